Context: an optimization exercise on an open-source flow, tuned for small area. The choices shown serve that exercise and are no tape-out recipe. At most, simulation tests tie the RTL to the original design; equivalence was not proved. Runs are listed by start time; runs that overlapped did not see each other's results, and the first one shown may already differ from the original design. Some runs may be left out. An edit can pass the tests and still lose a function that they never use. No functional check of the RTL was part of run 9. Power figures rest on the tool's default switching activity, not on a simulated workload. The clock port is modelled as an ideal driver; clocking choices that lean on that would not hold on a real chip.

`design/flow/design.v`:
```
`timescale 1ns / 1ps
module RegisterBank(clk,writeEnabled,regAddress1,regAddress2,writeAddress,writeData,pc,dataOut1,dataOut2);
	input logic clk;
	input writeEnabled;  
	input logic [3:0] regAddress1;  
	input logic [3:0] regAddress2;  
	input logic [3:0] writeAddress;  
	input logic [31:0] writeData;  
	input logic [31:0] pc; 
	output logic [31:0] dataOut1;  
	output logic [31:0] dataOut2;  
	logic [31:0] regs [15:0];
	always_ff @(posedge clk) 
		begin
			for (int i = 0; i < 16; i++)
				if(writeEnabled && writeAddress == i) begin
					regs[i] <= writeData;  
				end
		end
	assign dataOut1 = (regAddress1 == 4'b1111) ? pc : regs[regAddress1];  
	assign dataOut2 = (regAddress2 == 4'b1111) ? pc : regs[regAddress2];  
endmodule
```
`design/flow/run.sh`:
```
#!/bin/bash
# synth_recipe.tcl (not shown) runs the flow's synth.tcl, then flattens the netlist and writes it again
# the make line also repeats each setting of config.mk as NAME=value (left out here)
make -C /OpenROAD-flow-scripts/flow DESIGN_CONFIG=/design/flow/config.mk WORK_HOME=/design/flow/orfs CLKGATE_MAP_FILE= SYNTH_SCRIPT=/design/flow/synth_recipe.tcl finish
```
`design/flow/constraint.sdc`:
```
create_clock -name core_clock -period 5.0 [get_ports {clk}]
set_input_delay 1.0000 -clock core_clock [delete_from_list [all_inputs] [get_ports {clk}]]
set_output_delay 1.0000 -clock core_clock [all_outputs]
set_load 0.01 [all_outputs]
```
`design/flow/config.mk`:
```
export PLATFORM = sky130hd
export DESIGN_NAME = RegisterBank
export DESIGN_NICKNAME = RegisterBank
export VERILOG_FILES = /design/flow/design.v
export SDC_FILE = /design/flow/constraint.sdc
export NUM_CORES = 4
export LEC_CHECK = 0
export CAP_MARGIN = 20
export CORE_MARGIN = 2
export CORE_UTILIZATION = 40
export SLEW_MARGIN = 20
```
==> run_results.csv, run 1 <==
group,metric,value,unit
floorplan,initial_core_util,0.4035,
yosys,yosys.area.top_type,"edfxtp_1",
route,vias,19740,
clock_tree,cts-root-buf,"clkbuf_16",
final_layout,stdcell_count,2823,
final_layout,layout_commonest_cell,"edfxtp_1",
yosys,synthArstFlopShare,0,
yosys,synth_top_family_by_area,"compound AO/OA/AOI/OAI gates",
floorplan,fp-row-count,88,
placement,pre_cts_slack,0.2215,ns
final_layout,syn_to_final_growth,19.54,%
critical_path,cp-end-kind,"primary output",
placement,routabilityCongestion,0.9601,
grt,grt_pass1_vias,18800,
yosys,ys_types,69,
critical_path,path_max_fanout,25,
route,wire_per_inst,34.02,um
yosys,yosys_warnings,2,
clock_tree,cts_tree,"done",
pwr,p_leak,8.952,nW
timing,setup_viol,0,
timing,setup_slack,0.1616,ns
final_layout,utilization,0.4823,
timing,fmax,0.2067,GHz
pwr,vdd_drop_max,0.0002306,V
timing,finalCritPeriodShare,0.9677,
yosys,ys_ff_latch,480,
pwr,p_per_area,346.0,mW/mm^2
placement,placed_cells,2733,
floorplan,dieArea,0.05991,sq mm
grt,grt_max_degree,37,
clock_tree,htreeDepth,2,
timing,fin_crit,4.838,ns
floorplan,design.core.area,0.05748,sq mm
floorplan,fp.dieH,244.8,um
critical_path,cp-start-kind,"primary input",
grt,grt_first_pass_wirelength,134.4,mm
yosys,synth.area.top_cells,"edfxtp_1 (62%), a22oi_1 (4.9%), mux2i_1 (3.8%), o22ai_1 (3.1%), a21oi_1 (2.3%)",
clock_tree,cts.repair.resized,0,
clock_tree,hold_buffers,0,
route,wl_met1,35.14,mm
yosys,synth.avg_cell_area,12.72,sq um
route,routed_wl,96.04,mm
grt,grt_usage,0.3119,
yosys,synth_compound_area_frac,0.2104,
yosys,syn-num-nets,1901,
timing,max_slew_margin,0.3838,
route,dr.max_layer_used,"met5",
clock_tree,cts_buffers,50,
yosys,synth_top_flop_cell,"edfxtp_1",
route,ant_nets,0,
route,wl_met3,13.63,mm
critical_path,cp.required,4.00,ns
clock_tree,cts_buffer_depth,3,
final_layout,drive_above_1_share,0.1555,
floorplan,dieWidth,244.8,um
final_layout,top_regs,"regs (480)",
yosys,synth_cells,1823,
route,wl_met2,41.35,mm
route,drt-initial-drc-count,3562,
placement,io_buffers,141,
floorplan,io_pins,142,
yosys,synthXorXnorAreaFrac,0,
yosys,muxShareOfSynthArea,0.04818,
clock_tree,path_clk_slew,0.06,ns
grt,antenna_found_initial,1,
outcome,status,"finished clean",
timing,rsz0062_at_grt,"false",
critical_path,critPathKind,"primary input to primary output",
yosys,syn_area,0.02319,sq mm
clock_tree,post_cts_buffers,0,
yosys,ys_seq_area_frac,0.6216,
final_layout,fin_nets,2098,
yosys,synth_edf_count,480,
route,drt_pass1_iterations,6,
timing,hold_viol_final,0,
route,drc_errors,0,
timing,slew_viol_final,0,
clock_tree,cts.sinks,480,
final_layout,diodes,0,
final_layout,top_register,"regs",
job,drv_cap,0,
placement,dp_hpwl,61.18,mm
grt,overflow,0,
min_path,hp-class,"primary input to flop",
yosys,synth_top_area_share,0.6216,
final_layout,layout_common_cells,"edfxtp_1 (480), buf_4 (157), a22oi_1 (150)",
critical_path,worst_ep_arrival_time,3.84,ns
yosys,yosys.area_share.simple,0.07808,
timing,finalSetupTns,0,ns
timing,worst_pin_slew,0.9220,ns
final_layout,largest_reg_flops,480,
route,vias_per_cell,6.992,
yosys,synth_fa_ha_area_frac,0,
layout make-up:
cell class	instances	area (sq um)
clock buffer	58	1303
sequential	480	14410
timing repair buffer	303	2755
inverter	9	33.78
fill	5106	29760
multi-input combinational	1176	7944
tap	765	957.2
clock inverter	32	312.8
power by group:
| group | total [mW] | switching (mW) | internal, mW |
|---|---|---|---|
| Combinational | 1.26 | 0.789 | 0.476 |
| Clock | 3.77 | 1.60 | 2.17 |
| Sequential | 4.56 | 0.0427 | 4.52 |
final timing paths:
check / startpoint / endpoint / cells after the start
min: writeData[26] / regs[11][26]$_DFFE_PP_ / 1
max: regAddress1[2] / dataOut1[31] / 8
worst max-delay path: stages:
cell	delay (ns)
buf_2	0.65
buf_4	0.26
nand2b_1	0.21
nor2_1	0.10
a221o_1	0.36
a211oi_1	0.52
a21oi_1	0.18
clkdlybuf4s50_1	0.52
cell usage after synthesis, drive strengths merged, types with 5 or more instances:
cell / instances
a221oi: 56
a32oi: 7
o22ai: 115
o22a: 18
nor2b: 23
nor3b: 10
buf: 124
a32o: 10
a21o: 10
edfxtp: 480
inv: 8
a21oi: 106
nor4: 15
a22o: 30
a31oi: 16
a22oi: 150
a211oi: 5
and2: 8
nand2: 122
or3: 8
o211ai: 14
o221ai: 30
mux2: 13
o21ai: 108
mux2i: 88
nor2: 77
nand3: 26
nand2b: 16
clkbuf: 34
nor3: 37
and3: 5
layer usage:
metal | vias up | GRT usage
met5 | - | 0
met4 | 2 | 0.1713
met3 | 411 | 0.07752
met2 | 1922 | 0.4640
met1 | 9575 | 0.4185
li1 | 7828 | -
stage by stage:
stage	total power, mW	cell area (sq um)	hold WS [ns]
floorplan	5.208	23190	1.099
finish	9.590	27720	1.289
CTS	9.558	27720	1.284
global route	9.780	27720	1.320
global placement	5.849	26100	1.892
detailed placement	5.857	26100	1.917
logic make-up after synthesis:
group / after synthesis
muxes: 105
buffers and inverters: 167
DFF: 480
and+or+nand+nor: 362
AOI/OAI and AO/OA: 709
==> run 2: changes to the inputs <==
==> design/flow/design.v (replaced) <==
`timescale 1ns / 1ps
module rb_oai22(input logic a1, a2, b1, b2, output logic y);
	assign y = ~((a1 | a2) & (b1 | b2));
endmodule
module rb_nor8(input logic [7:0] a, output logic y);
	assign y = ~|a;
endmodule
module rb_rdbit(input logic [15:0] n, input logic [15:0] d, output logic y);
	logic [7:0] p;
	genvar k;
	generate
		for (k = 0; k < 8; k++) begin : g_p
			rb_oai22 u (.a1(n[2*k]), .a2(d[2*k]), .b1(n[2*k+1]), .b2(d[2*k+1]), .y(p[k]));
		end
	endgenerate
	rb_nor8 u_y (.a(p), .y(y));
endmodule
module RegisterBank(clk,writeEnabled,regAddress1,regAddress2,writeAddress,writeData,pc,dataOut1,dataOut2);
	input logic clk;
	input writeEnabled;
	input logic [3:0] regAddress1;
	input logic [3:0] regAddress2;
	input logic [3:0] writeAddress;
	input logic [31:0] writeData;
	input logic [31:0] pc;
	output logic [31:0] dataOut1;
	output logic [31:0] dataOut2;
	logic [31:0] regs [14:0];
	always_ff @(posedge clk)
		for (int i = 0; i < 15; i++)
			if (writeEnabled && writeAddress == i)
				regs[i] <= writeData;
	logic [15:0] n1, n2;
	always_comb
		for (int i = 0; i < 16; i++) begin
			n1[i] = regAddress1 != i;
			n2[i] = regAddress2 != i;
		end
	genvar b;
	generate
		for (b = 0; b < 32; b++) begin : g_bit
			logic [15:0] d;
			for (genvar i = 0; i < 15; i++) begin : g_d
				assign d[i] = regs[i][b];
			end
			assign d[15] = pc[b];
			rb_rdbit u_r1 (.n(n1), .d(d), .y(dataOut1[b]));
			rb_rdbit u_r2 (.n(n2), .d(d), .y(dataOut2[b]));
		end
	endgenerate
endmodule
--- a/design/flow/config.mk
+++ b/design/flow/config.mk
@@ -11 +11,2 @@
 export SLEW_MARGIN = 20
+export SYNTH_HIERARCHICAL = 1
==> run 2 against run 1 <==
Net effect: largest cell class unchanged; still clean on timing, DRC and antenna; total power down 8.4%; routed wire length shrank 32%; worst setup slack worse by 0.023 ns; sequential cell count unchanged; synthesized cell count down 31%.
==> run_results.csv, run 2 <==
group,metric,value,unit
clock_tree,htreeDepth,2,
final_layout,layout_common_cells,"o22ai_1 (512), edfxtp_1 (480), clkdlybuf4s50_1 (141)",
clock_tree,cts-root-buf,"clkbuf_16",
pwr,p_per_area,370.1,mW/mm^2
timing,hold_slack,1.309,ns
timing,worst_pin_slew,0.9583,ns
yosys,ys_types,13,
clock_tree,cts.repair.resized,0,
pwr,vdd_drop_max,0.0002410,V
clock_tree,cts_tree,"done",
floorplan,dieArea,0.04961,sq mm
placement,dpl_cell_area,0.02223,sq mm
grt,grt_pass1_vias,14700,
route,drt_pass1_iterations,6,
grt,grt_max_degree,33,
critical_path,cp-end-kind,"primary output",
yosys,synth_top_area_share,0.7532,
yosys,ys_ff_latch,480,
pwr,power,8.789,mW
critical_path,cp-start-kind,"primary input",
clock_tree,cts_buffers,49,
floorplan,io_pins,142,
timing,finalSetupTns,0,ns
final_layout,syn_to_final_growth,24.10,%
yosys,synth.most_common_cell,"o22ai_1",
yosys,synth_top_family_by_area,"compound AO/OA/AOI/OAI gates",
grt,grt_first_pass_wirelength,94.48,mm
yosys,syn-num-nets,1328,
pwr,p_leak,7.656,nW
yosys,synth_common_cells,"o22ai_1 (512), edfxtp_1 (480), or4_1 (128)",
grt,grt_usage,0.2606,
critical_path,cp.required,4.00,ns
placement,pre_cts_slack,0.3008,ns
clock_tree,post_cts_buffers,0,
yosys,yosys_warnings,8,
timing,hold_viol_final,0,
floorplan,fp-row-count,80,
grt,antenna_found_initial,1,
critical_path,critPathKind,"primary input to primary output",
yosys,yosys.area.top_type,"edfxtp_1",
yosys,muxShareOfSynthArea,0,
timing,rsz0062_at_grt,"false",
final_layout,layout_commonest_cell,"o22ai_1",
job,drv_cap,0,
clock_tree,cts.sinks,480,
yosys,synth_fa_ha_area_frac,0,
clock_tree,cts_buffer_depth,3,
timing,finalCritPeriodShare,0.9723,
route,drc_errors,0,
route,ant_nets,0,
critical_path,worst_ep_arrival_time,3.86,ns
final_layout,layout.area.seq,0.01441,sq mm
floorplan,initial_core_util,0.4033,
floorplan,dieWidth,222.7,um
grt,overflow,0,
final_layout,top_regs,"regs (480)",
placement,io_buffers,141,
placement,dp_hpwl,36.30,mm
yosys,synthXorXnorAreaFrac,0,
final_layout,final_area,0.02375,sq mm
outcome,status,"finished clean",
min_path,hp-class,"primary input to flop",
final_layout,largest_reg_flops,480,
placement,routabilityCongestion,0.8056,
route,vias_per_cell,6.730,
yosys,synthArstFlopShare,0,
clock_tree,path_clk_slew,0.06,ns
critical_path,path_max_fanout,32,
yosys,synth_cells,1250,
timing,setup_viol,0,
route,vias,14540,
timing,slew_viol_final,0,
timing,setup_slack,0.1384,ns
yosys,synth_compound_area_frac,0.1674,
yosys,synth_edf_count,480,
final_layout,top_register,"regs",
yosys,synth.area.top_cells,"edfxtp_1 (75%), o22ai_1 (17%), or4_1 (5.0%), nor2_1 (1.5%), nand2_1 (0.37%)",
floorplan,fp.dieH,222.7,um
yosys,yosys.area_share.simple,0.07944,
yosys,ys_seq_area_frac,0.7532,
timing,max_slew_margin,0.3596,
final_layout,fin_nets,1583,
floorplan,design.core.area,0.04745,sq mm
yosys,synth_top_flop_cell,"edfxtp_1",
yosys,synth.avg_cell_area,15.31,sq um
route,drt-initial-drc-count,2166,
timing,fmax,0.2057,GHz
final_layout,nFillCells,3990,
route,routed_wl,65.56,mm
timing,fin_crit,4.862,ns
clock_tree,hold_buffers,0,
yosys,syn_area,0.01914,sq mm
final_layout,drive_above_1_share,0.09197,
final_layout,multi_input_area,0.004837,sq mm
route,wire_per_inst,30.35,um
## run 2: where the power goes
group,switching (mW),internal [mW],leakage [nW],total [mW]
registers,0.0360,4.52,4.34,4.55
logic,0.420,0.318,2.59,0.737
clock network,1.48,2.02,0.733,3.50
## run 2: final cells by class
cell class,instances,area share
flip-flops and latches,480,0.6069
well taps,615,0.03240
clock inverters,20,0.007112
clock buffers,70,0.05674
repair buffers,204,0.09304
diodes,1,0.0001054
multi-input cells,770,0.2037
## run 2: routing by layer
layer | global-route usage | vias up | part of all wire
met5 | 0.01271 | - | 0.0013
met4 | 0.07794 | 2 | 0.023
met3 | 0.07141 | 139 | 0.13
met2 | 0.3891 | 997 | 0.44
met1 | 0.3720 | 7259 | 0.41
li1 | - | 6140 | -
## run 2: cells by family (layout without fill, tap and decap cells)
family                 count (synthesis)  after routing
AO/OA/AOI/OAI                        512            512
AND/OR/NAND/NOR                      258            258
flip-flops                           480            480
other                                  0              1
buffers and inverters                  0            294
## run 2: path summary, 6_finish.rpt
path,cells after the start,endpoint,slack [ns],startpoint
hold / removal,1,regs[2][23]$_DFFE_PP_,1.31,writeData[23]
setup / recovery,8,dataOut2[18],0.14,regAddress2[1]
## run 2: per-module statistics from Yosys, one instance, submodules excluded, a selection
| module | flip-flops and latches | cells inside |
|---|---|---|
| RegisterBank | 480 | 546 |
| rb_nor8 | 0 | 3 |
| rb_oai22 | 0 | 1 |
## run 2: worst max-delay path: stages
cell and delay (ns):
clkdlybuf4s50_1 0.55, nor2b_1 0.27, nand2_1 0.14, buf_12 0.26, o22ai_1 0.11, or4_1 0.59
nor2_1 0.32, clkdlybuf4s50_1 0.61
## run 2: through the flow
stage / cells / utilization
global placement: 2069 / 0.4685
detailed placement: 2069 / 0.4685
CTS: 2159 / 0.5005
floorplan: 1250 / -
finish: 2160 / 0.5006
global route: 2159 / 0.5005
==> run 3: changes to the inputs <==
==> design/flow/flow/run.sh (new file) <==
#!/bin/bash
set -euo pipefail
bash standard.sh \
  "BUFFER_PORTS_ARGS=-buffer_cell sky130_fd_sc_hd__buf_1" \
  "CTS_ARGS=-sink_clustering_enable -repair_clock_nets -dont_use_dummy_load -buf_list {sky130_fd_sc_hd__clkbuf_4 sky130_fd_sc_hd__clkbuf_8}" \
  finish > flow_make.log 2>&1
==> design/flow/standard.sh (new file) <==
#!/bin/bash
# synth_recipe.tcl (not shown) runs the flow's synth.tcl, then flattens the netlist and writes it again
# the make line also repeats each setting of config.mk as NAME=value (left out here)
make -C /OpenROAD-flow-scripts/flow DESIGN_CONFIG=/design/flow/config.mk WORK_HOME=/design/flow/orfs CLKGATE_MAP_FILE= SYNTH_SCRIPT=/design/flow/synth_recipe.tcl "${@:-finish}"
--- a/design/flow/config.mk
+++ b/design/flow/config.mk
@@ -7,6 +7,7 @@
 export LEC_CHECK = 0
-export CAP_MARGIN = 20
+export CAP_MARGIN = 0
 export CORE_MARGIN = 2
 export CORE_UTILIZATION = 40
-export SLEW_MARGIN = 20
+export CTS_BUF_LIST = sky130_fd_sc_hd__clkbuf_4 sky130_fd_sc_hd__clkbuf_8
+export SLEW_MARGIN = 0
 export SYNTH_HIERARCHICAL = 1
removed: design/flow/run.sh
==> run 3 against run 2 <==
Net effect: still clean; critical path depth is the same; worst setup slack gained 0.48 ns; maximum frequency is 11% higher; sequential power is essentially flat; final cell count down 0.74%; final area decreased by 5.7%; worst hold slack lost 0.44 ns; die area unchanged; non-clock buffer count down 5; synthesized area unchanged; total power fell by 10%.
==> run_results.csv, run 3 <==
group,metric,value,unit
yosys,synth_compound_area_frac,0.1674,
yosys,synthArstFlopShare,0,
floorplan,dieWidth,222.7,um
yosys,synth_top_area_share,0.7532,
clock_tree,path_clk_slew,0.07,ns
final_layout,fin_nets,1607,
floorplan,dieArea,0.04961,sq mm
min_path,hp-start,"writeData[5]",
grt,grt_max_degree,33,
final_layout,drive_above_1_share,0.1048,
route,drc_errors,0,
floorplan,design.core.area,0.04745,sq mm
timing,worst_pin_slew,1.115,ns
yosys,synth.most_common_cell,"o22ai_1",
final_layout,largest_reg_flops,480,
critical_path,cp-start-kind,"primary input",
clock_tree,hold_buffers,0,
final_layout,layout.area.seq,0.01441,sq mm
grt,grt_first_pass_wirelength,95.38,mm
yosys,synth_fa_ha_area_frac,0,
timing,slew_viol_final,0,
yosys,ys_seq_area_frac,0.7532,
route,routed_wl,67.64,mm
yosys,synth_top_flop_cell,"edfxtp_1",
grt,grt_usage,0.2663,
clock_tree,cts_buffer_depth,3,
placement,dp_hpwl,37.18,mm
yosys,synth_edf_count,480,
timing,hold_viol_final,0,
grt,overflow,0,
floorplan,io_pins,142,
pwr,vdd_drop_max,0.0001528,V
yosys,muxShareOfSynthArea,0,
critical_path,worst_ep_arrival_time,3.38,ns
route,vias_per_cell,7.008,
floorplan,initial_core_util,0.4033,
placement,io_buffers,141,
timing,rsz0062_at_grt,"false",
clock_tree,cts_buffers,78,
yosys,yosys_warnings,8,
job,drv_cap,0,
route,drt-initial-drc-count,2281,
yosys,yosys.area_share.simple,0.07944,
route,drt_pass1_iterations,5,
yosys,syn_area,0.01914,sq mm
timing,max_slew_margin,0.2548,
final_layout,top_register,"regs",
critical_path,path_max_fanout,13,
timing,fin_crit,4.378,ns
critical_path,cp-end-kind,"primary output",
timing,finalSetupTns,0,ns
floorplan,fp-row-count,80,
critical_path,cp.required,4.00,ns
yosys,synth.avg_cell_area,15.31,sq um
min_path,hold_end,"regs[13][5]$_DFFE_PP_",
route,wire_per_inst,31.55,um
yosys,ys_types,13,
clock_tree,cts-root-buf,"clkbuf_8",
timing,fmax,0.2284,GHz
route,vias,15030,
floorplan,fp.dieH,222.7,um
clock_tree,cts_tree,"done",
min_path,min_path_cells,1,
final_layout,nFillCells,4128,
placement,routabilityCongestion,0.8251,
grt,antenna_found_initial,3,
clock_tree,cts.repair.resized,0,
final_layout,multi_input_area,0.004867,sq mm
min_path,hp-class,"primary input to flop",
final_layout,top_regs,"regs (480)",
outcome,status,"finished clean",
yosys,synth_common_cells,"o22ai_1 (512), edfxtp_1 (480), or4_1 (128)",
grt,grt_pass1_vias,14530,
pwr,p_per_area,352.3,mW/mm^2
clock_tree,post_cts_buffers,0,
pwr,power,7.894,mW
yosys,ys_ff_latch,480,
pwr,p_leak,7.069,nW
yosys,synthXorXnorAreaFrac,0,
timing,setup_viol,0,
final_layout,layout_common_cells,"o22ai_1 (512), edfxtp_1 (480), buf_1 (141)",
yosys,synth_cells,1250,
yosys,synth.area.top_cells,"edfxtp_1 (75%), o22ai_1 (17%), or4_1 (5.0%), nor2_1 (1.5%), nand2_1 (0.37%)",
final_layout,layout_commonest_cell,"o22ai_1",
final_layout,syn_to_final_growth,17.08,%
route,ant_nets,0,
yosys,synth_top_family_by_area,"compound AO/OA/AOI/OAI gates",
yosys,syn-num-nets,1328,
critical_path,critPathKind,"primary input to primary output",
clock_tree,htreeDepth,3,
yosys,yosys.area.top_type,"edfxtp_1",
timing,finalCritPeriodShare,0.8756,
clock_tree,cts.sinks,480,
[run 3: cell counts after synthesis]
Identical to the previous run, type by type.
[run 3: Yosys stat by module (local to each module, per instance), a selection]
module / copies in the design / cell area [sq um]
rb_nor8: 64 / 18.77
rb_oai22: 512 / 6.256
RegisterBank: 1 / 14730
[run 3: layout make-up]
type	count	share of cell area
timing repair buffer	199	0.05701
clock buffer	78	0.04791
multi-input combinational	770	0.2172
antenna	2	0.0002234
tap	615	0.03434
sequential	480	0.6433
[run 3: worst max path at each step]
stage               startpoint  slack (ns)  cells after the start                    to
2_1_floorplan  writeAddress[3]        1.12                      2  regs[4][0]$_DFFE_PP_
3_3_place_gp    regAddress1[3]        0.77                      8          dataOut1[28]
3_5_place_dp    regAddress1[3]        0.72                      8          dataOut1[28]
4_1_cts         regAddress1[3]        0.70                      8          dataOut1[28]
5_1_grt         regAddress1[3]        0.56                      8          dataOut1[28]
6_report        regAddress1[3]        0.62                      8           dataOut1[6]
[run 3: metrics by stage]
stage	hold slack (ns)	utilization	worst slack, ns	cell area, sq um	cells
final	0.8655	0.4723	0.6220	22410	2144
after global routing	0.8730	0.4722	0.5636	22400	2142
after CTS	0.8185	0.4722	0.6978	22400	2142
after detailed placement	1.476	0.4495	0.7176	21330	2064
after global placement	1.481	0.4495	0.7744	21330	2064
after floorplan	1.099	-	1.123	19140	1250
[run 3: worst max-delay path: stages]
cell and delay (ns):
buf_1 0.27, nor2b_1 0.17, nand2_1 0.71, buf_4 0.28, o22ai_1 0.08, or4_1 0.44
nor2_1 0.23, buf_1 0.19
[run 3: power breakdown]
group	switching [mW]	leakage, nW	internal, mW
Combinational	0.430	2.17	0.186
Sequential	0.0358	4.34	4.52
Clock	1.35	0.561	1.37
Total	1.82	7.07	6.08
[run 3: logic make-up (layout without fill, tap and decap cells)]
logic type	count (synthesis)	after routing
AND/OR/NAND/NOR	258	258
flip-flops	480	480
AO/OA/AOI/OAI	512	512
other	0	2
buffers and inverters	0	277
[run 3: layer usage]
| metal | vias up | part of all wire | global-route usage |
|---|---|---|---|
| li1 | 6139 | - | - |
| met1 | 7404 | 0.39 | 0.3788 |
| met2 | 1287 | 0.43 | 0.3837 |
| met3 | 194 | 0.14 | 0.07630 |
| met4 | 2 | 0.033 | 0.1102 |
| met5 | - | 0.00016 | 0 |
==> run 4: changes to the inputs <==
==> design/flow/run.sh (new file) <==
#!/bin/bash
# synth_recipe.tcl (not shown) runs the flow's synth.tcl, then flattens the netlist and writes it again
# the make line also repeats each setting of config.mk as NAME=value (left out here)
make -C /OpenROAD-flow-scripts/flow DESIGN_CONFIG=/design/flow/config.mk WORK_HOME=/design/flow/orfs CLKGATE_MAP_FILE= SYNTH_SCRIPT=/design/flow/synth_recipe.tcl finish
removed: design/flow/flow/run.sh
removed: design/flow/standard.sh
==> run 4 against run 3 <==
Net effect: still clean on timing, DRC and antenna; routed wire length shrank 2.5%; worst hold slack gained 0.40 ns; maximum frequency shrank 10%; final cell count grew 2.9%; final area grew 5.8%; sequential share of layout area shrank 3.5 points; combinational power grew about 20%; synthesized area is the same; via count shrank 2.1%; critical path type unchanged; critical endpoint is now dataOut1[18]; largest power group unchanged; highest routed layer unchanged.
==> run_results.csv, run 4 <==
group,metric,value,unit
outcome,status,"finished clean",
final_layout,syn_to_final_growth,23.86,%
clock_tree,post_cts_buffers,0,
critical_path,cp-start-kind,"primary input",
clock_tree,cts-root-buf,"clkbuf_8",
grt,grt_max_degree,33,
floorplan,fp.dieH,222.7,um
timing,worst_pin_slew,0.9657,ns
yosys,synth_top_flop_cell,"edfxtp_1",
clock_tree,cts_buffers,78,
final_layout,top_register,"regs",
floorplan,dieArea,0.04961,sq mm
clock_tree,cts.repair.resized,0,
yosys,yosys_warnings,8,
route,routed_wl,65.95,mm
yosys,ys_ff_latch,480,
timing,fmax,0.2055,GHz
yosys,synth_edf_count,480,
route,drc_errors,0,
final_layout,drive_above_1_share,0.1263,
route,drt-initial-drc-count,2051,
placement,routabilityCongestion,0.8056,
clock_tree,htreeDepth,3,
route,vias_per_cell,6.666,
placement,dp_hpwl,36.30,mm
timing,rsz0062_at_grt,"false",
job,drv_cap,0,
yosys,ys_types,13,
final_layout,final_area,0.02370,sq mm
timing,setup_viol,0,
placement,dpl_cell_area,0.02223,sq mm
final_layout,layout_common_cells,"o22ai_1 (512), edfxtp_1 (480), clkdlybuf4s50_1 (141)",
final_layout,nFillCells,4006,
yosys,synth_top_area_share,0.7532,
timing,hold_viol_final,0,
critical_path,path_max_fanout,32,
yosys,synth.avg_cell_area,15.31,sq um
pwr,p_leak,7.696,nW
final_layout,layout_commonest_cell,"o22ai_1",
timing,max_slew_margin,0.3547,
placement,placed_cells,2069,
clock_tree,cts.sinks,480,
timing,finalCritPeriodShare,0.9731,
yosys,synth_cells,1250,
yosys,ys_seq_area_frac,0.7532,
final_layout,largest_reg_flops,480,
floorplan,io_pins,142,
critical_path,worst_ep_arrival_time,3.87,ns
min_path,hp-class,"primary input to flop",
route,ant_nets,0,
grt,grt_pass1_vias,14870,
timing,fin_crit,4.866,ns
pwr,vdd_drop_max,0.0001546,V
yosys,syn-num-nets,1328,
placement,io_buffers,141,
timing,slew_viol_final,0,
critical_path,critPathKind,"primary input to primary output",
floorplan,initial_core_util,0.4033,
timing,finalSetupTns,0,ns
yosys,synth.most_common_cell,"o22ai_1",
yosys,synth.area.top_cells,"edfxtp_1 (75%), o22ai_1 (17%), or4_1 (5.0%), nor2_1 (1.5%), nand2_1 (0.37%)",
floorplan,dieWidth,222.7,um
clock_tree,path_clk_slew,0.06,ns
final_layout,top_regs,"regs (480)",
route,vias,14710,
yosys,syn_area,0.01914,sq mm
yosys,yosys.area.top_type,"edfxtp_1",
final_layout,stdcell_count,2207,
pwr,p_per_area,360.7,mW/mm^2
grt,overflow,0,
yosys,synthArstFlopShare,0,
critical_path,cp.required,4.00,ns
yosys,synth_common_cells,"o22ai_1 (512), edfxtp_1 (480), or4_1 (128)",
clock_tree,cts_buffer_depth,3,
floorplan,fp-row-count,80,
clock_tree,hold_buffers,0,
critical_path,cp-end-kind,"primary output",
timing,hold_slack,1.267,ns
grt,antenna_found_initial,1,
grt,grt_first_pass_wirelength,95.30,mm
clock_tree,cts_tree,"done",
route,wire_per_inst,29.88,um
floorplan,design.core.area,0.04745,sq mm
final_layout,fin_nets,1612,
route,drt_pass1_iterations,8,
grt,grt_usage,0.2625,
-- run 4: cell count changes in the layout (fill, tap and decap cells not counted), sizes merged --
cell           change
clkinvlp           +4
clkinv            +26
diode              -1
clkbuf            +28
bufinv             +1
clkdlybuf4s50    +141
buf              -136
-- run 4: logic make-up (layout without fill, tap and decap cells) --
group,count (synthesis),after routing,share of synthesized area
AO/OA/AOI/OAI,512,512,0.1674
buffers and inverters,0,341,0
flip-flops,480,480,0.7532
other,0,1,0
AND/OR/NAND/NOR,258,258,0.07944
-- run 4: worst paths after layout --
check	from	endpoint	slack, ns	cells after the start
setup / recovery	regAddress1[3]	dataOut1[18]	0.13	8
hold / removal	writeData[23]	regs[2][23]$_DFFE_PP_	1.27	1
-- run 4: Yosys stat by module, one instance, submodules excluded, excerpt --
module,flip-flops and latches,cells inside,copies in the design
RegisterBank,480,546,1
rb_nor8,0,3,64
rb_oai22,0,1,512
-- run 4: metal layers --
metal / vias up / track usage / share of wire / wire, um
met4: 2 / 0.08508 / 0.022 / 1475
met5: - / 0.01271 / 0.0013 / 84
met2: 1070 / 0.3898 / 0.44 / 28780
met3: 137 / 0.07035 / 0.13 / 8901
li1: 6201 / - / - / -
met1: 7301 / 0.3749 / 0.40 / 26700
-- run 4: cell type report --
| type | count | area (sq um) | area share |
|---|---|---|---|
| Antenna cell | 1 | 2.502 | 0.0001056 |
| Clock inverter | 31 | 168.9 | 0.007126 |
| Clock buffer | 106 | 1303 | 0.05495 |
| Sequential cell | 480 | 14410 | 0.6081 |
| Tap cell | 615 | 769.5 | 0.03246 |
| Timing Repair Buffer | 204 | 2210 | 0.09322 |
| Multi-Input combinational cell | 770 | 4837 | 0.2041 |
-- run 4: power breakdown --
part           switching (mW)  internal (mW)
sequential             0.0359           4.52
combinational           0.420          0.318
clock                    1.52           1.74
total                    1.98           6.57
-- run 4: per-stage QoR --
step	total power [mW]	setup slack [ns]	util
CTS	8.576	0.2605	0.4996
global route	8.811	0.1114	0.4996
finish	8.550	0.1343	0.4996
floorplan	4.897	1.123	-
global placement	5.351	0.2904	0.4685
detailed placement	5.361	0.3008	0.4685
-- run 4: critical path, stage by stage --
cell             delay (ns)
clkdlybuf4s50_1        0.61
nor2_1                 0.15
nand2_1                0.14
buf_12                 0.27
o22ai_1                0.13
or4_1                  0.60
nor2_1                 0.34
clkdlybuf4s50_1        0.62
==> run 5: changes to the inputs <==
==> design/flow/flow/run.sh (new file) <==
#!/bin/bash
set -euo pipefail
bash standard.sh synth > flow_synth.log 2>&1
bash standard.sh \
  "BUFFER_PORTS_ARGS=-buffer_cell sky130_fd_sc_hd__buf_1" \
  "CTS_ARGS=-sink_clustering_enable -repair_clock_nets -dont_use_dummy_load -sink_clustering_size 30 -sink_clustering_max_diameter 100 -buf_list sky130_fd_sc_hd__clkbuf_16" \
  finish > flow_make.log 2>&1
==> design/flow/standard.sh (new file) <==
#!/bin/bash
# synth_recipe.tcl (not shown) runs the flow's synth.tcl, then flattens the netlist and writes it again
# the make line also repeats each setting of config.mk as NAME=value (left out here)
make -C /OpenROAD-flow-scripts/flow DESIGN_CONFIG=/design/flow/config.mk WORK_HOME=/design/flow/orfs CLKGATE_MAP_FILE= SYNTH_SCRIPT=/design/flow/synth_recipe.tcl "${@:-finish}"
--- a/design/flow/config.mk
+++ b/design/flow/config.mk
@@ -10,3 +10,3 @@
 export CORE_UTILIZATION = 40
-export CTS_BUF_LIST = sky130_fd_sc_hd__clkbuf_4 sky130_fd_sc_hd__clkbuf_8
+export GPL_TIMING_DRIVEN = 0
 export SLEW_MARGIN = 0
removed: design/flow/run.sh
==> run 5 against run 4 <==
Net effect: final area fell by 5.9%; clock-buffer cell count fell by 87; synthesized cell count unchanged; combinational power decreased by 15%; first-iteration DRC count down 2.4%; non-clock buffer count did not move; die area did not move; total power fell by 18%; final cell count down 5.3%; worst hold slack got worse by 0.35 ns; critical path type unchanged; critical endpoint is now dataOut1[23]; highest routed layer is now met4.
==> run_results.csv, run 5 <==
group,metric,value,unit
final_layout,final_area,0.02231,sq mm
final_layout,layout_common_cells,"o22ai_1 (512), edfxtp_1 (480), buf_1 (141)",
final_layout,layout.area.seq,0.01441,sq mm
yosys,yosys_warnings,8,
pwr,p_clk_frac,0.261,
floorplan,io_pins,142,
floorplan,initial_core_util,0.4033,
final_layout,fin_nets,1553,
grt,grt_max_degree,31,
critical_path,critPathKind,"primary input to primary output",
critical_path,path_cells,"buf_1, nor2_1, nand2_2, buf_12, o22ai_1, or4_1, nor2_1, buf_1",
grt,overflow,0,
pwr,share_seq_of_total_power,0.649,
grt,grt_usage,0.2576,
timing,fin_crit,4.396,ns
floorplan,fp-row-count,80,
placement,dp_hpwl,42.72,mm
critical_path,max_stage_delay,0.56,ns
clock_tree,cts.repair.resized,0,
critical_path,path_max_fanout,20,
min_path,hp-start,"writeData[20]",
pwr,comb_power_share,0.090,
grt,globalRouteMet1Util,0.3791,
critical_path,cp-end-kind,"primary output",
final_layout,multi_input_area,0.004932,sq mm
final_layout,top_register,"regs",
outcome,status,"finished clean",
grt,antenna_found_initial,1,
clock_tree,post_cts_buffers,0,
timing,finalSetupTns,0,ns
route,wire_per_inst,31.55,um
pwr,p_leak,6.925,nW
placement,dpl_cell_area,0.02183,sq mm
min_path,hp-class,"primary input to flop",
timing,hold_viol_final,0,
grt,use_met3,0.05343,
yosys,synth.area.top_cells,"edfxtp_1 (75%), o22ai_1 (17%), or4_1 (5.0%), nor2_1 (1.5%), nand2_1 (0.37%)",
pwr,p_per_area,313.5,mW/mm^2
route,routed_wl,65.91,mm
final_layout,syn_to_final_growth,16.59,%
timing,rsz0062_at_grt,"false",
route,drt_pass1_iterations,7,
clock_tree,hold_buffers,0,
pwr,switching_share,0.2283,
timing,finalCritPeriodShare,0.8792,
route,drt-initial-drc-count,2001,
final_layout,largest_reg_flops,480,
min_path,hold_end,"regs[9][20]$_DFFE_PP_",
yosys,yosys.area.top_type,"edfxtp_1",
timing,slew_viol_final,0,
final_layout,utilization,0.4703,
yosys,synthArstFlopShare,0,
critical_path,cp.required,4.00,ns
yosys,syn_area,0.01914,sq mm
yosys,ys_seq_area_frac,0.7532,
pwr,power.switching,1.597,mW
clock_tree,cts_tree,"done",
route,ant_nets,0,
floorplan,design.core.area,0.04745,sq mm
yosys,synth.avg_cell_area,15.31,sq um
pwr,cellInternalPower,5.398,mW
critical_path,cp_slowest_cell,"or4_1",
clock_tree,htreeDepth,1,
yosys,synth_edf_count,480,
placement,io_buffers,141,
yosys,synth_cells,1250,
final_layout,nFillCells,4122,
route,vias_per_cell,6.982,
route,drc_errors,0,
clock_tree,cts.sinks,480,
final_layout,layout_commonest_cell,"o22ai_1",
final_layout,top_regs,"regs (480)",
timing,max_slew_margin,0.4725,
pwr,vdd_drop_max,0.0001786,V
yosys,synth_top_flop_cell,"edfxtp_1",
clock_tree,path_clk_slew,0.12,ns
critical_path,worst_ep_arrival_time,3.40,ns
grt,grt_first_pass_wirelength,93.29,mm
grt,use_met2,0.3849,
critical_path,cp-start-kind,"primary input",
job,drv_cap,0,
placement,routabilityCongestion,0.7700,
floorplan,fp.dieH,222.7,um
floorplan,dieWidth,222.7,um
grt,busiest_layer,"met2",
pwr,power,6.995,mW
min_path,min_path_cells,1,
timing,worst_pin_slew,0.7869,ns
yosys,synth_common_cells,"o22ai_1 (512), edfxtp_1 (480), or4_1 (128)",
clock_tree,cts-root-buf,"clkbuf_16",
grt,grt_pass1_vias,14040,
route,vias,14590,
clock_tree,cts_buffers,19,
yosys,ys_ff_latch,480,
yosys,synth.most_common_cell,"o22ai_1",
yosys,syn-num-nets,1328,
final_layout,drive_above_1_share,0.08690,
yosys,synth_top_area_share,0.7532,
timing,fmax,0.2275,GHz
yosys,ys_types,13,
floorplan,dieArea,0.04961,sq mm
timing,setup_viol,0,
clock_tree,cts_buffer_depth,3,
[run 5: cell counts after synthesis]
No cell type changed its count.
[run 5: through the flow]
stage / setup WS [ns] / hold WS (ns) / cells
global route: 0.5477 / 0.9418 / 2088
CTS: 0.6688 / 0.9008 / 2088
floorplan: 1.123 / 1.099 / 1250
global placement: -2.116 / 1.482 / 2006
detailed placement: 0.6798 / 1.484 / 2069
finish: 0.6041 / 0.9133 / 2089
[run 5: layout make-up]
| type | instances | share of cell area |
|---|---|---|
| antenna | 1 | 0.0001122 |
| clock buffer | 19 | 0.02131 |
| multi-input combinational | 770 | 0.2211 |
| sequential | 480 | 0.6460 |
| tap | 615 | 0.03449 |
| timing repair buffer | 204 | 0.07705 |
[run 5: power by group through the flow]
stage	logic, mW	clock network, mW	registers (mW)
floorplan	0.269	0	4.63
global placement	0.552	0	4.64
detailed placement	0.619	0	4.63
CTS	0.621	1.85	4.54
global route	0.665	1.97	4.55
finish	0.629	1.82	4.54
[run 5: critical path, delay by kind of cell]
| family | cells | cell delay, ns |
|---|---|---|
| AOI/OAI and AO/OA | 1 | 0.10 |
| buffers and inverters | 3 | 0.78 |
| and+or+nand+nor | 4 | 1.49 |
[run 5: kinds of logic after synthesis]
kind of cell / count (synthesis) / synth area share
DFF: 480 / 0.7532
and+or+nand+nor: 258 / 0.07944
AOI/OAI and AO/OA: 512 / 0.1674
[run 5: worst max-delay path by stage]
stage	startpoint	to	slack, ns	cells past startpoint
after CTS	regAddress1[0]	dataOut1[23]	0.67	8
final	regAddress1[3]	dataOut1[23]	0.60	8
after detailed placement	regAddress1[3]	dataOut1[23]	0.68	8
after global placement	writeAddress[3]	regs[4][26]$_DFFE_PP_	-2.12	3
after global routing	regAddress1[0]	dataOut1[23]	0.55	8
after floorplan	writeAddress[3]	regs[4][0]$_DFFE_PP_	1.12	2
[run 5: modules after synthesis, one instance, submodules excluded, a selection]
module / flops+latches / cell area, sq um / cells inside
RegisterBank: 480 / 14730 / 546
rb_nor8: 0 / 18.77 / 3
rb_oai22: 0 / 6.256 / 1
[run 5: per-layer routing]
layer | vias up | wire [um]
li1 | 6037 | -
met4 | 0 | 1671
met5 | - | 0
met3 | 135 | 9170
met1 | 7302 | 25930
met2 | 1111 | 29140
==> run 6: changes to the inputs <==
--- a/design/flow/flow/run.sh
+++ b/design/flow/flow/run.sh
@@ -6,2 +6,3 @@
   "CTS_ARGS=-sink_clustering_enable -repair_clock_nets -dont_use_dummy_load -sink_clustering_size 30 -sink_clustering_max_diameter 100 -buf_list sky130_fd_sc_hd__clkbuf_16" \
+  "RECOVER_POWER=100" \
   finish > flow_make.log 2>&1
--- a/design/flow/config.mk
+++ b/design/flow/config.mk
@@ -10,3 +10,2 @@
 export CORE_UTILIZATION = 40
-export GPL_TIMING_DRIVEN = 0
 export SLEW_MARGIN = 0
==> run 6 against run 5 <==
Net effect: the layout now fails its checks (max-capacitance violations, max-slew violations); core utilization fell by 1.5 points; total power barely moved; non-clock buffer count decreased by 5; sequential cell count stayed put; critical endpoint is now dataOut1[16]; largest power group unchanged.
==> run_results.csv, run 6 <==
group,metric,value,unit
floorplan,fp-row-count,80,
yosys,synthArstFlopShare,0,
floorplan,design.core.area,0.04745,sq mm
final_layout,final_area,0.02161,sq mm
critical_path,worst_ep_arrival_time,3.58,ns
yosys,synth.area.top_cells,"edfxtp_1 (75%), o22ai_1 (17%), or4_1 (5.0%), nor2_1 (1.5%), nand2_1 (0.37%)",
yosys,syn-num-nets,1328,
grt,grt_pass1_vias,14050,
clock_tree,cts_tree,"done",
critical_path,worstSetupPathDepth,8,
critical_path,cp-start-kind,"primary input",
pwr,vdd_drop_max,0.0002045,V
placement,io_buffers,141,
floorplan,initial_core_util,0.4033,
job,drv_cap,17,
clock_tree,cts.sinks,480,
critical_path,cp.required,4.00,ns
timing,finalSetupTns,0,ns
route,ant_nets,0,
timing,fmax,0.2186,GHz
final_layout,largest_reg_flops,480,
clock_tree,post_cts_buffers,0,
pwr,switching_share,0.2299,
grt,grt_max_degree,33,
floorplan,fp.dieH,222.7,um
critical_path,max_stage_delay,0.70,ns
final_layout,top_register,"regs",
pwr,share_seq_of_total_power,0.650,
timing,fin_crit,4.575,ns
critical_path,setup.worst_path.start,"regAddress1[3]",
critical_path,critPathBufInv,3,
placement,dpl_cell_area,0.02133,sq mm
yosys,synth.most_common_cell,"o22ai_1",
clock_tree,path_clk_slew,0.11,ns
grt,antenna_found_initial,3,
placement,pre_cts_slack,0.7176,ns
timing,setup_viol,0,
timing,max_slew_margin,-1.081,
floorplan,io_pins,142,
yosys,syn_area,0.01914,sq mm
critical_path,path_cells,"clkbuf_1, nor2b_1, nand2_1, clkbuf_1, o22ai_1, or4_1, nor2_1, buf_1",
pwr,comb_power_share,0.087,
timing,setup_slack,0.4246,ns
floorplan,dieArea,0.04961,sq mm
placement,placed_cells,2064,
yosys,synth_edf_count,480,
grt,overflow,0,
yosys,synth.avg_cell_area,15.31,sq um
placement,dp_hpwl,37.18,mm
route,vias,14820,
clock_tree,cts_buffer_depth,3,
min_path,hp-class,"primary input to flop",
yosys,yosys_warnings,8,
yosys,synth_top_area_share,0.7532,
critical_path,cpLargestDelayFamily,"simple AND/OR/NAND/NOR gates",
critical_path,critPathKind,"primary input to primary output",
final_layout,nFillCells,4212,
yosys,yosys.area.top_type,"edfxtp_1",
yosys,synth_cells,1250,
final_layout,drive_above_1_share,0.04292,
timing,finalCritPeriodShare,0.9151,
clock_tree,cts.repair.resized,0,
critical_path,path_max_fanout,13,
outcome,status,"complete, but fails checks",
placement,routabilityCongestion,0.8251,
route,vias_per_cell,7.112,
pwr,cellInternalPower,5.384,mW
clock_tree,hold_buffers,0,
pwr,power.switching,1.607,mW
clock_tree,cts_buffers,19,
pwr,power,6.990,mW
route,drt_pass1_iterations,6,
final_layout,multi_input_area,0.004758,sq mm
grt,grt_first_pass_wirelength,94.06,mm
route,wire_per_inst,32.13,um
yosys,ys_ff_latch,480,
critical_path,cpMostUsedCell,"clkbuf_1",
final_layout,fin_nets,1548,
outcome,failed_checks,"max-capacitance violations, max-slew violations",
yosys,ys_types,13,
timing,rsz0062_at_grt,"false",
yosys,synth_top_flop_cell,"edfxtp_1",
floorplan,dieWidth,222.7,um
grt,grt_usage,0.2602,
pwr,p_per_area,323.4,mW/mm^2
yosys,synth_common_cells,"o22ai_1 (512), edfxtp_1 (480), or4_1 (128)",
final_layout,layout_common_cells,"o22ai_1 (512), edfxtp_1 (480), or4_1 (128)",
final_layout,stdcell_count,2084,
critical_path,endpoint,"dataOut1[16]",
route,drt-initial-drc-count,2503,
final_layout,layout_commonest_cell,"o22ai_1",
critical_path,cp_slowest_cell,"nand2_1",
clock_tree,htreeDepth,1,
pwr,p_clk_frac,0.263,
final_layout,syn_to_final_growth,12.93,%
final_layout,top_regs,"regs (480)",
timing,hold_viol_final,0,
clock_tree,cts-root-buf,"clkbuf_16",
yosys,ys_seq_area_frac,0.7532,
pwr,p_leak,6.645,nW
route,drc_errors,0,
timing,slew_viol_final,382,
min_path,hp-start,"writeData[7]",
route,routed_wl,66.95,mm
final_layout,layout.area.seq,0.01441,sq mm
timing,worst_pin_slew,3.110,ns
critical_path,cp-end-kind,"primary output",
==> run 6: cell counts after synthesis <==
Identical to the previous run, type by type.
==> run 6: area by class of cell <==
| type | instances | area share |
|---|---|---|
| Multi-Input combinational cell | 770 | 0.2202 |
| Timing Repair Buffer | 199 | 0.05517 |
| Tap cell | 615 | 0.03560 |
| Antenna cell | 1 | 0.0001158 |
| Clock buffer | 19 | 0.02200 |
| Sequential cell | 480 | 0.6669 |
==> run 6: worst min-delay path by stage <==
stage                                         to  slack (ns)  depth (start not counted)
after global placement    regs[10][17]$_DFFE_PP_        1.48                          1
after global routing        regs[7][1]$_DFFE_PP_        0.94                          1
after detailed placement   regs[11][7]$_DFFE_PP_        1.48                          1
after floorplan             regs[0][0]$_DFFE_PP_        1.10                          0
after CTS                  regs[11][7]$_DFFE_PP_        0.90                          1
final                      regs[11][7]$_DFFE_PP_        0.91                          1
==> run 6: power groups by stage <==
stage               registers, mW  logic, mW  clock network [mW]
finish                       4.55      0.605                1.84
detailed placement           4.63      0.603                   0
global placement             4.63      0.596                   0
floorplan                    4.63      0.269                   0
CTS                          4.54      0.605                1.86
global route                 4.56      0.639                1.97
==> run 6: logic make-up after synthesis <==
logic type	share of synthesized area
AOI/OAI and AO/OA	0.1674
and+or+nand+nor	0.07944
DFF	0.7532
==> run 6: modules after synthesis, one instance, submodules excluded, a selection <==
module	flops+latches	cell area, sq um	copies in the design
rb_oai22	0	6.256	512
rb_nor8	0	18.77	64
RegisterBank	480	14730	1
==> run 6: through the flow <==
| step | utilization | hold WS [ns] |
|---|---|---|
| 3_5_place_dp | 0.4495 | 1.476 |
| 2_1_floorplan | - | 1.099 |
| 5_1_grt | 0.4555 | 0.9439 |
| 4_1_cts | 0.4595 | 0.8967 |
| 6_report | 0.4555 | 0.9144 |
| 3_3_place_gp | 0.4495 | 1.481 |
==> run 6: layer usage <==
metal,global-route usage,up-vias,wire length [um]
li1,-,6027,-
met1,0.3818,7467,27280
met2,0.3855,1148,28940
met3,0.05964,175,8741
met4,0.08032,4,1961
met5,0,-,23
==> run 7: changes to the inputs <==
==> design/flow/flow/run.sh (replaced) <==
#!/bin/bash
set -euo pipefail
bash standard.sh synth > flow_synth.log 2>&1
DU="sky130_fd_sc_hd__probe_p_8 sky130_fd_sc_hd__probec_p_8 sky130_fd_sc_hd__lpflow_bleeder_1 sky130_fd_sc_hd__lpflow_clkbufkapwr_1 sky130_fd_sc_hd__lpflow_clkbufkapwr_16 sky130_fd_sc_hd__lpflow_clkbufkapwr_2 sky130_fd_sc_hd__lpflow_clkbufkapwr_4 sky130_fd_sc_hd__lpflow_clkbufkapwr_8 sky130_fd_sc_hd__lpflow_clkinvkapwr_1 sky130_fd_sc_hd__lpflow_clkinvkapwr_16 sky130_fd_sc_hd__lpflow_clkinvkapwr_2 sky130_fd_sc_hd__lpflow_clkinvkapwr_4 sky130_fd_sc_hd__lpflow_clkinvkapwr_8 sky130_fd_sc_hd__lpflow_decapkapwr_12 sky130_fd_sc_hd__lpflow_decapkapwr_3 sky130_fd_sc_hd__lpflow_decapkapwr_4 sky130_fd_sc_hd__lpflow_decapkapwr_6 sky130_fd_sc_hd__lpflow_decapkapwr_8 sky130_fd_sc_hd__lpflow_inputiso0n_1 sky130_fd_sc_hd__lpflow_inputiso0p_1 sky130_fd_sc_hd__lpflow_inputiso1n_1 sky130_fd_sc_hd__lpflow_inputiso1p_1 sky130_fd_sc_hd__lpflow_inputisolatch_1 sky130_fd_sc_hd__lpflow_isobufsrc_1 sky130_fd_sc_hd__lpflow_isobufsrc_16 sky130_fd_sc_hd__lpflow_isobufsrc_2 sky130_fd_sc_hd__lpflow_isobufsrc_4 sky130_fd_sc_hd__lpflow_isobufsrc_8 sky130_fd_sc_hd__lpflow_isobufsrckapwr_16 sky130_fd_sc_hd__lpflow_lsbuf_lh_hl_isowell_tap_1 sky130_fd_sc_hd__lpflow_lsbuf_lh_hl_isowell_tap_2 sky130_fd_sc_hd__lpflow_lsbuf_lh_hl_isowell_tap_4 sky130_fd_sc_hd__lpflow_lsbuf_lh_isowell_4 sky130_fd_sc_hd__lpflow_lsbuf_lh_isowell_tap_1 sky130_fd_sc_hd__lpflow_lsbuf_lh_isowell_tap_2 sky130_fd_sc_hd__lpflow_lsbuf_lh_isowell_tap_4 sky130_fd_sc_hd__buf_6 sky130_fd_sc_hd__buf_8 sky130_fd_sc_hd__buf_12 sky130_fd_sc_hd__buf_16 sky130_fd_sc_hd__bufinv_8 sky130_fd_sc_hd__bufinv_16"
bash standard.sh \
  "BUFFER_PORTS_ARGS=-buffer_cell sky130_fd_sc_hd__buf_1" \
  "CTS_ARGS=-sink_clustering_enable -repair_clock_nets -dont_use_dummy_load -sink_clustering_size 30 -sink_clustering_max_diameter 100 -buf_list sky130_fd_sc_hd__clkbuf_16" \
  "DONT_USE_CELLS=$DU" \
  finish > flow_make.log 2>&1
==> run 7 against run 6 <==
Net effect: now clean on timing, DRC and antenna; synthesized cell count unchanged; via count down 0.36%; sequential share of layout area down 1.5 points; die area unchanged; combinational power up 3%; clock-buffer cell count unchanged; synthesized area unchanged; worst hold slack better by 0.014 ns; final area up 2.3%; final cell count up 0.34%; critical path depth unchanged; worst setup slack better by 0.24 ns.
==> run_results.csv, run 7 <==
group,metric,value,unit
outcome,status,"finished clean",
yosys,ys_types,13,
route,wire_per_inst,32.17,um
critical_path,cp_slowest_cell,"or4_1",
pwr,comb_power_share,0.089,
grt,grt_max_degree,33,
critical_path,cp-start-kind,"primary input",
yosys,synth.area.top_cells,"edfxtp_1 (75%), o22ai_1 (17%), or4_1 (5.0%), nor2_1 (1.5%), nand2_1 (0.37%)",
grt,overflow,0,
min_path,hp-class,"primary input to flop",
pwr,switching_share,0.2301,
route,drt-initial-drc-count,2392,
route,drc_errors,0,
critical_path,cpLargestDelayFamily,"simple AND/OR/NAND/NOR gates",
grt,grt_first_pass_wirelength,95.30,mm
critical_path,critPathBufInv,3,
min_path,min_path_cells,1,
grt,antenna_found_initial,3,
critical_path,worstSetupPathDepth,8,
route,vias,14770,
timing,setup_viol,0,
final_layout,nFillCells,4167,
clock_tree,cts_buffer_depth,3,
yosys,syn_area,0.01914,sq mm
timing,slew_viol_final,0,
yosys,synthArstFlopShare,0,
placement,pre_cts_slack,0.7171,ns
final_layout,utilization,0.4662,
placement,routabilityCongestion,0.8192,
timing,setup_slack,0.6657,ns
yosys,synth_common_cells,"o22ai_1 (512), edfxtp_1 (480), or4_1 (128)",
clock_tree,cts.repair.resized,0,
grt,grt_pass1_vias,14290,
pwr,p_per_area,316.9,mW/mm^2
floorplan,io_pins,142,
yosys,synth_top_flop_cell,"edfxtp_1",
final_layout,syn_to_final_growth,15.57,%
floorplan,fp-row-count,80,
timing,rsz0062_at_grt,"false",
yosys,synth.avg_cell_area,15.31,sq um
pwr,p_leak,6.916,nW
yosys,yosys_warnings,8,
pwr,share_seq_of_total_power,0.648,
critical_path,cp-end-kind,"primary output",
critical_path,path_cells,"buf_1, nor2_1, nand3_2, bufbuf_8, o22ai_1, or4_1, nor2_1, buf_1",
floorplan,initial_core_util,0.4033,
yosys,syn-num-nets,1328,
timing,fmax,0.2307,GHz
final_layout,top_register,"regs",
yosys,synth_cells,1250,
clock_tree,hold_buffers,0,
floorplan,dieArea,0.04961,sq mm
clock_tree,cts_buffers,19,
final_layout,drive_above_1_share,0.06242,
pwr,vdd_drop_max,0.0001884,V
placement,dp_hpwl,38.42,mm
yosys,synth_top_area_share,0.7532,
clock_tree,cts.sinks,480,
placement,io_buffers,141,
timing,worst_pin_slew,1.139,ns
pwr,power,7.009,mW
yosys,synth.most_common_cell,"o22ai_1",
pwr,power.switching,1.613,mW
critical_path,max_stage_delay,0.57,ns
route,vias_per_cell,7.063,
timing,fin_crit,4.334,ns
floorplan,fp.dieH,222.7,um
yosys,synth_edf_count,480,
timing,max_slew_margin,0.2405,
yosys,yosys.area.top_type,"edfxtp_1",
clock_tree,htreeDepth,1,
clock_tree,post_cts_buffers,0,
final_layout,layout_commonest_cell,"o22ai_1",
critical_path,cp.required,4.00,ns
clock_tree,cts-root-buf,"clkbuf_16",
timing,hold_viol_final,0,
critical_path,path_max_fanout,18,
yosys,ys_seq_area_frac,0.7532,
critical_path,critPathKind,"primary input to primary output",
final_layout,largest_reg_flops,480,
floorplan,design.core.area,0.04745,sq mm
final_layout,layout_common_cells,"o22ai_1 (512), edfxtp_1 (480), buf_1 (141)",
final_layout,fin_nets,1554,
yosys,ys_ff_latch,480,
route,drt_pass1_iterations,5,
pwr,cellInternalPower,5.396,mW
floorplan,dieWidth,222.7,um
job,drv_cap,0,
pwr,p_clk_frac,0.263,
grt,grt_usage,0.2637,
critical_path,worst_ep_arrival_time,3.33,ns
timing,finalCritPeriodShare,0.8669,
clock_tree,path_clk_slew,0.11,ns
timing,finalSetupTns,0,ns
route,ant_nets,0,
route,routed_wl,67.26,mm
clock_tree,cts_tree,"done",
final_layout,top_regs,"regs (480)",
==> run 7: cell counts after synthesis <==
Identical to the previous run, type by type.
==> run 7: kinds of logic (layout without fill, tap and decap cells) <==
kind of cell,after synthesis,count (layout),synth area share
AND/OR/NAND/NOR,258,258,0.07944
buffers and inverters,0,224,0
AO/OA/AOI/OAI,512,512,0.1674
other,0,2,0
flip-flops,480,480,0.7532
==> run 7: per-layer routing <==
metal / global-route usage / routed length (um) / up-vias
met3: 0.06030 / 8949 / 215
li1: - / - / 6044
met2: 0.3907 / 28780 / 1179
met1: 0.3865 / 27040 / 7326
met5: 0 / 27 / -
met4: 0.08249 / 2471 / 4
==> run 7: power by group through the flow <==
stage	Sequential, mW	Combinational (mW)	Clock (mW)
final	4.54	0.623	1.84
after global routing	4.55	0.658	1.98
after CTS	4.54	0.613	1.85
after detailed placement	4.64	0.610	0
after global placement	4.63	0.602	0
after floorplan	4.63	0.269	0
==> run 7: stage by stage <==
step	std cells	hold slack (ns)	cell area, sq um
finish	2091	0.9287	22120
global route	2090	0.9569	22120
CTS	2089	0.9198	22110
detailed placement	2070	1.492	21640
global placement	2070	1.480	21640
floorplan	1250	1.099	19140
==> run 7: final timing paths <==
check / startpoint / endpoint / slack (ns)
worst max-delay path: regAddress2[1] / dataOut2[2] / 0.67
worst min-delay path: writeData[11] / regs[11][11]$_DFFE_PP_ / 0.93
==> run 7: final cells by class <==
cell class | instances | area [sq um] | area share
repair buffers | 205 | 1587 | 0.07173
clock buffers | 19 | 475.5 | 0.02150
diodes | 2 | 5.005 | 0.0002263
flip-flops and latches | 480 | 14410 | 0.6517
multi-input cells | 770 | 4867 | 0.2201
well taps | 615 | 769.5 | 0.03479
==> run 7: modules after synthesis, one instance, submodules excluded, excerpt <==
module	copies in the design	area [sq um]
rb_nor8	64	18.77
RegisterBank	1	14730
rb_oai22	512	6.256
==> run 8: changes to the inputs <==
==> design/flow/flow/run.sh (replaced) <==
#!/bin/bash
# The standard layout (standard.sh), run unchanged for synthesis; for the
# later steps: plain buf_1 cells as port buffers, a clock tree without dummy
# loads, and a smaller set of buffer cells for the resizer.
set -euo pipefail
bash standard.sh synth > flow_synth.log 2>&1
DU="sky130_fd_sc_hd__probe_p_8 sky130_fd_sc_hd__probec_p_8 sky130_fd_sc_hd__lpflow_bleeder_1 sky130_fd_sc_hd__lpflow_clkbufkapwr_1 sky130_fd_sc_hd__lpflow_clkbufkapwr_16 sky130_fd_sc_hd__lpflow_clkbufkapwr_2 sky130_fd_sc_hd__lpflow_clkbufkapwr_4 sky130_fd_sc_hd__lpflow_clkbufkapwr_8 sky130_fd_sc_hd__lpflow_clkinvkapwr_1 sky130_fd_sc_hd__lpflow_clkinvkapwr_16 sky130_fd_sc_hd__lpflow_clkinvkapwr_2 sky130_fd_sc_hd__lpflow_clkinvkapwr_4 sky130_fd_sc_hd__lpflow_clkinvkapwr_8 sky130_fd_sc_hd__lpflow_decapkapwr_12 sky130_fd_sc_hd__lpflow_decapkapwr_3 sky130_fd_sc_hd__lpflow_decapkapwr_4 sky130_fd_sc_hd__lpflow_decapkapwr_6 sky130_fd_sc_hd__lpflow_decapkapwr_8 sky130_fd_sc_hd__lpflow_inputiso0n_1 sky130_fd_sc_hd__lpflow_inputiso0p_1 sky130_fd_sc_hd__lpflow_inputiso1n_1 sky130_fd_sc_hd__lpflow_inputiso1p_1 sky130_fd_sc_hd__lpflow_inputisolatch_1 sky130_fd_sc_hd__lpflow_isobufsrc_1 sky130_fd_sc_hd__lpflow_isobufsrc_16 sky130_fd_sc_hd__lpflow_isobufsrc_2 sky130_fd_sc_hd__lpflow_isobufsrc_4 sky130_fd_sc_hd__lpflow_isobufsrc_8 sky130_fd_sc_hd__lpflow_isobufsrckapwr_16 sky130_fd_sc_hd__lpflow_lsbuf_lh_hl_isowell_tap_1 sky130_fd_sc_hd__lpflow_lsbuf_lh_hl_isowell_tap_2 sky130_fd_sc_hd__lpflow_lsbuf_lh_hl_isowell_tap_4 sky130_fd_sc_hd__lpflow_lsbuf_lh_isowell_4 sky130_fd_sc_hd__lpflow_lsbuf_lh_isowell_tap_1 sky130_fd_sc_hd__lpflow_lsbuf_lh_isowell_tap_2 sky130_fd_sc_hd__lpflow_lsbuf_lh_isowell_tap_4 sky130_fd_sc_hd__buf_6 sky130_fd_sc_hd__buf_8 sky130_fd_sc_hd__buf_12 sky130_fd_sc_hd__buf_16 sky130_fd_sc_hd__bufbuf_16 sky130_fd_sc_hd__bufbuf_8 sky130_fd_sc_hd__bufinv_16 sky130_fd_sc_hd__bufinv_8 sky130_fd_sc_hd__clkdlybuf4s15_1 sky130_fd_sc_hd__clkdlybuf4s15_2 sky130_fd_sc_hd__clkdlybuf4s18_1 sky130_fd_sc_hd__clkdlybuf4s18_2 sky130_fd_sc_hd__clkdlybuf4s25_1 sky130_fd_sc_hd__clkdlybuf4s25_2 sky130_fd_sc_hd__clkdlybuf4s50_1 sky130_fd_sc_hd__clkdlybuf4s50_2 sky130_fd_sc_hd__dlygate4sd1_1 sky130_fd_sc_hd__dlygate4sd2_1 sky130_fd_sc_hd__dlygate4sd3_1 sky130_fd_sc_hd__dlymetal6s2s_1 sky130_fd_sc_hd__dlymetal6s4s_1 sky130_fd_sc_hd__dlymetal6s6s_1 sky130_fd_sc_hd__clkbuf_8 sky130_fd_sc_hd__clkbuf_4 sky130_fd_sc_hd__clkbuf_2 sky130_fd_sc_hd__clkbuf_1"
bash standard.sh \
  "BUFFER_PORTS_ARGS=-buffer_cell sky130_fd_sc_hd__buf_1" \
  "CTS_ARGS=-sink_clustering_enable -repair_clock_nets -dont_use_dummy_load -sink_clustering_size 30 -sink_clustering_max_diameter 100 -buf_list sky130_fd_sc_hd__clkbuf_16" \
  "DONT_USE_CELLS=$DU" \
  finish > flow_make.log 2>&1
--- a/design/flow/config.mk
+++ b/design/flow/config.mk
@@ -9,3 +9,3 @@
 export CORE_MARGIN = 2
-export CORE_UTILIZATION = 40
+export CORE_UTILIZATION = 60
 export SLEW_MARGIN = 0
==> run 8 against run 7 <==
Net effect: still clean; clock-buffer cell count stayed put; sequential cell count stayed put; final cell count is 9.7% lower.
==> run_results.csv, run 8 <==
group,metric,value,unit
timing,hold_slack,0.9152,ns
timing,slew_viol_final,0,
clock_tree,cts.repair.resized,0,
route,dr.max_layer_used,"met4",
route,vias,14710,
grt,grt_first_pass_wirelength,89.36,mm
pwr,power,6.941,mW
yosys,synth_edf_count,480,
timing,hold_viol_final,0,
grt,grt_pass1_vias,13830,
timing,max_slew_margin,0.2269,
grt,grt_max_degree,33,
route,drt_pass1_iterations,6,
timing,fmax,0.2178,GHz
final_layout,layout_commonest_cell,"o22ai_1",
route,routed_wl,63.10,mm
route,ant_nets,0,
critical_path,worst_ep_arrival_time,3.59,ns
clock_tree,cts_buffers,19,
pwr,p_leak,6.599,nW
floorplan,fp-row-count,65,
timing,finalCritPeriodShare,0.9184,
grt,overflow,0,
grt,antenna_found_initial,0,
route,wire_per_inst,33.42,um
yosys,synth_cells,1250,
placement,io_buffers,141,
timing,rsz0062_at_grt,"false",
yosys,yosys_warnings,8,
yosys,synthArstFlopShare,0,
clock_tree,cts_buffer_depth,3,
critical_path,cp-end-kind,"primary output",
yosys,yosys.area.top_type,"edfxtp_1",
timing,setup_viol,0,
floorplan,dieArea,0.03334,sq mm
critical_path,cp-start-kind,"primary input",
yosys,ys_seq_area_frac,0.7532,
final_layout,layout_common_cells,"o22ai_1 (512), edfxtp_1 (480), buf_1 (150)",
pwr,vdd_drop_max,0.0002937,V
outcome,status,"finished clean",
grt,grt_usage,0.3735,
placement,pre_cts_slack,0.5863,ns
timing,finalSetupTns,0,ns
critical_path,critPathKind,"primary input to primary output",
route,wl_met3,9.932,mm
yosys,synth.avg_cell_area,15.31,sq um
final_layout,top_register,"regs",
final_layout,largest_reg_flops,480,
clock_tree,cts-root-buf,"clkbuf_16",
placement,dp_hpwl,38.14,mm
timing,fin_crit,4.592,ns
floorplan,io_pins,142,
floorplan,design.core.area,0.03147,sq mm
final_layout,top_regs,"regs (480)",
final_layout,final_area,0.02127,sq mm
yosys,synth_common_cells,"o22ai_1 (512), edfxtp_1 (480), or4_1 (128)",
route,wl_met1,23.94,mm
yosys,ys_types,13,
yosys,synth.most_common_cell,"o22ai_1",
route,vias_per_cell,7.790,
yosys,syn_area,0.01914,sq mm
clock_tree,path_clk_slew,0.11,ns
clock_tree,cts_tree,"done",
timing,setup_slack,0.4081,ns
clock_tree,cts.sinks,480,
floorplan,fp.dieH,182.6,um
route,wl_met2,27.68,mm
final_layout,nFillCells,2257,
floorplan,initial_core_util,0.6080,
pwr,p_per_area,326.3,mW/mm^2
yosys,synth_top_area_share,0.7532,
final_layout,fin_nets,1565,
final_layout,syn_to_final_growth,11.15,%
placement,dpl_cell_area,0.02079,sq mm
clock_tree,hold_buffers,0,
timing,worst_pin_slew,1.160,ns
critical_path,cp.required,4.00,ns
yosys,synth.area.top_cells,"edfxtp_1 (75%), o22ai_1 (17%), or4_1 (5.0%), nor2_1 (1.5%), nand2_1 (0.37%)",
clock_tree,post_cts_buffers,0,
route,drt-initial-drc-count,2551,
final_layout,drive_above_1_share,0.07609,
yosys,synth_top_flop_cell,"edfxtp_1",
critical_path,path_max_fanout,13,
yosys,syn-num-nets,1328,
min_path,hp-class,"primary input to flop",
clock_tree,htreeDepth,1,
placement,routabilityCongestion,0.8815,
yosys,ys_ff_latch,480,
floorplan,dieWidth,182.6,um
route,drc_errors,0,
job,drv_cap,0,
run 8: cell counts after synthesis:
No cell type changed its count.
run 8: path summary, 6_finish.rpt:
check / to / from / slack (ns) / cells after the start
worst max-delay path: dataOut2[16] / regAddress2[1] / 0.41 / 8
worst min-delay path: regs[6][17]$_DFFE_PP_ / writeData[17] / 0.92 / 1
run 8: cell families after synthesis:
family	count (synthesis)	synth area share
AO/OA/AOI/OAI	512	0.1674
AND/OR/NAND/NOR	258	0.07944
flip-flops	480	0.7532
run 8: power by group:
| part | total (mW) | internal, mW | leakage, nW | switching, mW |
|---|---|---|---|---|
| Sequential | 4.54 | 4.51 | 4.34 | 0.0365 |
| Clock | 1.82 | 0.691 | 0.234 | 1.13 |
| Combinational | 0.577 | 0.172 | 2.03 | 0.405 |
run 8: per-module statistics from Yosys (local to each module, per instance), excerpt:
module	times used	flip-flops and latches	area [sq um]	cells
rb_nor8	64	0	18.77	3
rb_oai22	512	0	6.256	1
RegisterBank	1	480	14730	546
run 8: critical path, cell delays in order:
cell and delay (ns):
buf_1 0.28, nor2_1 0.17, nand3_2 0.31, buf_1 0.79, o22ai_1 0.14, or4_1 0.54, nor2_1 0.15, buf_1 0.17
run 8: cell type report:
cell class / count / area (sq um) / area share
sequential: 480 / 14410 / 0.6776
timing repair buffer: 216 / 988.4 / 0.04647
antenna: 1 / 2.502 / 0.0001176
clock buffer: 19 / 475.5 / 0.02235
tap: 402 / 503.0 / 0.02365
multi-input combinational: 770 / 4887 / 0.2298
run 8: routing by layer:
layer  track usage  vias up
met5             0        -
met3        0.1056      159
met2        0.5522     1356
met4       0.09968        0
met1        0.5529     7133
li1              -     6059
run 8: metrics by stage:
stage,instances,util
2_1_floorplan,1250,-
3_3_place_gp,1868,0.6606
3_5_place_dp,1868,0.6606
4_1_cts,1887,0.6757
5_1_grt,1887,0.6757
6_report,1888,0.6758
==> run 9: changes to the inputs <==
--- a/design/flow/design.v
+++ b/design/flow/design.v
@@ -17,2 +17,23 @@
 endmodule
+module rb_nand2(input logic a, b, output logic y);
+	assign y = ~(a & b);
+endmodule
+module rb_rdec(input logic [3:0] a, output logic [15:0] n);
+	logic [3:0] lo, hi;
+	genvar i;
+	generate
+		for (i = 0; i < 4; i++) begin : g_pre
+			assign lo[i] = a[1:0] == i;
+			assign hi[i] = a[3:2] == i;
+		end
+		for (i = 0; i < 16; i++) begin : g_n
+			rb_nand2 u (.a(lo[i % 4]), .b(hi[i / 4]), .y(n[i]));
+		end
+	endgenerate
+endmodule
+module rb_wdec(input logic we, input logic [3:0] a, output logic [14:0] e);
+	always_comb
+		for (int i = 0; i < 15; i++)
+			e[i] = we && a == i;
+endmodule
 module RegisterBank(clk,writeEnabled,regAddress1,regAddress2,writeAddress,writeData,pc,dataOut1,dataOut2);
@@ -28,12 +49,11 @@
 	logic [31:0] regs [14:0];
+	logic [14:0] wen;
+	rb_wdec u_wdec (.we(writeEnabled), .a(writeAddress), .e(wen));
 	always_ff @(posedge clk)
 		for (int i = 0; i < 15; i++)
-			if (writeEnabled && writeAddress == i)
+			if (wen[i])
 				regs[i] <= writeData;
 	logic [15:0] n1, n2;
-	always_comb
-		for (int i = 0; i < 16; i++) begin
-			n1[i] = regAddress1 != i;
-			n2[i] = regAddress2 != i;
-		end
+	rb_rdec u_rdec1 (.a(regAddress1), .n(n1));
+	rb_rdec u_rdec2 (.a(regAddress2), .n(n2));
 	genvar b;
--- a/design/flow/config.mk
+++ b/design/flow/config.mk
@@ -9,3 +9,3 @@
 export CORE_MARGIN = 2
-export CORE_UTILIZATION = 60
+export CORE_UTILIZATION = 40
 export SLEW_MARGIN = 0
==> run 9 against run 8 <==
Net effect: sequential power is essentially flat; die area increased by 49%; sequential cell count unchanged; final cell count increased by 12%; first-iteration DRC count is 23% lower; largest power group unchanged; critical path depth stayed put; critical endpoint is now dataOut2[6]; global-route usage shrank 12 points; clock power grew 3%; synthesized cell count up 0.32%; non-clock buffer count rose by 11; combinational power rose by 2%; synthesized area grew 0.14%.
==> run_results.csv, run 9 <==
group,metric,value,unit
route,vias_per_cell,6.875,
route,drc_errors,0,
floorplan,design.core.area,0.04755,sq mm
grt,grt_usage,0.2564,
final_layout,layout.area.seq,0.01441,sq mm
final_layout,top_regs,"regs (480)",
grt,antenna_found_initial,3,
timing,setup_viol,0,
critical_path,cp-end-kind,"primary output",
clock_tree,cts-root-buf,"clkbuf_16",
clock_tree,cts_buffers,20,
clock_tree,cts_buffer_depth,3,
final_layout,top_register,"regs",
placement,routabilityCongestion,0.8330,
floorplan,io_pins,142,
grt,grt_max_degree,33,
timing,finalCritPeriodShare,0.8780,
yosys,synth_top_area_share,0.7521,
route,routed_wl,65.62,mm
route,wire_per_inst,31.01,um
final_layout,diodes,0,
yosys,ys_seq_area_frac,0.7521,
min_path,hp-class,"primary input to flop",
clock_tree,post_cts_buffers,0,
critical_path,critPathKind,"primary input to primary output",
route,vias,14550,
grt,grt_first_pass_wirelength,92.67,mm
final_layout,largest_reg_flops,480,
grt,busiest_layer,"met2",
yosys,synthXorXnorAreaFrac,0,
floorplan,fp-row-count,80,
grt,grt_pass1_vias,13850,
yosys,synth.area.top_cells,"edfxtp_1 (75%), o22ai_1 (17%), or4_1 (5.0%), nor2_1 (1.5%), nand2_1 (0.65%)",
timing,slew_viol_final,0,
yosys,syn_area,0.01916,sq mm
final_layout,fin_nets,1581,
yosys,yosys.area.top_type,"edfxtp_1",
clock_tree,path_clk_slew,0.11,ns
yosys,muxShareOfSynthArea,0,
clock_tree,htreeDepth,1,
critical_path,cp-start-kind,"primary input",
yosys,yosys_warnings,9,
timing,fin_crit,4.390,ns
placement,dp_hpwl,40.46,mm
yosys,ys_ff_latch,480,
critical_path,max_stage_delay,0.55,ns
yosys,synthArstFlopShare,0,
pwr,comb_power_share,0.084,
pwr,switching_share,0.2296,
timing,setup_slack,0.6098,ns
timing,rsz0062_at_grt,"false",
clock_tree,cts_tree,"done",
yosys,synth_fa_ha_area_frac,0,
route,drt_pass1_iterations,5,
yosys,syn-num-nets,1332,
timing,max_slew_margin,0.2356,
floorplan,dieArea,0.04968,sq mm
job,drv_cap,0,
timing,fmax,0.2278,GHz
critical_path,cpMostUsedCell,"buf_1",
critical_path,cp_slowest_cell,"or4_1",
yosys,synth_top_family_by_area,"compound AO/OA/AOI/OAI gates",
grt,globalRouteMet1Util,0.3712,
critical_path,path_cells,"buf_1, and2_2, nand2_1, buf_2, o22ai_1, or4_1, nor2_1, buf_1",
critical_path,worst_ep_arrival_time,3.39,ns
yosys,synth_compound_area_frac,0.1671,
yosys,synth.avg_cell_area,15.28,sq um
timing,hold_viol_final,0,
yosys,synth_edf_count,480,
floorplan,fp.dieH,222.9,um
critical_path,cpLargestDelayFamily,"simple AND/OR/NAND/NOR gates",
yosys,synth_common_cells,"o22ai_1 (512), edfxtp_1 (480), or4_1 (128)",
final_layout,drive_above_1_share,0.07728,
route,drt-initial-drc-count,1965,
floorplan,initial_core_util,0.4031,
clock_tree,cts.repair.resized,0,
yosys,synth_cells,1254,
outcome,status,"finished clean",
grt,overflow,0,
placement,io_buffers,141,
pwr,p_clk_frac,0.268,
pwr,power.switching,1.611,mW
pwr,p_leak,6.639,nW
yosys,synth_top_flop_cell,"edfxtp_1",
pwr,cellInternalPower,5.406,mW
clock_tree,hold_buffers,0,
critical_path,cp.required,4.00,ns
final_layout,nFillCells,4150,
floorplan,dieWidth,222.9,um
pwr,p_per_area,325.6,mW/mm^2
grt,use_met2,0.3886,
clock_tree,cts.sinks,480,
critical_path,path_max_fanout,14,
final_layout,multi_input_area,0.004855,sq mm
timing,worst_pin_slew,1.147,ns
yosys,yosys.area_share.simple,0.08076,
pwr,vdd_drop_max,0.0002650,V
pwr,share_seq_of_total_power,0.648,
placement,pre_cts_slack,0.7357,ns
yosys,synth.most_common_cell,"o22ai_1",
grt,use_met3,0.06177,
critical_path,critPathBufInv,3,
yosys,ys_types,13,
final_layout,layout_common_cells,"o22ai_1 (512), edfxtp_1 (480), buf_1 (158)",
final_layout,syn_to_final_growth,12.47,%
final_layout,layout_commonest_cell,"o22ai_1",
route,ant_nets,0,
timing,finalSetupTns,0,ns
-- run 9: cell count changes after synthesis --
cell     previous run  this run
nand2_1            19        33
nand4_1             2         0
or3b_1              0         1
or3b_4              1         0
and2_2              0         4
and2b_2             0         8
nand3_1            13         1
nor2b_1             8         0
-- run 9: logic make-up after synthesis --
| kind of cell | after synthesis |
|---|---|
| compound gates | 512 |
| simple gates | 262 |
| flops | 480 |
-- run 9: path summary, 6_finish.rpt --
path	from	depth (start not counted)	slack, ns	to
worst max-delay path	regAddress2[0]	8	0.61	dataOut2[6]
worst min-delay path	writeData[17]	1	0.89	regs[11][17]$_DFFE_PP_
-- run 9: power by group through the flow --
stage / combinational, mW / sequential (mW) / clock, mW
finish: 0.591 / 4.54 / 1.88
CTS: 0.581 / 4.54 / 1.90
global placement: 0.572 / 4.63 / 0
detailed placement: 0.579 / 4.64 / 0
global route: 0.627 / 4.55 / 2.03
floorplan: 0.272 / 4.63 / 0
-- run 9: layout make-up --
cell class,instances,share of cell area
Sequential cell,480,0.6687
Multi-Input combinational cell,774,0.2252
Timing Repair Buffer,227,0.04714
Tap cell,615,0.03570
Clock buffer,20,0.02322
-- run 9: per-stage QoR --
step                      hold slack (ns)  instances  total power [mW]  area [sq um]  utilization
final                              0.8892       2116             7.017         21550       0.4533
after global routing               0.9091       2116             7.210         21550       0.4533
after CTS                          0.8797       2116             7.020         21550       0.4533
after detailed placement            1.487       2096             5.215         21050       0.4428
after global placement              1.482       2096             5.205         21050       0.4428
after floorplan                     1.099       1254             4.900         19160            -
-- run 9: per-module statistics from Yosys, one instance, submodules excluded, excerpt --
module / cell area (sq um) / cells / copies in the design
rb_wdec: 111.4 / 22 / 1
rb_nor8: 18.77 / 3 / 64
rb_oai22: 6.256 / 1 / 512
rb_nand2: 3.754 / 1 / 32
RegisterBank: 14410 / 480 / 1
rb_rdec: 57.56 / 8 / 2
-- run 9: per-layer routing --
layer,up-vias,routed length (um)
met2,1067,28890
met3,157,8268
met1,7251,26540
li1,6066,-
met4,6,1884
met5,-,33
==> run 10: changes to the inputs <==
--- a/design/flow/design.v
+++ b/design/flow/design.v
@@ -17,23 +17,2 @@
 endmodule
-module rb_nand2(input logic a, b, output logic y);
-	assign y = ~(a & b);
-endmodule
-module rb_rdec(input logic [3:0] a, output logic [15:0] n);
-	logic [3:0] lo, hi;
-	genvar i;
-	generate
-		for (i = 0; i < 4; i++) begin : g_pre
-			assign lo[i] = a[1:0] == i;
-			assign hi[i] = a[3:2] == i;
-		end
-		for (i = 0; i < 16; i++) begin : g_n
-			rb_nand2 u (.a(lo[i % 4]), .b(hi[i / 4]), .y(n[i]));
-		end
-	endgenerate
-endmodule
-module rb_wdec(input logic we, input logic [3:0] a, output logic [14:0] e);
-	always_comb
-		for (int i = 0; i < 15; i++)
-			e[i] = we && a == i;
-endmodule
 module RegisterBank(clk,writeEnabled,regAddress1,regAddress2,writeAddress,writeData,pc,dataOut1,dataOut2);
@@ -49,11 +28,12 @@
 	logic [31:0] regs [14:0];
-	logic [14:0] wen;
-	rb_wdec u_wdec (.we(writeEnabled), .a(writeAddress), .e(wen));
 	always_ff @(posedge clk)
 		for (int i = 0; i < 15; i++)
-			if (wen[i])
+			if (writeEnabled && writeAddress == i)
 				regs[i] <= writeData;
 	logic [15:0] n1, n2;
-	rb_rdec u_rdec1 (.a(regAddress1), .n(n1));
-	rb_rdec u_rdec2 (.a(regAddress2), .n(n2));
+	always_comb
+		for (int i = 0; i < 16; i++) begin
+			n1[i] = regAddress1 != i;
+			n2[i] = regAddress2 != i;
+		end
 	genvar b;
==> run 10 against run 9 <==
Net effect: still clean; final cell count down 1.2%; via count up 0.82%; sequential power about the same; final area down 0.39%; combinational power up 0.8%; critical path depth unchanged; maximum frequency down 4.1%; critical endpoint is now dataOut2[30]; highest routed layer unchanged.
==> run_results.csv, run 10 <==
group,metric,value,unit
route,drt_pass1_iterations,5,
final_layout,top_register,"regs",
floorplan,fp.dieH,222.7,um
outcome,status,"finished clean",
floorplan,initial_core_util,0.4033,
floorplan,dieArea,0.04961,sq mm
floorplan,fp-row-count,80,
route,dr.max_layer_used,"met5",
yosys,ys_ff_latch,480,
grt,antenna_found_initial,3,
final_layout,layout_common_cells,"o22ai_1 (512), edfxtp_1 (480), buf_1 (154)",
clock_tree,cts_tree,"done",
final_layout,top_regs,"regs (480)",
yosys,ys_seq_area_frac,0.7532,
yosys,yosys_warnings,8,
final_layout,drive_above_1_share,0.06441,
final_layout,stdcell_count,2090,
timing,setup_viol,0,
yosys,synth_top_area_share,0.7532,
clock_tree,post_cts_buffers,0,
yosys,synth.most_common_cell,"o22ai_1",
critical_path,cp.required,4.00,ns
yosys,synthArstFlopShare,0,
floorplan,io_pins,142,
route,vias_per_cell,7.017,
route,wl_met3,9.297,mm
yosys,synth_top_flop_cell,"edfxtp_1",
final_layout,diodes,0,
yosys,syn-num-nets,1328,
route,ant_nets,0,
grt,grt_max_degree,33,
placement,placed_cells,2071,
critical_path,cp-start-kind,"primary input",
clock_tree,cts-root-buf,"clkbuf_16",
yosys,synth_common_cells,"o22ai_1 (512), edfxtp_1 (480), or4_1 (128)",
pwr,p_leak,6.562,nW
placement,pre_cts_slack,0.6284,ns
route,wl_met2,28.36,mm
route,routed_wl,66.63,mm
clock_tree,cts.repair.resized,0,
placement,dp_hpwl,37.49,mm
critical_path,worst_ep_arrival_time,3.58,ns
clock_tree,path_clk_slew,0.11,ns
route,drc_errors,0,
route,wl_met1,26.71,mm
final_layout,fin_nets,1555,
placement,routabilityCongestion,0.8185,
yosys,synth.avg_cell_area,15.31,sq um
final_layout,layout.area.seq,0.01441,sq mm
placement,io_buffers,141,
timing,finalCritPeriodShare,0.9154,
timing,finalSetupTns,0,ns
clock_tree,cts_buffer_depth,3,
min_path,hp-class,"primary input to flop",
pwr,power,6.966,mW
floorplan,dieWidth,222.7,um
grt,grt_first_pass_wirelength,93.73,mm
timing,hold_viol_final,0,
grt,grt_usage,0.2603,
yosys,ys_types,13,
timing,setup_slack,0.4231,ns
pwr,p_per_area,324.4,mW/mm^2
clock_tree,htreeDepth,1,
timing,fin_crit,4.577,ns
route,wire_per_inst,31.88,um
yosys,yosys.area.top_type,"edfxtp_1",
critical_path,path_max_fanout,32,
route,drt-initial-drc-count,2398,
final_layout,multi_input_area,0.004867,sq mm
timing,hold_slack,0.9161,ns
clock_tree,cts_buffers,19,
critical_path,cp-end-kind,"primary output",
grt,grt_pass1_vias,13950,
job,drv_cap,0,
yosys,synth_edf_count,480,
clock_tree,hold_buffers,0,
final_layout,largest_reg_flops,480,
final_layout,layout_commonest_cell,"o22ai_1",
pwr,vdd_drop_max,0.0002109,V
final_layout,syn_to_final_growth,12.19,%
critical_path,critPathKind,"primary input to primary output",
floorplan,design.core.area,0.04745,sq mm
route,vias,14670,
yosys,synth_cells,1250,
timing,max_slew_margin,0.2500,
timing,rsz0062_at_grt,"false",
yosys,syn_area,0.01914,sq mm
final_layout,nFillCells,4266,
timing,fmax,0.2185,GHz
grt,overflow,0,
timing,slew_viol_final,0,
clock_tree,cts.sinks,480,
timing,worst_pin_slew,1.125,ns
yosys,synth.area.top_cells,"edfxtp_1 (75%), o22ai_1 (17%), or4_1 (5.0%), nor2_1 (1.5%), nand2_1 (0.37%)",
==> run 10: changes by cell type after synthesis, sizes merged <==
cell   previous run  this run
nand2            33        19
nand3             1        13
and2b             8         0
nor2b             0         8
and2              4         0
nand4             0         2
==> run 10: modules after synthesis (local to each module, per instance), excerpt <==
module,area [sq um],cells inside,flops+latches
rb_nor8,18.77,3,0
RegisterBank,14730,546,480
rb_oai22,6.256,1,0
==> run 10: layer usage <==
layer	track usage	vias up
li1	-	6034
met4	0.08075	6
met3	0.06348	169
met2	0.3797	1150
met1	0.3845	7307
met5	0	-
==> run 10: worst paths after layout <==
kind	from	endpoint	slack, ns	cells past startpoint
max	regAddress2[3]	dataOut2[30]	0.42	8
min	writeData[7]	regs[5][7]$_DFFE_PP_	0.92	1
==> run 10: critical path, cell delays in order <==
cell	delay [ns]
buf_1	0.27
nor2b_1	0.16
nand3_2	0.11
buf_2	0.86
o22ai_1	0.14
or4_1	0.51
nor2_1	0.30
buf_1	0.20
==> run 10: power by group <==
part           internal [mW]  switching (mW)
Sequential              4.51          0.0355
Clock                  0.692            1.13
Combinational          0.171           0.426
Total                   5.37            1.60
==> run 10: cell type report <==
cell class	count	share of cell area
multi-input cells	770	0.2267
flip-flops and latches	480	0.6714
well taps	615	0.03584
clock buffers	19	0.02215
repair buffers	206	0.04394
==> run 10: stage by stage <==
step | util | cell area [sq um]
finish | 0.4525 | 21470
CTS | 0.4525 | 21470
floorplan | - | 19140
global placement | 0.4425 | 20990
global route | 0.4525 | 21470
detailed placement | 0.4425 | 20990
==> run 10: logic make-up (layout without fill, tap and decap cells) <==
kind of cell    after synthesis  count (layout)  share of synthesized area
compound gates              512             512                     0.1674
buf+inv                       0             225                          0
flops                       480             480                     0.7532
simple gates                258             258                    0.07944
==> run 11: changes to the inputs <==
==> design/flow/flow/run.sh (replaced) <==
#!/bin/bash
# The standard layout (standard.sh), run unchanged for synthesis; for the
# later steps: plain buf_1 cells as port buffers, a clock tree without dummy
# loads, and a smaller set of buffer cells for the resizer.
set -euo pipefail
bash standard.sh synth > flow_synth.log 2>&1
DU="sky130_fd_sc_hd__probe_p_8 sky130_fd_sc_hd__probec_p_8 sky130_fd_sc_hd__lpflow_bleeder_1 sky130_fd_sc_hd__lpflow_clkbufkapwr_1 sky130_fd_sc_hd__lpflow_clkbufkapwr_16 sky130_fd_sc_hd__lpflow_clkbufkapwr_2 sky130_fd_sc_hd__lpflow_clkbufkapwr_4 sky130_fd_sc_hd__lpflow_clkbufkapwr_8 sky130_fd_sc_hd__lpflow_clkinvkapwr_1 sky130_fd_sc_hd__lpflow_clkinvkapwr_16 sky130_fd_sc_hd__lpflow_clkinvkapwr_2 sky130_fd_sc_hd__lpflow_clkinvkapwr_4 sky130_fd_sc_hd__lpflow_clkinvkapwr_8 sky130_fd_sc_hd__lpflow_decapkapwr_12 sky130_fd_sc_hd__lpflow_decapkapwr_3 sky130_fd_sc_hd__lpflow_decapkapwr_4 sky130_fd_sc_hd__lpflow_decapkapwr_6 sky130_fd_sc_hd__lpflow_decapkapwr_8 sky130_fd_sc_hd__lpflow_inputiso0n_1 sky130_fd_sc_hd__lpflow_inputiso0p_1 sky130_fd_sc_hd__lpflow_inputiso1n_1 sky130_fd_sc_hd__lpflow_inputiso1p_1 sky130_fd_sc_hd__lpflow_inputisolatch_1 sky130_fd_sc_hd__lpflow_isobufsrc_1 sky130_fd_sc_hd__lpflow_isobufsrc_16 sky130_fd_sc_hd__lpflow_isobufsrc_2 sky130_fd_sc_hd__lpflow_isobufsrc_4 sky130_fd_sc_hd__lpflow_isobufsrc_8 sky130_fd_sc_hd__lpflow_isobufsrckapwr_16 sky130_fd_sc_hd__lpflow_lsbuf_lh_hl_isowell_tap_1 sky130_fd_sc_hd__lpflow_lsbuf_lh_hl_isowell_tap_2 sky130_fd_sc_hd__lpflow_lsbuf_lh_hl_isowell_tap_4 sky130_fd_sc_hd__lpflow_lsbuf_lh_isowell_4 sky130_fd_sc_hd__lpflow_lsbuf_lh_isowell_tap_1 sky130_fd_sc_hd__lpflow_lsbuf_lh_isowell_tap_2 sky130_fd_sc_hd__lpflow_lsbuf_lh_isowell_tap_4 sky130_fd_sc_hd__buf_6 sky130_fd_sc_hd__buf_8 sky130_fd_sc_hd__buf_12 sky130_fd_sc_hd__buf_16 sky130_fd_sc_hd__bufbuf_16 sky130_fd_sc_hd__bufbuf_8 sky130_fd_sc_hd__bufinv_16 sky130_fd_sc_hd__bufinv_8 sky130_fd_sc_hd__clkdlybuf4s15_1 sky130_fd_sc_hd__clkdlybuf4s15_2 sky130_fd_sc_hd__clkdlybuf4s18_1 sky130_fd_sc_hd__clkdlybuf4s18_2 sky130_fd_sc_hd__clkdlybuf4s25_1 sky130_fd_sc_hd__clkdlybuf4s25_2 sky130_fd_sc_hd__clkdlybuf4s50_1 sky130_fd_sc_hd__clkdlybuf4s50_2 sky130_fd_sc_hd__dlygate4sd1_1 sky130_fd_sc_hd__dlygate4sd2_1 sky130_fd_sc_hd__dlygate4sd3_1 sky130_fd_sc_hd__dlymetal6s2s_1 sky130_fd_sc_hd__dlymetal6s4s_1 sky130_fd_sc_hd__dlymetal6s6s_1 sky130_fd_sc_hd__clkbuf_8 sky130_fd_sc_hd__clkbuf_4 sky130_fd_sc_hd__clkbuf_2 sky130_fd_sc_hd__clkbuf_1 sky130_fd_sc_hd__buf_2 sky130_fd_sc_hd__buf_4"
bash standard.sh \
  "BUFFER_PORTS_ARGS=-buffer_cell sky130_fd_sc_hd__buf_1" \
  "CTS_ARGS=-sink_clustering_enable -repair_clock_nets -dont_use_dummy_load -sink_clustering_size 30 -sink_clustering_max_diameter 100 -buf_list sky130_fd_sc_hd__clkbuf_16" \
  "DONT_USE_CELLS=$DU" \
  finish > flow_make.log 2>&1
==> run 11 against run 10 <==
Net effect: routed wire length fell by 6.1%; core utilization is 0.62 points higher; first-iteration DRC count down 4.1%; critical endpoint is now dataOut1[21].
==> run_results.csv, run 11 <==
group,metric,value,unit
clock_tree,path_clk_slew,0.11,ns
floorplan,fp-row-count,80,
timing,slew_viol_final,0,
route,wire_per_inst,28.27,um
yosys,synth_common_cells,"o22ai_1 (512), edfxtp_1 (480), or4_1 (128)",
floorplan,dieArea,0.04961,sq mm
yosys,synth.area.top_cells,"edfxtp_1 (75%), o22ai_1 (17%), or4_1 (5.0%), nor2_1 (1.5%), nand2_1 (0.37%)",
clock_tree,cts_tree,"done",
floorplan,io_pins,142,
grt,grt_first_pass_wirelength,92.41,mm
timing,hold_slack,0.9303,ns
critical_path,critPathKind,"primary input to primary output",
yosys,synthArstFlopShare,0,
min_path,hp-class,"primary input to flop",
floorplan,fp.dieH,222.7,um
clock_tree,post_cts_buffers,0,
clock_tree,htreeDepth,1,
placement,routabilityCongestion,0.8937,
yosys,syn-num-nets,1328,
timing,finalSetupTns,0,ns
timing,setup_viol,0,
clock_tree,cts.repair.resized,0,
final_layout,fin_nets,1679,
final_layout,layout_common_cells,"o22ai_1 (512), edfxtp_1 (480), buf_1 (330)",
grt,grt_usage,0.2472,
clock_tree,cts_buffers,19,
clock_tree,cts-root-buf,"clkbuf_16",
timing,finalCritPeriodShare,0.9338,
critical_path,cp.required,4.00,ns
yosys,yosys_warnings,8,
outcome,status,"finished clean",
yosys,synth.most_common_cell,"o22ai_1",
route,vias_per_cell,6.687,
yosys,synth_top_area_share,0.7532,
critical_path,path_max_fanout,11,
floorplan,dieWidth,222.7,um
pwr,vdd_drop_max,0.0002452,V
grt,overflow,0,
timing,hold_viol_final,0,
final_layout,top_regs,"regs (480)",
route,drt-initial-drc-count,2300,
placement,io_buffers,141,
yosys,ys_ff_latch,480,
route,drc_errors,0,
final_layout,top_register,"regs",
final_layout,largest_reg_flops,480,
yosys,ys_types,13,
yosys,synth.avg_cell_area,15.31,sq um
grt,antenna_found_initial,1,
job,drv_cap,0,
pwr,p_per_area,321.0,mW/mm^2
placement,dp_hpwl,45.67,mm
route,routed_wl,62.59,mm
route,drt_pass1_iterations,6,
yosys,syn_area,0.01914,sq mm
route,vias,14800,
timing,rsz0062_at_grt,"false",
timing,fin_crit,4.669,ns
timing,max_slew_margin,0.1979,
critical_path,worst_ep_arrival_time,3.67,ns
clock_tree,hold_buffers,0,
timing,fmax,0.2142,GHz
critical_path,cp-end-kind,"primary output",
floorplan,design.core.area,0.04745,sq mm
final_layout,syn_to_final_growth,13.73,%
yosys,synth_edf_count,480,
grt,grt_pass1_vias,14370,
yosys,synth_top_flop_cell,"edfxtp_1",
clock_tree,cts.sinks,480,
yosys,yosys.area.top_type,"edfxtp_1",
route,ant_nets,0,
final_layout,layout_commonest_cell,"o22ai_1",
grt,grt_max_degree,31,
critical_path,cp-start-kind,"primary input",
final_layout,drive_above_1_share,0.02689,
final_layout,diodes,0,
clock_tree,cts_buffer_depth,3,
yosys,synth_cells,1250,
yosys,ys_seq_area_frac,0.7532,
floorplan,initial_core_util,0.4033,
timing,worst_pin_slew,1.203,ns
pwr,p_leak,6.543,nW
-- run 11: cell counts after synthesis --
Identical to the previous run, type by type.
-- run 11: Yosys stat by module (local to each module, per instance), a selection --
module	times used	cell area (sq um)	flip-flops and latches
rb_oai22	512	6.256	0
RegisterBank	1	14730	480
rb_nor8	64	18.77	0
-- run 11: worst max-delay path: stages --
cell     delay [ns]
buf_1          0.28
nor2b_1        0.17
nand2_1        0.58
buf_1          0.57
o22ai_1        0.14
or4_1          0.56
nor2_1         0.19
buf_1          0.17
-- run 11: path summary, 6_finish.rpt --
kind / startpoint / to / depth (start not counted)
max: regAddress1[3] / dataOut1[21] / 8
min: writeData[1] / regs[7][1]$_DFFE_PP_ / 1
-- run 11: logic make-up (layout without fill, tap and decap cells) --
logic type	count (synthesis)	after routing	share of synthesized area
flip-flops	480	480	0.7532
AO/OA/AOI/OAI	512	512	0.1674
buffers and inverters	0	349	0
AND/OR/NAND/NOR	258	258	0.07944
-- run 11: through the flow --
stage | cells | power [mW] | setup slack [ns] | util | cell area, sq um
finish | 2214 | 6.987 | 0.3312 | 0.4587 | 21760
global placement | 2195 | 5.216 | 0.5047 | 0.4487 | 21290
floorplan | 1250 | 4.897 | 1.123 | - | 19140
CTS | 2214 | 7.010 | 0.4572 | 0.4587 | 21760
global route | 2214 | 7.177 | 0.2752 | 0.4587 | 21760
detailed placement | 2195 | 5.226 | 0.4627 | 0.4487 | 21290
-- run 11: layout make-up --
| cell class | count | area, sq um |
|---|---|---|
| clock buffer | 19 | 475.5 |
| fill | 4270 | 25680 |
| multi-input combinational | 770 | 4867 |
| sequential | 480 | 14410 |
| tap | 615 | 769.5 |
| timing repair buffer | 330 | 1239 |
-- run 11: power breakdown --
group	internal, mW	switching, mW
clock	0.692	1.15
sequential	4.51	0.0375
combinational	0.174	0.420
-- run 11: layer usage --
| metal | up-vias | track usage | routed length [um] |
|---|---|---|---|
| li1 | 6297 | - | - |
| met1 | 7375 | 0.3670 | 25980 |
| met2 | 1012 | 0.3829 | 28340 |
| met3 | 116 | 0.03676 | 6627 |
| met4 | 4 | 0.06278 | 1621 |
| met5 | - | 0 | 22 |
==> run 12: changes to the inputs <==
==> design/flow/flow/run.sh (replaced) <==
#!/bin/bash
# The standard layout (standard.sh), run unchanged for synthesis; for the
# later steps: plain buf_1 cells as port buffers, a clock tree without dummy
# loads, and a smaller set of buffer cells for the resizer.
set -euo pipefail
bash standard.sh synth > flow_synth.log 2>&1
DU="sky130_fd_sc_hd__probe_p_8 sky130_fd_sc_hd__probec_p_8 sky130_fd_sc_hd__lpflow_bleeder_1 sky130_fd_sc_hd__lpflow_clkbufkapwr_1 sky130_fd_sc_hd__lpflow_clkbufkapwr_16 sky130_fd_sc_hd__lpflow_clkbufkapwr_2 sky130_fd_sc_hd__lpflow_clkbufkapwr_4 sky130_fd_sc_hd__lpflow_clkbufkapwr_8 sky130_fd_sc_hd__lpflow_clkinvkapwr_1 sky130_fd_sc_hd__lpflow_clkinvkapwr_16 sky130_fd_sc_hd__lpflow_clkinvkapwr_2 sky130_fd_sc_hd__lpflow_clkinvkapwr_4 sky130_fd_sc_hd__lpflow_clkinvkapwr_8 sky130_fd_sc_hd__lpflow_decapkapwr_12 sky130_fd_sc_hd__lpflow_decapkapwr_3 sky130_fd_sc_hd__lpflow_decapkapwr_4 sky130_fd_sc_hd__lpflow_decapkapwr_6 sky130_fd_sc_hd__lpflow_decapkapwr_8 sky130_fd_sc_hd__lpflow_inputiso0n_1 sky130_fd_sc_hd__lpflow_inputiso0p_1 sky130_fd_sc_hd__lpflow_inputiso1n_1 sky130_fd_sc_hd__lpflow_inputiso1p_1 sky130_fd_sc_hd__lpflow_inputisolatch_1 sky130_fd_sc_hd__lpflow_isobufsrc_1 sky130_fd_sc_hd__lpflow_isobufsrc_16 sky130_fd_sc_hd__lpflow_isobufsrc_2 sky130_fd_sc_hd__lpflow_isobufsrc_4 sky130_fd_sc_hd__lpflow_isobufsrc_8 sky130_fd_sc_hd__lpflow_isobufsrckapwr_16 sky130_fd_sc_hd__lpflow_lsbuf_lh_hl_isowell_tap_1 sky130_fd_sc_hd__lpflow_lsbuf_lh_hl_isowell_tap_2 sky130_fd_sc_hd__lpflow_lsbuf_lh_hl_isowell_tap_4 sky130_fd_sc_hd__lpflow_lsbuf_lh_isowell_4 sky130_fd_sc_hd__lpflow_lsbuf_lh_isowell_tap_1 sky130_fd_sc_hd__lpflow_lsbuf_lh_isowell_tap_2 sky130_fd_sc_hd__lpflow_lsbuf_lh_isowell_tap_4 sky130_fd_sc_hd__buf_6 sky130_fd_sc_hd__buf_8 sky130_fd_sc_hd__buf_12 sky130_fd_sc_hd__buf_16 sky130_fd_sc_hd__bufbuf_16 sky130_fd_sc_hd__bufbuf_8 sky130_fd_sc_hd__bufinv_16 sky130_fd_sc_hd__bufinv_8 sky130_fd_sc_hd__clkdlybuf4s15_1 sky130_fd_sc_hd__clkdlybuf4s15_2 sky130_fd_sc_hd__clkdlybuf4s18_1 sky130_fd_sc_hd__clkdlybuf4s18_2 sky130_fd_sc_hd__clkdlybuf4s25_1 sky130_fd_sc_hd__clkdlybuf4s25_2 sky130_fd_sc_hd__clkdlybuf4s50_1 sky130_fd_sc_hd__clkdlybuf4s50_2 sky130_fd_sc_hd__dlygate4sd1_1 sky130_fd_sc_hd__dlygate4sd2_1 sky130_fd_sc_hd__dlygate4sd3_1 sky130_fd_sc_hd__dlymetal6s2s_1 sky130_fd_sc_hd__dlymetal6s4s_1 sky130_fd_sc_hd__dlymetal6s6s_1 sky130_fd_sc_hd__clkbuf_8 sky130_fd_sc_hd__clkbuf_2 sky130_fd_sc_hd__clkbuf_1"
bash standard.sh \
  "BUFFER_PORTS_ARGS=-buffer_cell sky130_fd_sc_hd__buf_1" \
  "CTS_ARGS=-sink_clustering_enable -repair_clock_nets -dont_use_dummy_load -sink_clustering_size 32 -sink_clustering_max_diameter 100 -buf_list {sky130_fd_sc_hd__clkbuf_4 sky130_fd_sc_hd__clkbuf_16}" \
  "DONT_USE_CELLS=$DU" \
  finish > flow_make.log 2>&1
==> run 12 against run 11 <==
Net effect: combinational power is essentially flat; highest routed layer unchanged; critical path type unchanged; clock power is essentially flat; global-route usage grew 1.5 points; sequential share of layout area grew 0.70 points; sequential cell count is the same; synthesized cell count is the same; critical endpoint unchanged; still clean.
==> run_results.csv, run 12 <==
group,metric,value,unit
floorplan,fp-row-count,80,
grt,grt_usage,0.2624,
clock_tree,cts_buffer_depth,3,
floorplan,design.core.area,0.04745,sq mm
placement,dp_hpwl,41.73,mm
placement,pre_cts_slack,0.6387,ns
clock_tree,post_cts_buffers,0,
yosys,synth_edf_count,480,
final_layout,diodes,0,
timing,worst_pin_slew,1.207,ns
clock_tree,path_clk_slew,0.12,ns
yosys,syn-num-nets,1328,
timing,slew_viol_final,0,
clock_tree,cts.repair.resized,0,
critical_path,path_max_fanout,13,
final_layout,fin_nets,1573,
final_layout,multi_input_area,0.004867,sq mm
floorplan,initial_core_util,0.4033,
outcome,status,"finished clean",
pwr,p_per_area,324.9,mW/mm^2
clock_tree,cts_tree,"done",
timing,hold_viol_final,0,
min_path,hp-class,"primary input to flop",
placement,routabilityCongestion,0.8549,
route,vias,14700,
critical_path,critPathKind,"primary input to primary output",
yosys,yosys_warnings,8,
grt,antenna_found_initial,5,
yosys,synthArstFlopShare,0,
yosys,synth_top_area_share,0.7532,
pwr,p_leak,6.600,nW
yosys,synth_cells,1250,
pwr,comb_power_share,0.085,
route,drt_pass1_iterations,5,
route,vias_per_cell,6.972,
final_layout,top_register,"regs",
grt,grt_first_pass_wirelength,94.63,mm
route,ant_nets,0,
placement,io_buffers,141,
yosys,ys_types,13,
critical_path,cp.required,4.00,ns
clock_tree,htreeDepth,1,
timing,setup_viol,0,
critical_path,cp-start-kind,"primary input",
floorplan,io_pins,142,
final_layout,largest_reg_flops,480,
critical_path,cp-end-kind,"primary output",
pwr,vdd_drop_max,0.0001892,V
clock_tree,hold_buffers,0,
final_layout,top_regs,"regs (480)",
yosys,synth.area.top_cells,"edfxtp_1 (75%), o22ai_1 (17%), or4_1 (5.0%), nor2_1 (1.5%), nand2_1 (0.37%)",
clock_tree,cts-root-buf,"clkbuf_16",
grt,grt_max_degree,33,
timing,finalSetupTns,0,ns
pwr,power.switching,1.624,mW
pwr,share_seq_of_total_power,0.649,
pwr,p_clk_frac,0.265,
route,drc_errors,0,
critical_path,worst_ep_arrival_time,3.46,ns
clock_tree,cts_buffers,19,
yosys,synth_top_flop_cell,"edfxtp_1",
final_layout,layout_commonest_cell,"o22ai_1",
final_layout,layout_common_cells,"o22ai_1 (512), edfxtp_1 (480), buf_1 (154)",
route,wire_per_inst,31.71,um
final_layout,syn_to_final_growth,12.54,%
yosys,synth.avg_cell_area,15.31,sq um
final_layout,layout.area.seq,0.01441,sq mm
yosys,synth_common_cells,"o22ai_1 (512), edfxtp_1 (480), or4_1 (128)",
route,drt-initial-drc-count,2206,
pwr,cellInternalPower,5.373,mW
pwr,switching_share,0.2321,
grt,grt_pass1_vias,14010,
yosys,synth.most_common_cell,"o22ai_1",
timing,setup_slack,0.5385,ns
floorplan,dieArea,0.04961,sq mm
timing,fmax,0.2241,GHz
job,drv_cap,0,
yosys,ys_seq_area_frac,0.7532,
route,routed_wl,66.86,mm
grt,overflow,0,
min_path,min_path_cells,1,
timing,max_slew_margin,0.1952,
clock_tree,cts.sinks,480,
floorplan,dieWidth,222.7,um
timing,fin_crit,4.462,ns
floorplan,fp.dieH,222.7,um
timing,rsz0062_at_grt,"false",
yosys,ys_ff_latch,480,
timing,finalCritPeriodShare,0.8923,
yosys,yosys.area.top_type,"edfxtp_1",
final_layout,nFillCells,4265,
final_layout,drive_above_1_share,0.07569,
yosys,syn_area,0.01914,sq mm
==> run 12: cell count changes in the layout (fill, tap and decap cells not counted) <==
cell / change
buf_4: +33
buf_2: +37
buf_1: -176
==> run 12: through the flow <==
step | power (mW) | util | hold WS (ns) | instance area (sq um) | cells
3_5_place_dp | 5.222 | 0.4439 | 1.492 | 21060 | 2089
2_1_floorplan | 4.897 | - | 1.099 | 19140 | 1250
5_1_grt | 7.161 | 0.4539 | 0.9337 | 21540 | 2108
3_3_place_gp | 5.212 | 0.4439 | 1.477 | 21060 | 2089
4_1_cts | 6.990 | 0.4539 | 0.9033 | 21540 | 2108
6_report | 6.997 | 0.4539 | 0.9176 | 21540 | 2108
==> run 12: per-layer routing <==
metal,GRT usage,vias up,part of all wire
li1,-,6059,-
met1,0.3938,7354,0.41
met2,0.3891,1129,0.43
met3,0.05144,144,0.13
met4,0.07339,10,0.029
met5,0,-,0.00096
==> run 12: critical path: stages <==
cell and delay [ns]:
buf_1 0.26, nor2b_1 0.16, nand2_1 0.60, buf_4 0.37
o22ai_1 0.11, or4_1 0.56, nor2_1 0.21, buf_1 0.17
==> run 12: final timing paths <==
kind	start	to	slack (ns)
worst min-delay path	writeData[20]	regs[5][20]$_DFFE_PP_	0.92
worst max-delay path	regAddress1[3]	dataOut1[21]	0.54
==> run 12: Yosys stat by module (local to each module, per instance), a selection <==
module / flip-flops and latches / cell area, sq um
RegisterBank: 480 / 14730
rb_nor8: 0 / 18.77
rb_oai22: 0 / 6.256
==> run 12: logic make-up (layout without fill, tap and decap cells) <==
logic type,count (synthesis),after routing,synth area share
simple gates,258,258,0.07944
flops,480,480,0.7532
compound gates,512,512,0.1674
buf+inv,0,243,0
==> run 12: area by class of cell <==
type / count / share of cell area
tap: 615 / 0.03573
clock buffer: 19 / 0.02208
multi-input combinational: 770 / 0.2260
timing repair buffer: 224 / 0.04694
sequential: 480 / 0.6693
==> run 12: power by group through the flow <==
| stage | sequential, mW | combinational, mW | clock, mW |
|---|---|---|---|
| floorplan | 4.63 | 0.269 | 0 |
| global placement | 4.63 | 0.580 | 0 |
| detailed placement | 4.64 | 0.586 | 0 |
| CTS | 4.54 | 0.588 | 1.86 |
| global route | 4.55 | 0.632 | 1.98 |
| finish | 4.54 | 0.597 | 1.86 |
==> run 13: changes to the inputs <==
==> design/flow/flow/run.sh: back to that of run 8 <==
--- a/design/flow/config.mk
+++ b/design/flow/config.mk
@@ -9,3 +9,4 @@
 export CORE_MARGIN = 2
-export CORE_UTILIZATION = 40
+export CORE_UTILIZATION = 55
+export PLACE_DENSITY = 0.85
 export SLEW_MARGIN = 0
==> run 13 against run 12 <==
Net effect: global-route usage increased by 6.6 points; core utilization up 16 points; routed wire length is 9.1% lower; critical path type unchanged; critical endpoint is now dataOut2[6]; largest cell class unchanged.
==> run_results.csv, run 13 <==
group,metric,value,unit
timing,worst_pin_slew,1.138,ns
final_layout,layout_common_cells,"o22ai_1 (512), edfxtp_1 (480), buf_1 (145)",
yosys,ys_seq_area_frac,0.7532,
yosys,syn-num-nets,1328,
clock_tree,path_clk_slew,0.11,ns
floorplan,initial_core_util,0.5567,
grt,grt_first_pass_wirelength,88.55,mm
pwr,p_leak,6.579,nW
final_layout,top_regs,"regs (480)",
yosys,synth_top_area_share,0.7532,
final_layout,drive_above_1_share,0.06950,
final_layout,diodes,0,
pwr,vdd_drop_max,0.0002330,V
pwr,p_clk_frac,0.261,
critical_path,path_max_fanout,10,
route,drc_errors,0,
final_layout,largest_reg_flops,480,
timing,finalSetupTns,0,ns
clock_tree,htreeDepth,1,
timing,fin_crit,4.332,ns
critical_path,worst_ep_arrival_time,3.33,ns
final_layout,syn_to_final_growth,11.02,%
pwr,p_per_area,326.5,mW/mm^2
grt,grt_pass1_vias,14910,
outcome,status,"finished clean",
floorplan,fp-row-count,68,
pwr,switching_share,0.2259,
pwr,comb_power_share,0.083,
floorplan,dieArea,0.03630,sq mm
pwr,power,6.937,mW
critical_path,max_stage_delay,0.56,ns
timing,setup_slack,0.6683,ns
timing,rsz0062_at_grt,"false",
route,drt-initial-drc-count,2802,
yosys,synth_cells,1250,
clock_tree,post_cts_buffers,0,
clock_tree,cts.sinks,480,
route,drt_pass1_iterations,9,
grt,grt_usage,0.3284,
final_layout,multi_input_area,0.004827,sq mm
route,vias,15110,
critical_path,cp.required,4.00,ns
placement,io_buffers,141,
timing,hold_viol_final,0,
critical_path,cp_slowest_cell,"or4_1",
timing,max_slew_margin,0.2391,
route,vias_per_cell,7.802,
final_layout,nFillCells,2482,
placement,routabilityCongestion,0.9409,
yosys,yosys_warnings,8,
clock_tree,cts_buffer_depth,3,
timing,hold_slack,0.9009,ns
clock_tree,hold_buffers,0,
route,routed_wl,60.75,mm
clock_tree,cts-root-buf,"clkbuf_16",
final_layout,layout.area.seq,0.01441,sq mm
yosys,synthArstFlopShare,0,
grt,grt_max_degree,33,
final_layout,layout_commonest_cell,"o22ai_1",
placement,dp_hpwl,37.23,mm
critical_path,critPathBufInv,3,
yosys,ys_types,13,
critical_path,cp-end-kind,"primary output",
floorplan,io_pins,142,
yosys,synth.area.top_cells,"edfxtp_1 (75%), o22ai_1 (17%), or4_1 (5.0%), nor2_1 (1.5%), nand2_1 (0.37%)",
min_path,hp-class,"primary input to flop",
yosys,syn_area,0.01914,sq mm
placement,pre_cts_slack,0.8139,ns
pwr,cellInternalPower,5.370,mW
yosys,synth_common_cells,"o22ai_1 (512), edfxtp_1 (480), or4_1 (128)",
route,ant_nets,0,
yosys,synth.most_common_cell,"o22ai_1",
clock_tree,cts.repair.resized,0,
pwr,power.switching,1.567,mW
critical_path,critPathKind,"primary input to primary output",
yosys,ys_ff_latch,480,
timing,finalCritPeriodShare,0.8663,
clock_tree,cts_tree,"done",
yosys,yosys.area.top_type,"edfxtp_1",
critical_path,path_cells,"buf_1, nor2_1, nand2_1, buf_2, o22ai_1, or4_1, nor2_1, buf_1",
final_layout,fin_nets,1562,
floorplan,design.core.area,0.03437,sq mm
critical_path,cpLargestDelayFamily,"simple AND/OR/NAND/NOR gates",
grt,overflow,0,
timing,slew_viol_final,0,
pwr,share_seq_of_total_power,0.656,
clock_tree,cts_buffers,19,
floorplan,dieWidth,190.5,um
final_layout,top_register,"regs",
route,wire_per_inst,31.36,um
final_layout,utilization,0.6181,
yosys,synth_edf_count,480,
timing,fmax,0.2309,GHz
grt,antenna_found_initial,0,
job,drv_cap,0,
critical_path,cp-start-kind,"primary input",
yosys,synth.avg_cell_area,15.31,sq um
timing,setup_viol,0,
floorplan,fp.dieH,190.5,um
yosys,synth_top_flop_cell,"edfxtp_1",
==> run 13: final timing paths <==
path,startpoint,endpoint,slack [ns],cells after the start
setup / recovery,regAddress2[0],dataOut2[6],0.67,8
hold / removal,writeData[26],regs[8][26]$_DFFE_PP_,0.90,1
==> run 13: per-module statistics from Yosys, one instance, submodules excluded, a selection <==
module	copies in the design	flops+latches
rb_nor8	64	0
rb_oai22	512	0
RegisterBank	1	480
==> run 13: layer usage <==
metal / up-vias / wire length [um] / share of wire / global-route usage
met5: - / 0 / 0 / 0
met4: 0 / 3157 / 0.052 / 0.1330
met3: 359 / 9270 / 0.15 / 0.08060
met2: 1657 / 28230 / 0.46 / 0.5324
met1: 7050 / 20090 / 0.33 / 0.4291
li1: 6046 / - / - / -
==> run 13: kinds of logic after synthesis <==
logic type	count (synthesis)	synth area share
compound gates	512	0.1674
flops	480	0.7532
simple gates	258	0.07944
==> run 13: area by class of cell <==
class | instances | area share
Multi-Input combinational cell | 770 | 0.2272
Clock buffer | 19 | 0.02238
Sequential cell | 480 | 0.6784
Timing Repair Buffer | 213 | 0.04517
Tap cell | 455 | 0.02680
==> run 13: through the flow <==
| stage | instance area, sq um | instances |
|---|---|---|
| 2_1_floorplan | 19140 | 1250 |
| 4_1_cts | 21250 | 1937 |
| 3_5_place_dp | 20770 | 1918 |
| 6_report | 21250 | 1937 |
| 3_3_place_gp | 20770 | 1918 |
| 5_1_grt | 21250 | 1937 |
==> run 13: power by group through the flow <==
stage / clock network (mW) / registers, mW / logic (mW)
finish: 1.81 / 4.55 / 0.576
detailed placement: 0 / 4.64 / 0.555
floorplan: 0 / 4.63 / 0.269
global route: 1.92 / 4.56 / 0.605
CTS: 1.79 / 4.55 / 0.558
global placement: 0 / 4.63 / 0.537

static timing again, ports no longer ideal:
Ports are ideal in the flow. The routed layouts listed here were re-timed in OpenROAD.
Step 1 sets driving cells, clkbuf_16 on the clock port and buf_2 on the other inputs (assumed; they add their load-dependent delay and slew).
Step 2 also shifts input and output timing later by t, the mid clock arrival at the registers, as if the neighbouring blocks saw the same clock.
a / b / c = ideal ports / drivers / drivers and shift; a / b = the first two.
| run | t (ns) | slack for setup (ns) | worst hold slack (ns) |
|---|---|---|---|
| run 1 | 0.661 | 0.162 / 0.135 / 0.135 | 1.289 / 1.249 / 1.910 |
| run 2 | 0.631 | 0.138 / 0.115 / 0.115 | 1.309 / 1.298 / 1.929 |
| run 3 | 0.654 | 0.622 / 0.585 / 0.585 | 0.865 / 0.837 / 1.491 |
| run 4 | 0.675 | 0.134 / 0.101 / 0.101 | 1.267 / 1.244 / 1.919 |
| run 5 | 0.599 | 0.604 / 0.573 / 0.573 | 0.913 / 0.882 / 1.480 |
| run 6 | 0.601 | 0.425 / 0.390 / -0.013 | 0.914 / 0.885 / 1.486 |
| run 7 | 0.593 | 0.666 / 0.641 / 0.641 | 0.929 / 0.905 / 1.498 |
| run 8 | 0.592 | 0.408 / 0.383 / 0.383 | 0.915 / 0.880 / 1.472 |
| run 9 | 0.589 | 0.610 / 0.537 / 0.537 | 0.889 / 0.856 / 1.444 |
| run 10 | 0.591 | 0.423 / 0.396 / 0.396 | 0.916 / 0.884 / 1.475 |
| run 11 | 0.602 | 0.331 / 0.307 / 0.307 | 0.930 / 0.903 / 1.505 |
| run 12 | 0.591 | 0.538 / 0.454 / 0.454 | 0.918 / 0.884 / 1.476 |
| run 13 | 0.593 | 0.668 / 0.606 / 0.606 | 0.901 / 0.878 / 1.471 |
For run 6, which loses most, drivers alone change the setup slack by -0.035 ns; drivers and shift together by -0.438 ns.
